This is an optimization exercise on Yosys and OpenROAD, whose aim is small area, not a production implementation.
Where RTL was checked, it was by simulation tests only, not by an equivalence proof against the original.
Runs are listed by start time; runs that overlapped did not see each other's results, and the first one shown may already differ from the original design.
The series may have gaps, and a smaller design here may also do less where the tests do not look.
No functional check of the RTL was part of runs 4 and 5.
No driver is modelled on the clock port, so clocking that relies on it looks cheaper here than on a real chip.
No activity file was given, so power comes from the tool's default toggle rates.

<file path="design.v">
`timescale 1ns / 1ps
module Seven_seg_decoder(
    input [3:0] input_digit,
    output reg [7:0] seg_set
    );
    always @(*)
    begin
        case(input_digit)
            0: seg_set = 8'b00000011; 
            1: seg_set = 8'b10011111;
            2: seg_set = 8'b00100101;
            3: seg_set = 8'b00001101;
            4: seg_set = 8'b10011001;
            5: seg_set = 8'b01001001;
            6: seg_set = 8'b11000001;
            7: seg_set = 8'b00011111;
            8: seg_set = 8'b00000001;
            9: seg_set = 8'b00011001;
            default: seg_set = 8'b11111111;
        endcase
    end
endmodule
`timescale 1ns / 1ps
module Debouncer(
    input clk_i,
    input rst_i,
    input button,
    output reg debounced_signal
    );
    integer counter;
    localparam integer bounce_time = 500;
    reg [2:0] state;
    always @(posedge clk_i or posedge rst_i)
    begin
        if(rst_i)
        begin
            counter = 0;
            state <= 0;
            debounced_signal <= 0;
        end
        else
        begin
            case(state)
                0: begin
                    counter = 0;
                    if(button)
                        state <= 1;
                    end
                1: begin 
                    debounced_signal <= 1;
                    if(counter == bounce_time)
                        state <= 2;
                        counter = counter + 1;
                    end
                2: begin
                    counter = 0;
                    if(!button)
                        state <= 3;
                    end    
                3: begin
                    debounced_signal <= 0;
                    if(counter == bounce_time)
                        state <= 4;
                        counter = counter + 1;
                    end
                4: state <= 0;
            endcase
        end
    end
endmodule
`timescale 1ns / 1ps
module Main_clock(
    input clk_i,
    input rst_i,
    input set_hour,
    input set_min,
    input set_test,
    output reg [3:0] hr_left,
    output reg [3:0] hr_right,
    output reg [3:0] min_left,
    output reg [3:0] min_right
    );
    integer counter;
    integer test;
    reg [5:0] seconds;
    reg set_test_state;
    reg new_test_state;
    reg set_hour_state;
    reg new_set_hour_state;
    reg set_min_state;
    reg new_set_min_state;
    reg set_test_d;
    reg set_hour_d;
    reg set_min_d;
    localparam integer TICK_SLOW = 20000;
    localparam integer TICK_FAST = 20;
    always @(posedge clk_i or posedge rst_i)
    begin
        if(rst_i)
        begin
            counter = 1'b0;
            set_test_d <= 1'b0;
            set_hour_d <= 1'b0;
            set_min_d <= 1'b0;
            set_test_state <= 1'b0;
            set_hour_state <= 1'b0;
            set_min_state <= 1'b0;
            test <= TICK_SLOW;
            seconds <= 5'b00000;
            new_test_state <= 1'b0;
            new_set_hour_state <= 1'b0;
            new_set_min_state <= 1'b0;
            hr_left <= 4'b0000;
            hr_right <= 4'b0000;
            min_left <= 4'b0000;
            min_right <= 4'b0000;
        end
        else
        begin
            set_test_d <= set_test;
            set_hour_d <= set_hour;
            set_min_d <= set_min;
            if(set_test && !set_test_d)
                set_test_state <= ~set_test_state;
            if(set_hour && !set_hour_d)
                set_hour_state <= ~set_hour_state;
            if(set_min && !set_min_d)
                set_min_state <= ~set_min_state;
            if(new_test_state != set_test_state)
            begin
                counter = 0;
                new_test_state <= set_test_state;
                if(set_test_state == 1)
                test <= TICK_FAST;
                else if (set_test_state == 0)
                test <= TICK_SLOW;
            end
            else if(new_set_hour_state != set_hour_state)
            begin
                new_set_hour_state <= set_hour_state;
                hr_right <= hr_right + 1;
            end
            else if(new_set_min_state != set_min_state)
            begin
                new_set_min_state <= set_min_state;
                min_right <= min_right + 1;
            end
            if(counter ==  test)
            begin
                counter = 0;
                seconds <= seconds + 1;
            end
            if (seconds == 60)
            begin
                seconds <= 0;
                min_right <= min_right + 1;
            end
            else if (min_right == 10)
            begin
                min_right <= 0;
                min_left <= min_left + 1;
            end
            else if (min_left == 6)
            begin
                min_left <= 0;
                hr_right <= hr_right + 1;
            end
            else if(hr_right == 10)
            begin
                hr_right <= 0;
                hr_left <= hr_left + 1;
            end
            else if(hr_left == 2 && hr_right == 4)
            begin
                hr_right <= 0;
                hr_left <= 0;
            end
            counter = counter + 1;
        end
    end 
endmodule
`timescale 1ns / 1ps
module Display_driver(
    input clk_i,
    input rst_i,
    input [3:0] hr_left,
    input [3:0] hr_right,
    input [3:0] min_left,
    input [3:0] min_right,
    output reg [7:0] led7_an_o,
    output reg [7:0] led7_seg_o    
    );
    localparam LEFT = 2'b00;
    localparam MID_LEFT = 2'b01;
    localparam MID_RIGHT = 2'b10;
    localparam RIGHT = 2'b11;
    localparam integer REFRESH = 50;
    localparam integer BLINK = 20000;
    wire [7:0] seg1, seg2, seg3, seg4;
    reg [1:0] state;
    reg blink;
    integer counter;
    integer counter2;
    always @(posedge clk_i or posedge rst_i)
    begin
        if(rst_i)
        begin
            counter = 1'b0;
            counter2 = 1'b0;
            state <= LEFT;
            blink <= 1'b0;
            led7_seg_o <= 8'b00000000;
            led7_an_o <= 8'b11110000;
        end
        else
        begin
            if(counter == REFRESH)
            begin
                case (state)
                    LEFT: begin
                            led7_seg_o <= seg1;
                            led7_an_o <= 8'b11110111;
                            state <= MID_LEFT;
                        end
                    MID_LEFT: begin
                            led7_seg_o[7:1] <= seg2[7:1];
                            led7_seg_o[0] <= blink;
                            led7_an_o <= 8'b11111011;
                            state <= MID_RIGHT;
                        end
                    MID_RIGHT: begin
                            led7_seg_o <= seg3;
                            led7_an_o <= 8'b11111101;
                            state <= RIGHT;
                        end
                    RIGHT: begin
                            led7_seg_o <= seg4;
                            led7_an_o <= 8'b11111110;
                            state <= LEFT;
                        end
                endcase
                counter = 0;
            end
            if(counter2 == BLINK)
            begin
                blink <= ~blink;
                counter2 = 0;
            end
            counter = counter + 1;
            counter2 = counter2  + 1;
        end
    end 
    Seven_seg_decoder Display1(hr_left, seg1);
    Seven_seg_decoder Display2(hr_right, seg2);
    Seven_seg_decoder Display3(min_left, seg3);
    Seven_seg_decoder Display4(min_right, seg4);
endmodule
`timescale 1ns / 1ps
module Top_module(
    input clk_i,
    input rst_i,
    input button_hr_i,
    input button_min_i,
    input button_test_i,
    output [7:0] led7_an_o,
    output [7:0] led7_seg_o    
    );
    wire [3:0] hr_left;
    wire [3:0] hr_right;
    wire [3:0] min_left;
    wire [3:0] min_right;
    wire set_hour, set_min, set_test;
    Debouncer hr_up(.clk_i(clk_i), .rst_i(rst_i), .button(button_hr_i), .debounced_signal(set_hour));
    Debouncer min_up(.clk_i(clk_i), .rst_i(rst_i), .button(button_min_i), .debounced_signal(set_min));
    Debouncer testing(.clk_i(clk_i), .rst_i(rst_i), .button(button_test_i), .debounced_signal(set_test));
    Main_clock Clock(.clk_i(clk_i), .rst_i(rst_i), .set_hour(set_hour), .set_min(set_min), .set_test(set_test), .hr_left(hr_left), .hr_right(hr_right), .min_left(min_left), .min_right(min_right));
    Display_driver Display(.clk_i(clk_i), .rst_i(rst_i), .hr_left(hr_left), .hr_right(hr_right), .min_left(min_left), .min_right(min_right), .led7_an_o(led7_an_o), .led7_seg_o(led7_seg_o));
endmodule
</file>
<file path="run.sh">
#!/bin/bash
# synth_recipe.tcl (not shown) runs the flow's synth.tcl, then flattens the netlist and writes it again
# the make line also repeats each setting of config.mk as NAME=value (left out here)
make -C /OpenROAD-flow-scripts/flow DESIGN_CONFIG=/design/flow/config.mk WORK_HOME=/design/flow/orfs CLKGATE_MAP_FILE= SYNTH_SCRIPT=/design/flow/synth_recipe.tcl finish
</file>
<file path="config.mk">
export PLATFORM = sky130hd
export DESIGN_NAME = Top_module
export DESIGN_NICKNAME = Top_module
export VERILOG_FILES = /design/flow/design.v
export SDC_FILE = /design/flow/constraint.sdc
export NUM_CORES = 4
export LEC_CHECK = 0
export CAP_MARGIN = 20
export CORE_MARGIN = 2
export CORE_UTILIZATION = 40
export SLEW_MARGIN = 20
</file>
<file path="constraint.sdc">
create_clock -name core_clock -period 10.0 [get_ports {clk_i}]
set_input_delay 2.0000 -clock core_clock [delete_from_list [all_inputs] [get_ports {clk_i}]]
set_output_delay 2.0000 -clock core_clock [all_outputs]
set_load 0.01 [all_outputs]
</file>
==> results.txt, run 1 <==
outcome=complete, no violations; Worst Path Arrival=between 3000 and 4000 ps; Psw=0.7908 mW; initial antenna violation count=0; core footprint=approximately 0.033 mm^2; combinational cell fraction of total power=approximately 17%; Initial Util=roughly two fifths; RSZ-0062 raised after global routing=no; worst path bufs/invs=0; Avg WL per Cell=between 10 and 15 um; Clock Path Buffers=3; Int Pwr=1.946 mW; total gr overflow=0; Max Cap Viol=0; P_leak=~6.4 nW; chip width=185.9 um; CTS clk-pin slew, worst paths=approximately 60 ps; actual slew at the worst max-slew pin=1057 ps; DIE HEIGHT=185.9 um; Final Cell Area=between 0.01 and 0.015 mm^2; Vias/cell=roughly 5.3; total I/O pin count=21; R2R setup slack=between 6000 and 7000 ps; H-tree Lvls=1; CTS sink cnt=approximately 250; Slew Limit Fails=0; dominant synthesized flop cell=dfrtp_1; Iteration-0 DRC Markers=533; syn_area_per_cell=between 9 and 10 um^2; first-pass GRT wire length=45040 um; site row count=between 60 and 70; worst endpoint required time=roughly 10000 ps; GRT Total Usage=15.40%; worst hold path class=flop to flop; Reg2Reg Depth=10; # nets final=about 1400; clock share of power=between 30% and 40%; Clock Skews=between 15 and 20 ps; total negative slack=0 ps; Detail Route Antenna Nets=0; Worst setup startpoint=Display.counter[12]; DRT Wirelength=roughly 26000 um; cells along the critical path=or4_1, or4_4, nor3_4, nor2b_1, ha_1, nand3_1, nor2_1, and2_1, nand4_1, xnor2_1; EDFF count, synth=0; max_slew headroom=29.27%; Post-Synthesis Cells=about 1400; post-place instance area=roughly 0.014 mm^2; CP max-delay cell=nor3_4; fin crit share=34.60%; Final min period=between 3000 and 4000 ps; number of global-route vias before repair=about 9500; path length in cells of the critical path=10; CTS tree=yes; Syn. warnings=4; clock root cell=clkbuf_16; CTS Buf Count=27; Worst path max stage delay=between 800 and 900 ps; crit path launch type=flop; sequential-to-total area share from yosys stat=47.47%; number of gates resized after cts=0; reg-to-reg endpoint=Display.counter[18]; sequential power share=44.7%; Final Hold Fails=0; DR vias=just under 10000; most frequent cells in the layout=dfrtp_1 (250), nor2_1 (146), nand2_1 (103), xnor2_1 (96), nand3_1 (76); Netlist cell types=68; Post-CTS Setup Repair Bufs=0; antenna cells=0; VDD IR max=~0.12 mV; worst skew pair latency=roughly 540 ps; Synth Cell Area=0.01323 mm^2; Setup-failing EPs final=0; fraction of layout cells with a size suffix above 1=5.203%; Reg-to-Reg Start=Display.counter[12]; worst-path maximum fanout=28; # DRC=0; fraction of registers with async set/reset=100.0%; PortBufs=16; flop and latch count out of synthesis=roughly 250; Syn-to-layout area delta=11.43%; drt pass-1 iters=6; Switching Share=around 29%; CP endpoint=Display.counter[18]; die area=0.03456 mm^2; Worst Setup End Kind=flop; fmax=289.1 MHz; GP Congestion=around 0.81; critical path's top delay family=simple AND/OR/NAND/NOR gates; commonest non-fill, non-tap cell in the layout=dfrtp_1; Setup CP Type=flop to flop; largest net degree at the start of global routing=between 100 and 150; Hold Buf Count CTS=0; pwr dens=around 190 mW/mm^2; DP HPWL=about 17000 um
[per-stage QoR]
step	std cells	worst slack (ps)	utilization [%]	hold slack (ps)	total power [mW]
5_1_grt	1845	6220	45.32	419.1	2.893
4_1_cts	1845	6438	45.32	405.3	2.771
6_report	1845	6540	45.32	399.8	2.737
3_3_place_gp	1797	5890	42.42	388.5	1.687
3_5_place_dp	1797	5862	42.42	393.1	1.698
2_1_floorplan	1383	1102	-	366.6	1.577
[synth_stat cells (13+ instances only)]
cell type	count	area [um^2]
xnor2_1	96	840.8
and3_1	27	168.9
and2_1	17	106.4
inv_1	51	191.4
nand2b_1	20	125.1
nor4b_1	14	122.6
nand4_1	55	344.1
ha_1	38	475.5
nand2_1	103	386.6
a21oi_1	43	215.2
nor4_1	42	262.8
or3_1	23	143.9
nor3_1	36	180.2
clkbuf_1	43	161.4
xor2_1	69	604.3
o211ai_1	13	97.59
dfrtp_1	250	6256
o21ai_0	65	325.3
nand3_1	76	380.4
and4_1	18	157.7
nor2_1	146	548.0
[area by class of cell]
class	count	area (um^2)
Clock buffer	38	787.0
Clock inverter	10	156.4
Fill cell	3187	17790
Inverter	51	198.9
Multi-Input combinational cell	1029	6549
Sequential cell	251	6282
Tap cell	442	553.0
Timing Repair Buffer	24	220.2
[layer usage]
layer	global-route usage [%]	part of all wire, %
met1	21.58	49
met2	24.79	45
met3	2.250	3.0
met4	4.409	2.4
met5	0	0
[registers in the layout (all words and copies together) (netlist names), 2 cells and up]
register            count
Clock.test              2
Clock.min_right         4
testing.counter        32
min_up.counter         32
Clock.hr_right          4
min_up.state            3
hr_up.counter          32
Clock.counter          32
Clock.hr_left           4
Display.led7_an_o       4
testing.state           3
Display.led7_seg_o      8
Display.state           2
Display.counter2       32
hr_up.state             3
Clock.min_left          4
Display.counter        32
Clock.seconds           6
[logic make-up (layout without fill, tap and decap cells)]
logic type	Yosys count	count (layout)	synth area share (%)
multiplexers	14	14	1.125
AO/OA/AOI/OAI	185	185	8.717
other	1	4	0.02834
buffers and inverters	103	123	3.186
AND/OR/NAND/NOR	622	622	24.88
adder cells (fa/ha/maj)	39	39	3.668
XOR/XNOR	165	165	10.92
flip-flops	251	251	47.47
[power by group through the flow]
stage          Combinational (mW)  Clock [mW]  Sequential, mW
2_1_floorplan               0.382           0            1.20
3_3_place_gp                0.449           0            1.24
5_1_grt                     0.528        1.12            1.24
3_5_place_dp                0.460           0            1.24
6_report                    0.458        1.05            1.22
4_1_cts                     0.460        1.09            1.22
[worst min path at each step]
stage / slack, ps / depth (start not counted) / start / endpoint
floorplan: 370 / 0 / testing.debounced_signal / Clock.set_test_d
global placement: 390 / 0 / min_up.debounced_signal / Clock.set_min_d
detailed placement: 390 / 0 / min_up.debounced_signal / Clock.set_min_d
CTS: 410 / 0 / min_up.debounced_signal / Clock.set_min_d
global route: 420 / 0 / min_up.debounced_signal / Clock.set_min_d
finish: 400 / 0 / min_up.debounced_signal / Clock.set_min_d
==> inputs of run 2 (changes only) <==
==> design.v (replaced) <==
`timescale 1ns / 1ps
module Seven_seg_decoder(
    input [3:0] input_digit,
    output reg [7:1] seg_set
    );
    always @(*)
    begin
        case(input_digit)
            0: seg_set = 7'b0000001;
            1: seg_set = 7'b1001111;
            2: seg_set = 7'b0010010;
            3: seg_set = 7'b0000110;
            4: seg_set = 7'b1001100;
            5: seg_set = 7'b0100100;
            6: seg_set = 7'b1100000;
            7: seg_set = 7'b0001111;
            8: seg_set = 7'b0000000;
            9: seg_set = 7'b0001100;
            default: seg_set = 7'b1111111;
        endcase
    end
endmodule
`timescale 1ns / 1ps
module Debouncer #(parameter [8:0] KV = 9'b000000011) (
    input clk_i,
    input rst_i,
    input button,
    output pulse
    );
    localparam [8:0] TV = 9'b010000111;    
    reg P, C;
    reg [8:0] c;
    wire tc = (c == TV);
    always @(posedge clk_i or posedge rst_i)
    begin
        if(rst_i)
        begin
            P <= 1'b0;
            C <= 1'b0;
        end
        else
        begin
            P <= P ^ (C & tc);
            C <= C ? ~tc : (P ^ button);
        end
    end
    always @(posedge clk_i)
        c <= C ? {c[7:0], ~(c[8] ^ c[4])} : {8'b0, ~P};
    assign pulse = C & ~P & (c == KV);
endmodule
`timescale 1ns / 1ps
module Main_clock(
    input clk_i,
    input rst_i,
    input t_pulse,       
    input h_pulse,       
    input m_pulse,       
    output reg [3:0] hr_left,
    output reg [3:0] hr_right,
    output reg [2:0] min_left,
    output reg [3:0] min_right
    );
    localparam [14:0] TF = 15'b010101010110011;
    localparam [14:0] MF = 15'b000000000101000;
    localparam [14:0] TS = 15'b000001000111100;
    localparam [14:0] MS = 15'b111110111110110;
    reg mode;
    reg ph, pm;
    reg [14:0] tc;
    reg [5:0] seconds;
    wire ht = t_pulse;
    wire hh = ph & ~ht;
    wire hm = pm & ~ht & ~ph;
    wire tick = ~ht & (mode ? ((tc & MF) == (TF & MF)) : ((tc & MS) == (TS & MS)));
    wire A = &seconds[5:2];                        
    wire B = ~A & (min_right == 4'd10);
    wire Cc = ~A & ~B & min_left[2] & min_left[1];  
    wire D = ~A & ~B & ~Cc & (hr_right == 4'd10);
    wire E = ~A & ~B & ~Cc & ~D & (hr_left == 4'd2) & (hr_right == 4'd4);
    always @(posedge clk_i or posedge rst_i)
    begin
        if(rst_i)
        begin
            mode <= 1'b0;
            ph <= 1'b0;
            pm <= 1'b0;
            tc <= 15'd0;
            seconds <= 6'd0;
            hr_left <= 4'd0;
            hr_right <= 4'd0;
            min_left <= 3'd0;
            min_right <= 4'd0;
        end
        else
        begin
            mode <= mode ^ ht;
            ph <= h_pulse | (ph & ht);
            pm <= m_pulse | (pm & (ht | ph));
            tc <= (tick | ht) ? 15'd1 : {tc[13:0], ~(tc[14] ^ tc[0])};
            seconds <= A ? 6'd0 : seconds + {5'd0, tick};
            min_right <= B ? 4'd0 : (A | hm) ? min_right + 4'd1 : min_right;
            min_left <= B ? min_left + 3'd1 : Cc ? 3'd0 : min_left;
            hr_right <= (D | E) ? 4'd0 : (Cc | hh) ? hr_right + 4'd1 : hr_right;
            hr_left <= D ? hr_left + 4'd1 : E ? 4'd0 : hr_left;
        end
    end
endmodule
`timescale 1ns / 1ps
module Display_driver(
    input clk_i,
    input rst_i,
    input [3:0] hr_left,
    input [3:0] hr_right,
    input [2:0] min_left,
    input [3:0] min_right,
    output [7:0] led7_an_o,
    output [7:0] led7_seg_o
    );
    localparam [5:0] T50 = 6'b100111;
    localparam [5:0] M50 = 6'b100111;
    reg [5:0] c50;
    reg [8:0] r;         
    reg blink;
    reg started;
    reg [3:0] d;         
    wire refresh = (c50 & M50) == (T50 & M50);
    wire wrap = &r;
    reg [3:0] dsel;
    always @(*)
        case (r[1:0])
            2'd0: dsel = hr_left;
            2'd1: dsel = hr_right;
            2'd2: dsel = {1'b0, min_left};
            default: dsel = min_right;
        endcase
    always @(posedge clk_i or posedge rst_i)
    begin
        if(rst_i)
        begin
            c50 <= 6'd0;
            r <= 9'd112;
            blink <= 1'b0;
            started <= 1'b0;
        end
        else
        begin
            c50 <= refresh ? 6'd1 : {c50[4:0], ~(c50[5] ^ c50[0])};
            if (refresh)
                r <= wrap ? 9'd112 : r + 9'd1;
            blink <= blink ^ (refresh & wrap);
            started <= started | refresh;
        end
    end
    always @(posedge clk_i)
        if (refresh)
            d <= dsel;
    wire [7:1] seg;
    Seven_seg_decoder dec(d, seg);
    assign led7_an_o[7:4] = 4'b1111;
    assign led7_an_o[3] = started & (r[1:0] != 2'd1);
    assign led7_an_o[2] = started & (r[1:0] != 2'd2);
    assign led7_an_o[1] = started & (r[1:0] != 2'd3);
    assign led7_an_o[0] = started & (r[1:0] != 2'd0);
    assign led7_seg_o[7:1] = started ? seg : 7'd0;
    assign led7_seg_o[0] = started & ((r[1:0] != 2'd2) | blink);
endmodule
`timescale 1ns / 1ps
module Top_module(
    input clk_i,
    input rst_i,
    input button_hr_i,
    input button_min_i,
    input button_test_i,
    output [7:0] led7_an_o,
    output [7:0] led7_seg_o
    );
    wire [3:0] hr_left;
    wire [3:0] hr_right;
    wire [2:0] min_left;
    wire [3:0] min_right;
    wire h_pulse, m_pulse, t_pulse;
    Debouncer #(.KV(9'b000000011)) hr_up(.clk_i(clk_i), .rst_i(rst_i), .button(button_hr_i), .pulse(h_pulse));
    Debouncer #(.KV(9'b000000011)) min_up(.clk_i(clk_i), .rst_i(rst_i), .button(button_min_i), .pulse(m_pulse));
    Debouncer #(.KV(9'b000000111)) testing(.clk_i(clk_i), .rst_i(rst_i), .button(button_test_i), .pulse(t_pulse));
    Main_clock Clock(.clk_i(clk_i), .rst_i(rst_i), .t_pulse(t_pulse), .h_pulse(h_pulse), .m_pulse(m_pulse), .hr_left(hr_left), .hr_right(hr_right), .min_left(min_left), .min_right(min_right));
    Display_driver Display(.clk_i(clk_i), .rst_i(rst_i), .hr_left(hr_left), .hr_right(hr_right), .min_left(min_left), .min_right(min_right), .led7_an_o(led7_an_o), .led7_seg_o(led7_seg_o));
endmodule
==> results.txt, run 2 <==
outcome=complete, no violations; Final Hold Fails=0; Post-CTS Setup Repair Bufs=0; Syn-to-layout area delta=10.46%; fmax=roughly 260 MHz; dominant synthesized flop cell=dfrtp_1; GRT Total Usage=between 10% and 20%; WL met2=between 3000 and 4000 um; DRT Wirelength=about 7000 um; clock root cell=clkbuf_8; Largest register FFs=15; Most flops, register=Clock.tc; WL met3=267 um; XOR/XNOR Fraction of Synth Area=under 10%; max_slew headroom=about half; Post-Synthesis Cells=408; flop and latch count out of synthesis=100; drt pass-1 iters=6; DIE HEIGHT=roughly 110 um; DR vias=~2800; leading area contributor after synthesis=dfrtp_1; met1 WL=3455 um; hold path cells=1; mux contribution to synthesized area=roughly 3.8%; adder-cell share of the synthesized area=6.017%; Reg2Reg Depth=7; Reg-to-Reg Start=Display.c50[0]; fraction of layout cells with a size suffix above 1=under 10%; fraction of registers with async set/reset=approximately 62%; number of gates resized after cts=0; P_leak=a little over 2 nW; die area=around 0.012 mm^2; fin crit share=between 30% and 40%; Vias/cell=~4.9; Worst Path Arrival=between 1500 and 2000 ps; actual slew at the worst max-slew pin=762.2 ps; # DRC=0; area occupied by registers=about 0.0024 mm^2; CTS tree=yes; total gr overflow=0; Clock Path Buffers=2; Avg WL per Cell=around 13 um; # nets final=450; Final min period=3865 ps; Synth Cell Area=roughly 0.0044 mm^2; RSZ-0062 raised after global routing=no; top-area cell type share of the netlist area=33.81%; Worst setup startpoint=Display.r[0]; CTS sink cnt=100; most frequent cell after synthesis=dfrtp_1; Detail Route Antenna Nets=0; DP HPWL=~5000 um; worst setup slack after layout=between 6000 and 7000 ps; synth cell count leaders=dfrtp_1 (59), and2_1 (51), dfxtp_1 (34); Final Util=between 40% and 50%; worst hold path class=flop to flop; H-tree Lvls=3; worst endpoint required time=8000 ps; Final Cell Area=just under 0.005 mm^2; Setup WS pre-CTS=between 6000 and 7000 ps; first-pass GRT wire length=12700 um; CTS Buf Count=9; worst skew pair latency=approximately 370 ps; Hold Slack=between 400 and 500 ps; site row count=38; DR top layer=met4; chip width=108.5 um; initial antenna violation count=0; Clock Skews=between 10 and 15 ps; pwr dens=205.7 mW/mm^2; Setup CP Type=flop to output pin; Hold Buf Count CTS=0; total I/O pin count=21; Initial Util=40.64%; Synth area leaders=dfrtp_1 (34%), dfxtp_1 (16%), and2_1 (7.3%), ha_1 (6.0%), mux2i_1 (3.0%); Syn. warnings=5; overall power=between 0.9 and 1 mW; core footprint=between 0.01 and 0.015 mm^2; Hold EP=Display.c50[4]; post-place instance area=about 0.0046 mm^2; total negative slack=0 ps; crit path launch type=flop; number of global-route vias before repair=2735; largest net degree at the start of global routing=63; sequential-to-total area share from yosys stat=53.95%; VDD IR max=~0.15 mV; FILL cells=1042; Setup-failing EPs final=0; most frequent cells in the layout=dfrtp_1 (59), and2_1 (51), dfxtp_1 (34), nand2_1 (29), o21ai_0 (22); R2R setup slack=between 7000 and 8000 ps; Iteration-0 DRC Markers=approximately 160; Post-Synth Simple-Gate Area=roughly 20%; CTS clk-pin slew, worst paths=~90 ps; Netlist cell types=between 50 and 60; Max Cap Viol=0; largest family of logic cells by synthesized area=simple AND/OR/NAND/NOR gates; syn_area_per_cell=between 10 and 15 um^2; PortBufs=16; Inst Count DP=~550; antenna cells=0; Slew Limit Fails=0; reg-to-reg endpoint=Display.seg[7]; Synth Area in Compound Gates=8.596%; multi-input logic area=0.001854 mm^2; GP Congestion=around 0.74; commonest non-fill, non-tap cell in the layout=dfrtp_1; worst-path maximum fanout=5; EDFF count, synth=4; Worst Setup End Kind=output pin; non-filler cells, final=569; Hold Startpoint=Display.c50[3]
## run 2: cell count changes after synthesis, sizes merged, moves of 38 or more
cell | previous run | this run
xnor2 | 96 | 9
nor4 | 43 | 5
dfrtp | 250 | 59
o21ai | 66 | 22
nor2 | 146 | 21
xor2 | 69 | 9
nand4 | 55 | 6
nand2 | 103 | 29
nand3 | 76 | 8
## run 2: how the worst max path moves through the flow
stage                            end  slack, ps
floorplan           Clock.hr_left[0]       6460
global placement        led7_an_o[1]       6550
detailed placement     led7_seg_o[0]       6530
CTS                    led7_seg_o[0]       6120
global route            led7_an_o[1]       6020
finish                 led7_seg_o[0]       6130
## run 2: layout make-up
cell class                      count  share of cell area, %
Tap cell                          140                  3.632
Multi-Input combinational cell    274                  38.44
Clock buffer                       12                  3.217
Inverter                           22                  1.712
Sequential cell                   100                  48.85
Clock inverter                      4                 0.6744
Timing Repair Buffer               17                  3.476
## run 2: logic make-up (layout without fill, tap and decap cells)
group,count (synthesis),in the layout
simple gates,157,157
buf+inv,37,55
other cells,1,4
fa+ha+maj,21,21
xor+xnor,18,18
mux,16,16
flops,100,100
compound gates,58,58
## run 2: worst max-delay path, stage by stage, from the launching register on
cell	delay (ps)
dfrtp_1	410
inv_1	100
ha_1	270
a21boi_0	170
clkdlybuf4s50_1	550
## run 2: power breakdown
part,internal [mW],switching [mW],leakage (nW),total (mW)
combinational,0.0934,0.0742,0.868,0.168
clock,0.106,0.136,0.0971,0.242
sequential,0.514,0.0683,1.11,0.583
## run 2: per-layer routing
| metal | up-vias | global-route usage [%] |
|---|---|---|
| li1 | 1414 | - |
| met4 | 0 | 5.861 |
| met5 | - | 0 |
| met1 | 1324 | 18.00 |
| met2 | 42 | 21.47 |
| met3 | 10 | 3.918 |
==> inputs of run 3 (changes only) <==
--- a/config.mk
+++ b/config.mk
@@ -8,4 +8,5 @@
 export CAP_MARGIN = 20
 export CORE_MARGIN = 2
-export CORE_UTILIZATION = 40
+export CORE_UTILIZATION = 65
+export PLACE_DENSITY = 0.75
 export SLEW_MARGIN = 20
==> results.txt, run 3 <==
outcome=complete, no violations; DIE HEIGHT=between 80 and 90 um; CTS sink cnt=100; worst skew pair latency=roughly 350 ps; Worst Setup End Kind=output pin; flop and latch count out of synthesis=100; pwr dens=~210 mW/mm^2; Avg WL per Cell=between 10 and 15 um; VDD IR max=between 0.1 and 0.15 mV; Final min period=between 3000 and 4000 ps; Hold Buf Count CTS=0; drt pass-1 iters=4; total negative slack=0 ps; largest family of logic cells by synthesized area=simple AND/OR/NAND/NOR gates; XOR/XNOR Fraction of Synth Area=3.610%; Synth Cell Area=0.004367 mm^2; EDFF count, synth=4; # DRC=0; Initial Util=67.99%; P_leak=~2.1 nW; synth cell count leaders=dfrtp_1 (59), and2_1 (51), dfxtp_1 (34); antenna cells=0; dominant synthesized flop cell=dfrtp_1; Vias/cell=5.606; Syn-to-layout area delta=8.510%; Final Hold Fails=0; H-tree Lvls=3; DR vias=~2800; crit path launch type=flop; RSZ-0062 raised after global routing=no; adder-cell share of the synthesized area=6.017%; total I/O pin count=21; actual slew at the worst max-slew pin=749.2 ps; initial antenna violation count=0; top-area cell type share of the netlist area=between 30% and 40%; syn_area_per_cell=~11 um^2; fraction of registers with async set/reset=62.00%; largest net degree at the start of global routing=63; worst hold path class=flop to flop; Post-Synthesis Cells=approximately 410; Syn. warnings=5; mux contribution to synthesized area=about 3.8%; total gr overflow=0; PortBufs=16; Netlist cell types=between 50 and 60; Clock Path Buffers=2; Worst Path Arrival=roughly 1900 ps; Slew Limit Fails=0; Setup-failing EPs final=0; CTS clk-pin slew, worst paths=~90 ps; clock root cell=clkbuf_8; fraction of layout cells with a size suffix above 1=~6.5%; Synth Area in Compound Gates=under 10%; chip width=around 86 um; GRT Total Usage=21.29%; sequential-to-total area share from yosys stat=between 50% and 60%; Largest register FFs=15; site row count=29; FILL cells=~480; commonest non-fill, non-tap cell in the layout=dfrtp_1; most frequent cell after synthesis=dfrtp_1; CTS tree=yes; Iteration-0 DRC Markers=~170; number of gates resized after cts=0; GR Util met2=roughly 34%; met3 Track Usage GR=6.449%; most frequent cells in the layout=dfrtp_1 (59), and2_1 (51), dfxtp_1 (34), nand2_1 (29), o21ai_0 (22); Most flops, register=Clock.tc; met1 GRT Util=between 20% and 30%; worst-path maximum fanout=5; Max Cap Viol=0; leading area contributor after synthesis=dfrtp_1; Synth area leaders=dfrtp_1 (34%), dfxtp_1 (16%), and2_1 (7.3%), ha_1 (6.0%), mux2i_1 (3.0%); fin crit share=just under 40%; max_slew headroom=50.05%; Post-Synth Simple-Gate Area=20.06%; Post-CTS Setup Repair Bufs=0; most congested layer reported by global routing=met2; Setup CP Type=flop to output pin; fmax=259.5 MHz; die area=roughly 0.0074 mm^2; core footprint=between 0.006 and 0.007 mm^2; number of global-route vias before repair=between 2000 and 3000; DRT Wirelength=7057 um; Hold Slack=453.7 ps; CTS Buf Count=9; DP HPWL=approximately 5000 um; GP Congestion=roughly 0.83; # nets final=450; worst endpoint required time=roughly 8000 ps; first-pass GRT wire length=between 10000 and 15000 um; Clock Skews=approximately 11 ps; Detail Route Antenna Nets=0
run 3: cell counts after synthesis:
Identical to the previous run, type by type.
run 3: final timing paths:
check	startpoint	endpoint	slack, ps	depth (start not counted)
setup / recovery	Display.r[0]	led7_seg_o[0]	6150	4
hold reg to reg	Clock.tc[9]	Clock.tc[10]	450	1
setup reg to reg	Display.c50[0]	Display.seg[7]	7300	7
min in group asynchronous	rst_i	Clock.tc[3]	2190	3
hold / removal	Clock.tc[9]	Clock.tc[10]	450	1
max in group asynchronous	rst_i	Clock.hr_right[0]	7320	3
run 3: layout make-up:
cell class	instances	area [um^2]	area share, %
multi-input combinational	274	1854	39.13
sequential	100	2356	49.72
clock inverter	4	50.05	1.056
inverter	22	82.58	1.743
timing repair buffer	17	167.7	3.538
clock buffer	11	131.4	2.773
tap	77	96.34	2.033
run 3: logic make-up (layout without fill, tap and decap cells):
kind of cell	after synthesis	count (layout)
simple gates	157	157
other cells	1	4
fa+ha+maj	21	21
compound gates	58	58
flops	100	100
mux	16	16
xor+xnor	18	18
buf+inv	37	54
run 3: layer usage:
layer  up-vias  share of wire, %
li1       1416                 -
met1      1357                48
met2        54                47
met3         4               4.3
met4         0              0.68
met5         -                 0
run 3: critical path, stage by stage, from the launching register on:
cell             delay [ps]
dfrtp_1                 410
inv_1                   100
ha_1                    280
a21boi_0                170
clkdlybuf4s50_1         550
run 3: report_power, final:
part / internal [mW] / total [mW] / switching (mW)
logic: 0.0937 / 0.169 / 0.0751
clock network: 0.115 / 0.243 / 0.127
registers: 0.515 / 0.585 / 0.0703
run 3: through the flow:
stage | total power [mW] | instance area, um^2 | util (%) | std cells | setup slack [ps]
finish | 0.9962 | 4738 | 73.78 | 505 | 6147
global route | 1.064 | 4738 | 73.78 | 505 | 6016
CTS | 1.005 | 4738 | 73.78 | 505 | 6129
detailed placement | 0.7625 | 4557 | 70.95 | 490 | 6525
global placement | 0.7525 | 4557 | 70.95 | 490 | 6563
floorplan | 0.7158 | 4378 | - | 411 | 6464
==> inputs of run 4 (changes only) <==
--- a/design.v
+++ b/design.v
@@ -29,6 +29,8 @@
     );
     localparam [8:0] TV = 9'b010000111;    
+    localparam [8:0] INV = 9'b010101010;
     reg P, C;
-    reg [8:0] c;
+    reg [8:0] q;
+    wire [8:0] c = q ^ INV;
     wire tc = (c == TV);
     always @(posedge clk_i or posedge rst_i)
@@ -46,5 +48,5 @@
     end
     always @(posedge clk_i)
-        c <= C ? {c[7:0], ~(c[8] ^ c[4])} : {8'b0, ~P};
+        q <= (C ? {c[7:0], ~(c[8] ^ c[4])} : {8'b0, ~P}) ^ INV;
     assign pulse = C & ~P & (c == KV);
 endmodule
@@ -61,11 +63,14 @@
     output reg [3:0] min_right
     );
-    localparam [14:0] TF = 15'b010101010110011;
-    localparam [14:0] MF = 15'b000000000101000;
-    localparam [14:0] TS = 15'b000001000111100;
-    localparam [14:0] MS = 15'b111110111110110;
+    localparam [14:0] INV = 15'b010101010101010;
+    localparam [14:0] LV = 15'b101010101010101;
+    localparam [14:0] TF = 15'b111010101001010;
+    localparam [14:0] MF = 15'b000000000110000;
+    localparam [14:0] TS = 15'b101001010010011;
+    localparam [14:0] MS = 15'b101011111111011;
     reg mode;
     reg ph, pm;
-    reg [14:0] tc;
+    reg [14:0] tq;
+    wire [14:0] tc = tq ^ INV;
     reg [5:0] seconds;
     wire ht = t_pulse;
@@ -85,5 +90,5 @@
             ph <= 1'b0;
             pm <= 1'b0;
-            tc <= 15'd0;
+            tq <= 15'd0;
             seconds <= 6'd0;
             hr_left <= 4'd0;
@@ -97,5 +102,5 @@
             ph <= h_pulse | (ph & ht);
             pm <= m_pulse | (pm & (ht | ph));
-            tc <= (tick | ht) ? 15'd1 : {tc[13:0], ~(tc[14] ^ tc[0])};
+            tq <= ((tick | ht) ? LV : {tc[13:0], ~(tc[14] ^ tc[6])}) ^ INV;
             seconds <= A ? 6'd0 : seconds + {5'd0, tick};
             min_right <= B ? 4'd0 : (A | hm) ? min_right + 4'd1 : min_right;
@@ -117,6 +122,6 @@
     output [7:0] led7_seg_o
     );
-    localparam [5:0] T50 = 6'b100111;
-    localparam [5:0] M50 = 6'b100111;
+    localparam [5:0] T50 = 6'b010001;
+    localparam [5:0] R50 = 6'b110001;
     reg [5:0] c50;
     reg [8:0] r;         
@@ -124,5 +129,5 @@
     reg started;
     reg [3:0] d;         
-    wire refresh = (c50 & M50) == (T50 & M50);
+    wire refresh = (c50 == T50);
     wire wrap = &r;
     reg [3:0] dsel;
@@ -138,5 +143,5 @@
         if(rst_i)
         begin
-            c50 <= 6'd0;
+            c50 <= R50;
             r <= 9'd112;
             blink <= 1'b0;
@@ -145,5 +150,5 @@
         else
         begin
-            c50 <= refresh ? 6'd1 : {c50[4:0], ~(c50[5] ^ c50[0])};
+            c50 <= {c50[4:0], ~(c50[5] ^ c50[0]) ^ refresh};
             if (refresh)
                 r <= wrap ? 9'd112 : r + 9'd1;
--- a/config.mk
+++ b/config.mk
@@ -8,5 +8,8 @@
 export CAP_MARGIN = 20
 export CORE_MARGIN = 2
-export CORE_UTILIZATION = 65
-export PLACE_DENSITY = 0.75
+export CORE_UTILIZATION = 50
+export CTS_BUF_LIST = sky130_fd_sc_hd__clkbuf_8
+export CTS_CLUSTER_DIAMETER = 60
+export CTS_CLUSTER_SIZE = 25
+export PLACE_DENSITY = 0.65
 export SLEW_MARGIN = 20
==> results.txt, run 4 <==
Post-Synthesis Cells=400; initial antenna violation count=0; Worst Setup End Kind=output pin; # nets final=approximately 440; first-pass GRT wire length=approximately 12000 um; total I/O pin count=21; top-area cell type share of the netlist area=32.34%; DR vias=between 2000 and 3000; Initial Util=a little over half; leading area contributor after synthesis=dfrtp_1; worst endpoint required time=approximately 8000 ps; Synth area leaders=dfrtp_1 (32%), dfxtp_1 (16%), ha_1 (6.1%), nand2_1 (4.2%), dfstp_2 (3.6%); syn_area_per_cell=approximately 11 um^2; CTS Buf Count=9; overall power=a little under 1 mW; Switching Share=between 20% and 30%; Psw=0.2942 mW; flop and latch count out of synthesis=100; Setup CP Type=flop to output pin; Setup-failing EPs final=0; total gr overflow=0; Hold Buf Count CTS=0; combinational cell fraction of total power=between 10% and 20%; R2R setup slack=7200 ps; max_slew headroom=about 43%; Syn-to-layout area delta=9.125%; Avg WL per Cell=approximately 13 um; non-filler cells, final=roughly 530; Largest register FFs=15; CTS clk-pin slew, worst paths=approximately 90 ps; hold path cells=0; Hold Startpoint=Display.c50[4]; Final Hold Fails=0; chip width=97.09 um; CTS sink cnt=100; CP endpoint=led7_seg_o[0]; sequential-to-total area share from yosys stat=between 50% and 60%; Post-CTS Setup Repair Bufs=0; Iteration-0 DRC Markers=106; Slew Limit Fails=0; number of global-route vias before repair=2527; sequential power share=between 60 and 70%; Synth Cell Area=between 0.004 and 0.005 mm^2; Setup WS pre-CTS=~6500 ps; met3 Track Usage GR=between 4 and 5%; CTS tree=yes; GP Congestion=between 0.7 and 0.8; die area=approximately 0.0094 mm^2; outcome=complete, no violations; largest net degree at the start of global routing=63; DRT Wirelength=about 7100 um; actual slew at the worst max-slew pin=about 850 ps; Clock Skews=roughly 11 ps; VDD IR max=approximately 0.12 mV; most congested layer reported by global routing=met2; DIE HEIGHT=97.09 um; met1 GRT Util=21.87%; FILL cells=approximately 750; Reg2Reg Depth=9; Int Pwr=a little under 0.7 mW; fmax=between 200 and 300 MHz; synth cell count leaders=dfrtp_1 (56), nand2_1 (48), dfxtp_1 (34); H-tree Lvls=3; Worst Path Arrival=around 1900 ps; RSZ-0062 raised after global routing=no; Worst path max stage delay=between 500 and 600 ps; Most flops, register=Clock.tq; most frequent cells in the layout=dfrtp_1 (56), nand2_1 (48), dfxtp_1 (34), nor2_1 (21), ha_1 (21); commonest non-fill, non-tap cell in the layout=dfrtp_1; dominant synthesized flop cell=dfrtp_1; CP max-delay cell=clkdlybuf4s50_1; clock root cell=clkbuf_8; fraction of registers with async set/reset=62.00%; Syn. warnings=5; GR Util met2=22.97%; Detail Route Antenna Nets=0; antenna cells=0; DP HPWL=around 4900 um; PortBufs=16; # DRC=0; EDFF count, synth=4; most frequent cell after synthesis=dfrtp_1; pwr dens=207.5 mW/mm^2; clock share of power=between 20% and 30%; number of gates resized after cts=0; Inst Count DP=509; cells along the critical path=inv_1, ha_1, a21boi_0, clkdlybuf4s50_1; reg-to-reg endpoint=Display.seg[7]; Reg-to-Reg Start=Display.r[0]; Vias/cell=5.170; site row count=33; worst setup slack after layout=about 6100 ps; total negative slack=0 ps; P_leak=roughly 2.1 nW; crit path launch type=flop; GRT Total Usage=~15%; worst hold path class=flop to flop; Clock Path Buffers=2; Final min period=~4000 ps; Worst setup startpoint=Display.r[0]; core footprint=just over 0.008 mm^2; drt pass-1 iters=4; Max Cap Viol=0; fraction of layout cells with a size suffix above 1=~7.6%; Netlist cell types=60; fin crit share=39.36%; worst skew pair latency=360 ps; worst-path maximum fanout=8
==> run 4: cell count changes in the layout (fill, tap and decap cells not counted), sizes merged, moves of 5 or more <==
cell | previous run | this run
nand2 | 29 | 48
nor4bb | 0 | 5
nor2b | 7 | 19
nor4 | 5 | 0
o21ai | 22 | 17
and2 | 52 | 10
==> run 4: final cells by class <==
cell class | count | area, um^2 | share of cell area, %
timing repair buffer | 17 | 167.7 | 3.546
tap | 105 | 131.4 | 2.779
clock inverter | 7 | 61.31 | 1.297
clock buffer | 9 | 123.9 | 2.620
sequential | 100 | 2360 | 49.91
multi-input combinational | 267 | 1797 | 38.00
inverter | 20 | 87.58 | 1.852
==> run 4: cell families after synthesis <==
| group | synth area share (%) |
|---|---|
| AOI/OAI and AO/OA | 9.760 |
| xor gates and xnor gates | 3.436 |
| adders and majority gates | 6.064 |
| buffers and inverters | 4.332 |
| DFF | 54.46 |
| muxes | 3.696 |
| other | 0.08655 |
| and+or+nand+nor | 18.16 |
==> run 4: layer usage <==
metal	share of wire (%)	wire length [um]	vias to the layer above
li1	-	-	1395
met1	52	3691	1273
met2	43	3059	37
met3	3.3	232	9
met4	1.2	87	0
met5	0	0	-
==> run 4: critical path, delay by kind of cell (launching register included) <==
kind / cells / cell delay (ps)
AOI/OAI and AO/OA: 1 / 170
adders and majority gates: 1 / 260
buffers and inverters: 2 / 660
DFF: 1 / 490
==> run 4: worst min path at each step <==
stage                     endpoint  slack [ps]
floorplan           Display.c50[5]         350
CTS                 Display.c50[5]         370
detailed placement  Display.c50[5]         360
global route        Display.c50[5]         380
finish              Display.c50[5]         370
global placement    Display.c50[5]         360
==> run 4: stage by stage <==
| stage | util, % | instance area (um^2) | hold WS, ps |
|---|---|---|---|
| global route | 56.97 | 4728 | 378.1 |
| CTS | 56.97 | 4728 | 373.2 |
| floorplan | - | 4344 | 351.0 |
| finish | 56.97 | 4728 | 372.3 |
| detailed placement | 54.74 | 4543 | 355.0 |
| global placement | 54.74 | 4543 | 355.0 |
==> run 4: power groups by stage <==
stage	Sequential, mW	Combinational (mW)	Clock (mW)
2_1_floorplan	0.574	0.130	0
3_3_place_gp	0.597	0.145	0
3_5_place_dp	0.598	0.151	0
4_1_cts	0.590	0.152	0.250
5_1_grt	0.605	0.175	0.267
6_report	0.590	0.148	0.243
==> inputs of run 5 (changes only) <==
--- a/config.mk
+++ b/config.mk
@@ -9,7 +9,6 @@
 export CORE_MARGIN = 2
 export CORE_UTILIZATION = 50
-export CTS_BUF_LIST = sky130_fd_sc_hd__clkbuf_8
-export CTS_CLUSTER_DIAMETER = 60
-export CTS_CLUSTER_SIZE = 25
+export CTS_BUF_LIST = sky130_fd_sc_hd__clkbuf_4 sky130_fd_sc_hd__clkbuf_8
+export CTS_CLUSTER_SIZE = 15
 export PLACE_DENSITY = 0.65
 export SLEW_MARGIN = 20
==> results.txt, run 5 <==
Vias/cell=roughly 5.2; Setup CP Type=flop to output pin; VDD IR max=around 0.12 mV; DR vias=2721; GP Congestion=~0.78; first-pass GRT wire length=11870 um; clock root cell=clkbuf_8; die area=0.009426 mm^2; Final Hold Fails=0; CTS Buf Count=9; most frequent cell after synthesis=dfrtp_1; Synth area leaders=dfrtp_1 (32%), dfxtp_1 (16%), ha_1 (6.1%), nand2_1 (4.2%), dfstp_2 (3.6%); fraction of registers with async set/reset=roughly 62%; pwr dens=around 210 mW/mm^2; PortBufs=16; synth cell count leaders=dfrtp_1 (56), nand2_1 (48), dfxtp_1 (34); CTS clk-pin slew, worst paths=approximately 90 ps; Setup-failing EPs final=0; top-area cell type share of the netlist area=32.34%; Post-CTS Setup Repair Bufs=0; # nets final=around 440; Synth Cell Area=around 0.0043 mm^2; FILL cells=743; H-tree Lvls=3; max_slew headroom=42.59%; number of global-route vias before repair=roughly 2500; Most flops, register=Clock.tq; total I/O pin count=21; worst skew pair latency=between 300 and 400 ps; dominant synthesized flop cell=dfrtp_1; # DRC=0; chip width=a little under 100 um; Avg WL per Cell=~14 um; Syn-to-layout area delta=9.212%; core footprint=between 0.008 and 0.009 mm^2; Slew Limit Fails=0; syn_area_per_cell=around 11 um^2; DIE HEIGHT=about 97 um; GRT Total Usage=15.43%; flop and latch count out of synthesis=100; CTS tree=yes; DP HPWL=4897 um; worst hold path class=flop to flop; Clock Path Buffers=2; Netlist cell types=60; most frequent cells in the layout=dfrtp_1 (56), nand2_1 (48), dfxtp_1 (34), nor2_1 (21), ha_1 (21); R2R setup slack=7200 ps; P_leak=approximately 2.1 nW; total gr overflow=0; fmax=254.2 MHz; fin crit share=between 30% and 40%; EDFF count, synth=4; Detail Route Antenna Nets=0; Initial Util=roughly 52%; largest net degree at the start of global routing=63; actual slew at the worst max-slew pin=about 860 ps; site row count=33; total negative slack=0 ps; overall power=0.9845 mW; Final min period=3935 ps; sequential-to-total area share from yosys stat=54.46%; antenna cells=0; Worst Setup End Kind=output pin; Max Cap Viol=0; leading area contributor after synthesis=dfrtp_1; Hold Buf Count CTS=0; crit path launch type=flop; commonest non-fill, non-tap cell in the layout=dfrtp_1; initial antenna violation count=0; Post-Synthesis Cells=400; worst-path maximum fanout=8; Syn. warnings=5; Largest register FFs=15; Worst Path Arrival=1930 ps; Iteration-0 DRC Markers=approximately 130; Clock Skews=~10 ps; fraction of layout cells with a size suffix above 1=around 8%; number of gates resized after cts=0; outcome=complete, no violations; worst endpoint required time=approximately 8000 ps; RSZ-0062 raised after global routing=no; CTS sink cnt=100; DRT Wirelength=a little over 7000 um; drt pass-1 iters=5
-- run 5: cell counts after synthesis --
No cell type changed its count.
-- run 5: area by class of cell --
class	count	area (um^2)	share of cell area (%)
clock buffer	10	131.4	2.776
clock inverter	6	57.56	1.216
inverter	20	87.58	1.851
multi-input combinational	267	1797	37.97
sequential	100	2360	49.87
tap	105	131.4	2.776
timing repair buffer	17	167.7	3.543
-- run 5: cell families (layout without fill, tap and decap cells) --
kind of cell / after synthesis / count (layout) / share of synthesized area (%)
AOI/OAI and AO/OA: 65 / 65 / 9.760
xor gates and xnor gates: 17 / 17 / 3.436
adders and majority gates: 21 / 21 / 6.064
buffers and inverters: 36 / 53 / 4.332
DFF: 100 / 100 / 54.46
muxes: 15 / 15 / 3.696
other: 1 / 4 / 0.08655
and+or+nand+nor: 145 / 145 / 18.16
-- run 5: final timing paths --
path	cells past startpoint	end	startpoint
setup / recovery	4	led7_seg_o[0]	Display.r[0]
hold / removal	0	Display.c50[5]	Display.c50[4]
setup reg to reg	9	Display.seg[7]	Display.r[0]
hold reg to reg	0	Display.c50[5]	Display.c50[4]
max in group asynchronous	3	Display.c50[3]	rst_i
min in group asynchronous	3	Clock.hr_right[2]	rst_i
-- run 5: metrics by stage --
stage | area [um^2] | hold WS [ps] | setup WS [ps] | cells | util (%)
detailed placement | 4543 | 355.0 | 6452 | 509 | 54.74
global placement | 4543 | 355.0 | 6511 | 509 | 54.74
finish | 4732 | 372.3 | 6065 | 525 | 57.02
CTS | 4732 | 373.2 | 6044 | 525 | 57.02
floorplan | 4344 | 351.0 | 6469 | 403 | -
global route | 4732 | 378.1 | 5938 | 525 | 57.02
-- run 5: worst max-delay path: stages (launching register included) --
cell and delay, ps:
dfrtp_1 490, inv_1 100, ha_1 260, a21boi_0 170
clkdlybuf4s50_1 560
-- run 5: where the power goes --
part	leakage, nW	internal (mW)	switching, mW
registers	1.10	0.517	0.0733
logic	0.915	0.0752	0.0727
clock network	0.0979	0.0987	0.148
total	2.11	0.691	0.294
-- run 5: routing by layer --
metal,up-vias,track usage [%],share of wire (%),wire [um]
met5,-,0,0,0
met4,0,4.550,1.3,89
met3,9,4.676,3.3,232
met2,35,22.92,43,3081
met1,1278,21.91,52,3684
li1,1399,-,-,-
==> inputs of run 6 (changes only) <==
--- a/design.v
+++ b/design.v
@@ -2,22 +2,15 @@
 module Seven_seg_decoder(
     input [3:0] input_digit,
-    output reg [7:1] seg_set
+    output [7:1] seg_set
     );
-    always @(*)
-    begin
-        case(input_digit)
-            0: seg_set = 7'b0000001;
-            1: seg_set = 7'b1001111;
-            2: seg_set = 7'b0010010;
-            3: seg_set = 7'b0000110;
-            4: seg_set = 7'b1001100;
-            5: seg_set = 7'b0100100;
-            6: seg_set = 7'b1100000;
-            7: seg_set = 7'b0001111;
-            8: seg_set = 7'b0000000;
-            9: seg_set = 7'b0001100;
-            default: seg_set = 7'b1111111;
-        endcase
-    end
+    localparam [15:0] S7 = 16'b1111110001010010;
+    localparam [15:0] S6 = 16'b1111110001100000;
+    localparam [15:0] S5 = 16'b1111110000000100;
+    localparam [15:0] S4 = 16'b1111111010010010;
+    localparam [15:0] S3 = 16'b1111111010111010;
+    localparam [15:0] S2 = 16'b1111110010001110;
+    localparam [15:0] S1 = 16'b1111110010000011;
+    assign seg_set = {S7[input_digit], S6[input_digit], S5[input_digit], S4[input_digit],
+                      S3[input_digit], S2[input_digit], S1[input_digit]};
 endmodule
 `timescale 1ns / 1ps
--- a/config.mk
+++ b/config.mk
@@ -8,7 +8,4 @@
 export CAP_MARGIN = 20
 export CORE_MARGIN = 2
-export CORE_UTILIZATION = 50
-export CTS_BUF_LIST = sky130_fd_sc_hd__clkbuf_4 sky130_fd_sc_hd__clkbuf_8
-export CTS_CLUSTER_SIZE = 15
-export PLACE_DENSITY = 0.65
+export CORE_UTILIZATION = 40
 export SLEW_MARGIN = 20
==> results.txt, run 6 <==
CP max-delay cell=clkdlybuf4s50_1; fin crit share=42.65%; total negative slack=0 ps; Max Cap Viol=0; core footprint=~0.010 mm^2; CTS tree=yes; dominant synthesized flop cell=dfrtp_1; Most flops, register=Clock.tq; flop and latch count out of synthesis=93; H-tree Lvls=3; DP HPWL=5042 um; Syn-to-layout area delta=12.25%; clock root cell=clkbuf_8; Synth Cell Area=0.004158 mm^2; Hold EP=Display.c50[3]; worst endpoint required time=~8000 ps; RSZ-0062 raised after global routing=no; Post-CTS Setup Repair Bufs=0; Final min period=4265 ps; total I/O pin count=21; GRT Total Usage=14.23%; Vias/cell=5.168; Iteration-0 DRC Markers=~130; Netlist cell types=just over 60; Hold Startpoint=Display.c50[2]; worst-path maximum fanout=6; DIE HEIGHT=106.0 um; Final Hold Fails=0; Final Util=a little under half; Reg2Reg Depth=8; Worst Setup End Kind=output pin; syn_area_per_cell=just over 10 um^2; reg-to-reg endpoint=Display.r[5]; Detail Route Antenna Nets=0; fraction of registers with async set/reset=between 60% and 70%; # DRC=0; first-pass GRT wire length=roughly 13000 um; crit path launch type=flop; Avg WL per Cell=between 10 and 15 um; Initial Util=40.82%; Syn. warnings=4; cells along the critical path=inv_1, ha_1, or2_2, a21boi_0, o221a_2, clkdlybuf4s50_1; Clock Skews=roughly 14 ps; fmax=approximately 230 MHz; total gr overflow=0; drt pass-1 iters=5; number of global-route vias before repair=about 2700; outcome=complete, no violations; site row count=37; top-area cell type share of the netlist area=about a third; Setup-failing EPs final=0; # nets final=roughly 440; PortBufs=16; worst skew pair latency=360 ps; commonest non-fill, non-tap cell in the layout=dfrtp_1; hold path cells=0; die area=0.01123 mm^2; critical path's top delay family=buffers and inverters; most frequent cells in the layout=dfrtp_1 (56), nand2_1 (51), o21ai_0 (29), dfxtp_1 (27); CTS Buf Count=9; largest net degree at the start of global routing=63; initial antenna violation count=0; Worst path max stage delay=470 ps; Slew Limit Fails=0; sequential-to-total area share from yosys stat=between 50% and 60%; fraction of layout cells with a size suffix above 1=6.921%; Reg-to-Reg Start=Display.r[0]; actual slew at the worst max-slew pin=1019 ps; EDFF count, synth=4; DR vias=around 2900; R2R setup slack=approximately 7400 ps; max_slew headroom=between 30% and 40%; Setup CP Type=flop to output pin; FILL cells=980; DRT Wirelength=roughly 7300 um; chip width=roughly 110 um; Clock Path Buffers=2; Hold Buf Count CTS=0; synth cell count leaders=dfrtp_1 (56), nand2_1 (51), o21ai_0 (29); pwr dens=between 200 and 250 mW/mm^2; VDD IR max=0.1390 mV; worst hold path class=flop to flop; number of gates resized after cts=0; CTS clk-pin slew, worst paths=roughly 100 ps; GP Congestion=~0.82; most frequent cell after synthesis=dfrtp_1; Synth area leaders=dfrtp_1 (34%), dfxtp_1 (13%), ha_1 (6.0%), nand2_1 (4.6%), dfstp_2 (3.8%); Worst Path Arrival=2260 ps; leading area contributor after synthesis=dfrtp_1; antenna cells=0; Post-Synthesis Cells=400; worst path bufs/invs=2; CTS sink cnt=93; P_leak=roughly 2 nW; Largest register FFs=15
[run 6: cell types whose count changed after synthesis, moves of 4 or more]
cell	change
mux2i_1	-7
inv_1	-4
a21oi_1	-10
and3_1	+5
o21ai_0	+12
nor2_1	-6
dfxtp_1	-7
nand2b_1	+7
[run 6: final cells by class]
class / instances / area [um^2] / share of cell area, %
clock inverters: 4 / 75.07 / 1.609
repair buffers: 17 / 167.7 / 3.592
flip-flops and latches: 93 / 2220 / 47.56
multi-input cells: 277 / 1808 / 38.74
inverters: 16 / 60.06 / 1.287
well taps: 136 / 170.2 / 3.646
clock buffers: 12 / 166.4 / 3.566
[run 6: worst max path at each step]
stage                       from          endpoint  slack (ps)  cells past startpoint
floorplan                  rst_i  Clock.hr_left[0]        6470                      1
global placement    Display.d[1]     led7_seg_o[4]        6170                      6
detailed placement  Display.d[1]     led7_seg_o[4]        6120                      6
CTS                 Display.d[1]     led7_seg_o[4]        5720                      6
global route        Display.d[1]     led7_seg_o[4]        5640                      6
finish              Display.d[1]     led7_seg_o[4]        5740                      6
[run 6: cells by family (layout without fill, tap and decap cells)]
group	after synthesis	in the layout	share of synthesized area, %
multiplexers	5	5	1.204
other	1	4	0.09019
AND/OR/NAND/NOR	156	156	20.40
adder cells (fa/ha/maj)	20	20	6.019
XOR/XNOR	16	16	3.371
AO/OA/AOI/OAI	76	76	12.13
buffers and inverters	33	49	3.400
flip-flops	93	93	53.39
[run 6: layer usage]
metal / track usage, % / part of all wire (%)
met1: 19.35 / 50
met4: 7.237 / 2.4
met2: 21.89 / 45
met5: 0 / 0
met3: 2.514 / 3.3
[run 6: worst reg2reg max path, cell delays in order, from the launching register on]
cell and delay [ps]:
dfrtp_1 450, ha_1 380, and4_1 240, and3_1 200, and2_1 160, ha_1 300, or3_1 490, o21ai_0 190
o21ai_0 110
[run 6: power by group]
group / internal (mW) / switching (mW)
logic: 0.0752 / 0.0742
clock network: 0.164 / 0.131
registers: 0.489 / 0.0745
total: 0.728 / 0.279
[run 6: through the flow]
stage | total power, mW | setup slack (ps) | cell area, um^2 | hold slack, ps | instances
after detailed placement | 0.7229 | 6123 | 4425 | 356.3 | 539
after CTS | 1.020 | 5717 | 4667 | 371.2 | 555
after global placement | 0.7146 | 6167 | 4425 | 355.9 | 539
after floorplan | 0.6769 | 6469 | 4169 | 346.5 | 403
after global routing | 1.074 | 5641 | 4667 | 376.0 | 555
final | 1.008 | 5735 | 4667 | 359.5 | 555
==> inputs of run 7 (changes only) <==
==> flow/run.sh (new file) <==
#!/bin/bash
# Own layout flow: the standard layout (standard.sh) with three changes:
#  - synthesis maps logic with an area-oriented ABC script (flow/area.abc) and skips the
#    adder extraction; registers are inferred and mapped exactly as in the standard synthesis
#  - ports are buffered with the smallest buffer cell
#  - clock tree synthesis inserts no dummy loads
# make's full output goes to make.log in the work folder; ORFS's per-step logs are under orfs/logs.
set -euo pipefail
HERE=$(pwd)
export MY_ABC_SCRIPT="$HERE/flow/area.abc"
bash standard.sh \
  "SYNTH_SCRIPT=$HERE/flow/synth.tcl" \
  "ADDER_MAP_FILE=" \
  "BUFFER_PORTS_ARGS=-buffer_cell sky130_fd_sc_hd__buf_1" \
  "CTS_ARGS=-sink_clustering_enable -repair_clock_nets -dont_use_dummy_load" \
  finish > "$HERE/make.log" 2>&1
==> flow/area.abc (new file) <==
&get -n
&st
&dch -f
&nf -R 1000
&put
mfs2
strash
&get -n
&dch -f
&nf -R 1000
&put
==> flow/synth.tcl (new file) <==
proc synth {args} { yosys synth -nofsm -noshare {*}$args }
# The standard synthesis (synth_recipe.tcl), with ORFS's ABC mapping script swapped for the
# area-oriented script in MY_ABC_SCRIPT; registers and everything else are as standard.
proc abc {args} {
  set i [lsearch -exact $args -script]
  if {$i >= 0 && [info exists ::env(MY_ABC_SCRIPT)]} {
    set args [lreplace $args $i [expr {$i + 1}] -script $::env(MY_ABC_SCRIPT)]
  }
  yosys abc {*}$args
}
source $::env(SCRIPTS_DIR)/synth.tcl
# left out here: clear keep_hierarchy, flatten, clean up, hide names made inside functions, write 1_2_yosys.v
==> standard.sh (new file) <==
#!/bin/bash
# synth_recipe.tcl (not shown) runs the flow's synth.tcl, then flattens the netlist and writes it again
# the make line also repeats each setting of config.mk as NAME=value (left out here)
make -C /OpenROAD-flow-scripts/flow DESIGN_CONFIG=/design/flow/config.mk WORK_HOME=/design/flow/orfs CLKGATE_MAP_FILE= SYNTH_SCRIPT=/design/flow/synth_recipe.tcl "${@:-finish}"
removed: run.sh
==> results.txt, run 7 <==
Setup CP Type=flop to output pin; Post-Synth Simple-Gate Area=22.13%; FILL cells=848; commonest non-fill, non-tap cell in the layout=dfrtp_1; largest family of logic cells by synthesized area=simple AND/OR/NAND/NOR gates; leading area contributor after synthesis=dfrtp_1; core footprint=0.008636 mm^2; fraction of registers with async set/reset=66.67%; DIE HEIGHT=a little under 100 um; Netlist cell types=38; fraction of layout cells with a size suffix above 1=5.042%; total I/O pin count=21; mux contribution to synthesized area=0%; Max Cap Viol=0; antenna cells=0; Synth area leaders=dfrtp_1 (40%), dfxtp_1 (15%), nand2_1 (4.8%), dfstp_2 (4.5%), nor2_1 (4.1%); VDD IR max=0.1350 mV; Detail Route Antenna Nets=0; worst skew pair latency=between 300 and 400 ps; CTS tree=yes; Slew Limit Fails=0; GP Congestion=around 0.8; max_slew headroom=approximately 44%; EDFF count, synth=4; Post-CTS Setup Repair Bufs=0; GRT Total Usage=between 10% and 20%; Setup-failing EPs final=0; Initial Util=about 41%; R2R setup slack=about 7500 ps; area occupied by registers=about 0.0022 mm^2; DRT Wirelength=5498 um; largest net degree at the start of global routing=63; most frequent cells in the layout=dfrtp_1 (56), nand2_1 (45), nor2_1 (39), dfxtp_1 (27), nor2b_1 (21); clock root cell=clkbuf_8; Final Hold Fails=0; Clock Path Buffers=2; DR vias=approximately 2300; Worst Setup End Kind=output pin; CTS clk-pin slew, worst paths=about 70 ps; # DRC=0; Avg WL per Cell=approximately 12 um; most frequent cell after synthesis=dfrtp_1; number of global-route vias before repair=~2200; total negative slack=0 ps; synth cell count leaders=dfrtp_1 (56), nand2_1 (45), nor2_1 (39); fmax=between 200 and 300 MHz; crit path launch type=flop; worst-path maximum fanout=6; Iteration-0 DRC Markers=69; site row count=34; dominant synthesized flop cell=dfrtp_1; worst hold path class=flop to flop; outcome=complete, no violations; flop and latch count out of synthesis=93; multi-input logic area=about 0.0013 mm^2; syn_area_per_cell=about 11 um^2; CTS sink cnt=93; worst endpoint required time=~8000 ps; RSZ-0062 raised after global routing=no; chip width=98.07 um; # nets final=about 360; drt pass-1 iters=4; number of gates resized after cts=0; Synth Area in Compound Gates=under 10%; first-pass GRT wire length=slightly below 10000 um; pwr dens=233.7 mW/mm^2; Final min period=between 3000 and 4000 ps; fin crit share=about 38%; Hold Buf Count CTS=0; adder-cell share of the synthesized area=0%; Syn. warnings=4; H-tree Lvls=3; Post-Synthesis Cells=332; Worst Path Arrival=1790 ps; PortBufs=16; total gr overflow=0; Hold Slack=365.9 ps; Clock Skews=approximately 37 ps; Syn-to-layout area delta=8.872%; sequential-to-total area share from yosys stat=roughly 63%; Most flops, register=Clock.tq; P_leak=between 1.5 and 2 nW; actual slew at the worst max-slew pin=around 830 ps; CTS Buf Count=9; Largest register FFs=15; Vias/cell=~5.0; Synth Cell Area=0.003540 mm^2; top-area cell type share of the netlist area=39.59%; DP HPWL=3762 um; XOR/XNOR Fraction of Synth Area=5.196%; initial antenna violation count=0; die area=0.009618 mm^2
==> run 7: changes by cell type after synthesis, moves of 11 or more <==
cell      previous run  this run
ha_1                20         0
a21oi_1              7        19
o21ai_0             29        14
nor2_1              15        39
inv_1               15         0
clkbuf_1            11         0
==> run 7: logic make-up after synthesis <==
logic type,after synthesis
other,1
AOI/OAI and AO/OA,51
xor gates and xnor gates,21
buffers and inverters,8
DFF,93
and+or+nand+nor,158
==> run 7: layer usage <==
metal / vias up / global-route usage, % / share of wire (%)
li1: 1182 / - / -
met5: - / 0 / 0
met2: 44 / 19.44 / 43
met1: 1078 / 16.72 / 50
met4: 0 / 3.846 / 1.5
met3: 8 / 4.223 / 5.1
==> run 7: where the power goes <==
part,internal (mW),switching (mW)
Sequential,0.496,0.0840
Combinational,0.0694,0.0612
Clock,0.0807,0.109
==> run 7: through the flow <==
stage | instances | utilization, % | cell area (um^2) | power, mW | setup slack [ps]
detailed placement | 456 | 43.19 | 3730 | 0.7200 | 6555
global route | 465 | 44.62 | 3854 | 0.9642 | 5979
finish | 465 | 44.62 | 3854 | 0.9007 | 6213
CTS | 465 | 44.62 | 3854 | 0.9137 | 6193
floorplan | 335 | - | 3551 | 0.6768 | 6758
global placement | 456 | 43.12 | 3724 | 0.7125 | 6602
==> run 7: worst paths after layout <==
kind	to	cells after the start	start
max	led7_seg_o[4]	4	Display.d[1]
min	Display.c50[5]	0	Display.c50[4]
max reg2reg	Display.r[8]	8	Display.c50[4]
min reg2reg	Display.c50[5]	0	Display.c50[4]
max in group asynchronous	Clock.seconds[4]	3	rst_i
min in group asynchronous	Clock.seconds[1]	3	rst_i
==> run 7: area by class of cell <==
class / instances / area share, %
Multi-Input combinational cell: 234 / 33.54
Inverter: 4 / 0.3896
Clock buffer: 9 / 3.214
Sequential cell: 93 / 57.60
Timing Repair Buffer: 17 / 1.753
Tap cell: 108 / 3.507
==> run 7: worst max-delay path, cell delays in order (launching register included) <==
cell	delay, ps
edfxtp_1	440
o21ai_0	270
a21boi_0	470
a21oi_1	130
buf_1	150
==> inputs of run 8 (changes only) <==
--- a/design.v
+++ b/design.v
@@ -17,5 +17,5 @@
 module Debouncer #(parameter [8:0] KV = 9'b000000011) (
     input clk_i,
-    input rst_i,
+    input alive,
     input button,
     output pulse
@@ -26,26 +26,19 @@
     reg [8:0] q;
     wire [8:0] c = q ^ INV;
+    wire Pe = P & alive;
+    wire Ce = C & alive;
     wire tc = (c == TV);
-    always @(posedge clk_i or posedge rst_i)
+    always @(posedge clk_i)
     begin
-        if(rst_i)
-        begin
-            P <= 1'b0;
-            C <= 1'b0;
-        end
-        else
-        begin
-            P <= P ^ (C & tc);
-            C <= C ? ~tc : (P ^ button);
-        end
+        P <= Pe ^ (Ce & tc);
+        C <= Ce ? ~tc : (Pe ^ button);
+        q <= (Ce ? {c[7:0], ~(c[8] ^ c[4])} : {8'b0, ~Pe}) ^ INV;
     end
-    always @(posedge clk_i)
-        q <= (C ? {c[7:0], ~(c[8] ^ c[4])} : {8'b0, ~P}) ^ INV;
-    assign pulse = C & ~P & (c == KV);
+    assign pulse = Ce & ~Pe & (c == KV);
 endmodule
 `timescale 1ns / 1ps
 module Main_clock(
     input clk_i,
-    input rst_i,
+    input alive,
     input t_pulse,       
     input h_pulse,       
@@ -76,30 +69,15 @@
     wire D = ~A & ~B & ~Cc & (hr_right == 4'd10);
     wire E = ~A & ~B & ~Cc & ~D & (hr_left == 4'd2) & (hr_right == 4'd4);
-    always @(posedge clk_i or posedge rst_i)
+    always @(posedge clk_i)
     begin
-        if(rst_i)
-        begin
-            mode <= 1'b0;
-            ph <= 1'b0;
-            pm <= 1'b0;
-            tq <= 15'd0;
-            seconds <= 6'd0;
-            hr_left <= 4'd0;
-            hr_right <= 4'd0;
-            min_left <= 3'd0;
-            min_right <= 4'd0;
-        end
-        else
-        begin
-            mode <= mode ^ ht;
-            ph <= h_pulse | (ph & ht);
-            pm <= m_pulse | (pm & (ht | ph));
-            tq <= ((tick | ht) ? LV : {tc[13:0], ~(tc[14] ^ tc[6])}) ^ INV;
-            seconds <= A ? 6'd0 : seconds + {5'd0, tick};
-            min_right <= B ? 4'd0 : (A | hm) ? min_right + 4'd1 : min_right;
-            min_left <= B ? min_left + 3'd1 : Cc ? 3'd0 : min_left;
-            hr_right <= (D | E) ? 4'd0 : (Cc | hh) ? hr_right + 4'd1 : hr_right;
-            hr_left <= D ? hr_left + 4'd1 : E ? 4'd0 : hr_left;
-        end
+        mode <= alive & (mode ^ ht);
+        ph <= alive & (h_pulse | (ph & ht));
+        pm <= alive & (m_pulse | (pm & (ht | ph)));
+        tq <= ((tick | ht | ~alive) ? LV : {tc[13:0], ~(tc[14] ^ tc[6])}) ^ INV;
+        seconds <= (A | ~alive) ? 6'd0 : seconds + {5'd0, tick};
+        min_right <= (B | ~alive) ? 4'd0 : (A | hm) ? min_right + 4'd1 : min_right;
+        min_left <= ~alive ? 3'd0 : B ? min_left + 3'd1 : Cc ? 3'd0 : min_left;
+        hr_right <= (D | E | ~alive) ? 4'd0 : (Cc | hh) ? hr_right + 4'd1 : hr_right;
+        hr_left <= ~alive ? 4'd0 : D ? hr_left + 4'd1 : E ? 4'd0 : hr_left;
     end
 endmodule
@@ -112,4 +90,5 @@
     input [2:0] min_left,
     input [3:0] min_right,
+    output alive,
     output [7:0] led7_an_o,
     output [7:0] led7_seg_o
@@ -118,9 +97,10 @@
     localparam [5:0] R50 = 6'b110001;
     reg [5:0] c50;
+    reg started;
     reg [8:0] r;         
     reg blink;
-    reg started;
     reg [3:0] d;         
     wire refresh = (c50 == T50);
+    assign alive = (c50 != R50);
     wire wrap = &r;
     reg [3:0] dsel;
@@ -137,6 +117,4 @@
         begin
             c50 <= R50;
-            r <= 9'd112;
-            blink <= 1'b0;
             started <= 1'b0;
         end
@@ -144,13 +122,17 @@
         begin
             c50 <= {c50[4:0], ~(c50[5] ^ c50[0]) ^ refresh};
-            if (refresh)
-                r <= wrap ? 9'd112 : r + 9'd1;
-            blink <= blink ^ (refresh & wrap);
             started <= started | refresh;
         end
     end
     always @(posedge clk_i)
+    begin
+        if (~alive)
+            r <= 9'd112;
+        else if (refresh)
+            r <= wrap ? 9'd112 : r + 9'd1;
+        blink <= alive & (blink ^ (refresh & wrap));
         if (refresh)
             d <= dsel;
+    end
     wire [7:1] seg;
     Seven_seg_decoder dec(d, seg);
@@ -178,8 +160,9 @@
     wire [3:0] min_right;
     wire h_pulse, m_pulse, t_pulse;
-    Debouncer #(.KV(9'b000000011)) hr_up(.clk_i(clk_i), .rst_i(rst_i), .button(button_hr_i), .pulse(h_pulse));
-    Debouncer #(.KV(9'b000000011)) min_up(.clk_i(clk_i), .rst_i(rst_i), .button(button_min_i), .pulse(m_pulse));
-    Debouncer #(.KV(9'b000000111)) testing(.clk_i(clk_i), .rst_i(rst_i), .button(button_test_i), .pulse(t_pulse));
-    Main_clock Clock(.clk_i(clk_i), .rst_i(rst_i), .t_pulse(t_pulse), .h_pulse(h_pulse), .m_pulse(m_pulse), .hr_left(hr_left), .hr_right(hr_right), .min_left(min_left), .min_right(min_right));
-    Display_driver Display(.clk_i(clk_i), .rst_i(rst_i), .hr_left(hr_left), .hr_right(hr_right), .min_left(min_left), .min_right(min_right), .led7_an_o(led7_an_o), .led7_seg_o(led7_seg_o));
+    wire alive;      
+    Debouncer #(.KV(9'b000000011)) hr_up(.clk_i(clk_i), .alive(alive), .button(button_hr_i), .pulse(h_pulse));
+    Debouncer #(.KV(9'b000000011)) min_up(.clk_i(clk_i), .alive(alive), .button(button_min_i), .pulse(m_pulse));
+    Debouncer #(.KV(9'b000000111)) testing(.clk_i(clk_i), .alive(alive), .button(button_test_i), .pulse(t_pulse));
+    Main_clock Clock(.clk_i(clk_i), .alive(alive), .t_pulse(t_pulse), .h_pulse(h_pulse), .m_pulse(m_pulse), .hr_left(hr_left), .hr_right(hr_right), .min_left(min_left), .min_right(min_right));
+    Display_driver Display(.clk_i(clk_i), .rst_i(rst_i), .hr_left(hr_left), .hr_right(hr_right), .min_left(min_left), .min_right(min_right), .alive(alive), .led7_an_o(led7_an_o), .led7_seg_o(led7_seg_o));
 endmodule
==> results.txt, run 8 <==
P_leak=about 1.5 nW; Final Hold Fails=0; synth cell count leaders=dfxtp_1 (82), nand2_1 (59), nor2_1 (52); initial antenna violation count=0; Worst path max stage delay=around 440 ps; XOR/XNOR Fraction of Synth Area=3.410%; syn_area_per_cell=about 9.1 um^2; antenna cells=0; Syn-to-layout area delta=9.104%; most frequent cells in the layout=dfxtp_1 (82), nand2_1 (59), nor2_1 (52), a21oi_1 (32), o21ai_0 (17); RSZ-0062 raised after global routing=no; CTS Buf Count=9; multi-input logic area=0.001350 mm^2; Setup-failing EPs final=0; DR vias=2436; Post-CTS Setup Repair Bufs=0; Hold Startpoint=Clock.tq[12]; crit path launch type=flop; mux contribution to synthesized area=0.2997%; leading area contributor after synthesis=dfxtp_1; Synth Area in Compound Gates=approximately a tenth; most frequent cell after synthesis=dfxtp_1; Switching Share=about a quarter; adder-cell share of the synthesized area=0%; clock root cell=clkbuf_8; sequential power share=64.6%; Post-Synth Simple-Gate Area=between 20 and 30%; Most flops, register=Clock.tq; Post-Synthesis Cells=365; pwr dens=around 200 mW/mm^2; Syn. warnings=4; EDFF count, synth=4; dominant synthesized flop cell=dfxtp_1; VDD IR max=around 0.12 mV; fraction of registers with async set/reset=under 10%; Worst setup startpoint=Display.d[2]; CP max-delay cell=edfxtp_1; Worst Setup End Kind=output pin; # nets final=a little under 400; combinational cell fraction of total power=about 8.7%; worst setup slack after layout=6386 ps; Synth area leaders=dfxtp_1 (49%), nand2_1 (6.6%), nor2_1 (5.8%), a21oi_1 (4.8%), edfxtp_1 (3.6%); actual slew at the worst max-slew pin=roughly 720 ps; GRT Total Usage=13.84%; fmax=~280 MHz; DP HPWL=~4200 um; top-area cell type share of the netlist area=about 49%; clock share of power=around a quarter; Psw=between 0.15 and 0.2 mW; # DRC=0; fraction of layout cells with a size suffix above 1=~3.3%; total negative slack=0 ps; GP Congestion=around 0.74; sequential-to-total area share from yosys stat=58.11%; Inst Count DP=around 500; Detail Route Antenna Nets=0; die area=slightly above 0.009 mm^2; worst-path maximum fanout=6; drt pass-1 iters=4; CTS tree=yes; number of global-route vias before repair=between 2000 and 2500; largest family of logic cells by synthesized area=simple AND/OR/NAND/NOR gates; Hold Buf Count CTS=0; Synth Cell Area=0.003339 mm^2; H-tree Lvls=3; Clock Skews=21.57 ps; area occupied by registers=between 0.0015 and 0.002 mm^2; PortBufs=16; commonest non-fill, non-tap cell in the layout=dfxtp_1; site row count=33; Largest register FFs=15; Slew Limit Fails=0; Setup WS pre-CTS=6536 ps; Final Util=~45%; Initial Util=41.06%; Setup CP Type=flop to output pin; Iteration-0 DRC Markers=between 70 and 80; cells along the critical path=clkinv_1, a21oi_1, nor2b_1, nor2_1, o21ai_0, buf_1; Worst Path Arrival=approximately 1600 ps; fin crit share=36.14%; CTS sink cnt=93; total I/O pin count=21; DIE HEIGHT=around 95 um; max_slew headroom=approximately half; Clock Path Buffers=2; Final min period=3614 ps; non-filler cells, final=around 500; Int Pwr=~0.54 mW; FILL cells=~800; core footprint=~0.0081 mm^2; outcome=complete, no violations; number of gates resized after cts=0; DRT Wirelength=roughly 5800 um; worst endpoint required time=around 8000 ps; largest net degree at the start of global routing=17; chip width=between 90 and 100 um; first-pass GRT wire length=9763 um; Max Cap Viol=0; Avg WL per Cell=between 10 and 15 um; worst hold path class=flop to flop; Reg-to-Reg Start=Display.c50[0]; CTS clk-pin slew, worst paths=roughly 90 ps; worst skew pair latency=350 ps; flop and latch count out of synthesis=93; Netlist cell types=37; total gr overflow=0; Vias/cell=between 4 and 5
run 8: cell count changes in the layout (fill, tap and decap cells not counted), sizes merged, moves of 13 or more:
cell / delta
dfxtp: +55
dfrtp: -52
nand2: +14
a21oi: +13
nor2: +13
nor2b: -13
run 8: worst paths after layout:
kind	endpoint	slack, ps	depth (start not counted)
max	led7_seg_o[3]	6390	6
min	Clock.tq[13]	370	1
max reg2reg	Clock.min_right[3]	6560	12
min reg2reg	Clock.tq[13]	370	1
max in group asynchronous	Display.c50[5]	8250	2
min in group asynchronous	Display.c50[1]	1510	2
run 8: power groups by stage:
stage | Sequential, mW | Combinational [mW] | Clock, mW
final | 0.460 | 0.0620 | 0.190
after detailed placement | 0.468 | 0.0638 | 0
after global routing | 0.468 | 0.0739 | 0.211
after floorplan | 0.461 | 0.0517 | 0
after global placement | 0.468 | 0.0605 | 0
after CTS | 0.460 | 0.0639 | 0.197
run 8: kinds of logic after synthesis:
logic type	Yosys count
compound gates	61
flops	93
mux	1
buf+inv	12
simple gates	184
xor+xnor	13
other cells	1
run 8: layout make-up:
cell class,instances,area share [%]
inverter,8,0.8242
multi-input combinational,263,37.05
clock buffer,9,3.400
timing repair buffer,17,1.854
tap,105,3.606
sequential,93,53.26
run 8: critical path: cells and delay by family (launching register included):
| family | cells | cell delay [ps] |
|---|---|---|
| DFF | 1 | 440 |
| AOI/OAI and AO/OA | 2 | 350 |
| buffers and inverters | 2 | 260 |
| and+or+nand+nor | 2 | 210 |
run 8: per-stage QoR:
| step | hold slack (ps) | power (mW) | area [um^2] |
|---|---|---|---|
| final | 373.5 | 0.7127 | 3643 |
| after global routing | 381.5 | 0.7523 | 3643 |
| after CTS | 371.6 | 0.7209 | 3643 |
| after detailed placement | 356.4 | 0.5314 | 3520 |
| after global placement | 344.0 | 0.5283 | 3520 |
| after floorplan | 343.4 | 0.5123 | 3351 |
run 8: metal layers:
| metal | global-route usage [%] | vias up | routed length, um |
|---|---|---|---|
| li1 | - | 1289 | - |
| met1 | 16.85 | 1111 | 2811 |
| met2 | 22.83 | 31 | 2686 |
| met3 | 3.241 | 5 | 189 |
| met4 | 7.143 | 0 | 69 |
| met5 | 0 | - | 0 |
==> inputs of run 9 (changes only) <==
--- a/flow/run.sh
+++ b/flow/run.sh
@@ -13,4 +13,4 @@
   "ADDER_MAP_FILE=" \
   "BUFFER_PORTS_ARGS=-buffer_cell sky130_fd_sc_hd__buf_1" \
-  "CTS_ARGS=-sink_clustering_enable -repair_clock_nets -dont_use_dummy_load" \
+  "CTS_ARGS=-buf_list sky130_fd_sc_hd__clkbuf_8 -sink_clustering_enable -sink_clustering_size 30 -sink_clustering_max_diameter 150 -repair_clock_nets -dont_use_dummy_load" \
   finish > "$HERE/make.log" 2>&1
==> results.txt, run 9 <==
Setup CP Type=flop to output pin; # nets final=397; Max Cap Viol=0; most frequent cell after synthesis=dfxtp_1; Netlist cell types=37; worst endpoint required time=about 8000 ps; fmax=approximately 280 MHz; syn_area_per_cell=between 9 and 10 um^2; GRT Total Usage=about 14%; P_leak=1.510 nW; total I/O pin count=21; Largest register FFs=15; Post-Synthesis Cells=around 370; VDD IR max=0.1211 mV; PortBufs=16; pwr dens=about 200 mW/mm^2; commonest non-fill, non-tap cell in the layout=dfxtp_1; cells along the critical path=clkinv_1, a21oi_1, nor2b_1, nor2_1, o21ai_0, buf_1; first-pass GRT wire length=9763 um; R2R setup slack=6560 ps; Worst path max stage delay=about 440 ps; Final min period=3614 ps; Slew Limit Fails=0; DIE HEIGHT=95.37 um; CTS tree=yes; worst skew pair latency=350 ps; Most flops, register=Clock.tq; top-area cell type share of the netlist area=49.16%; worst setup slack after layout=6386 ps; antenna cells=0; actual slew at the worst max-slew pin=approximately 720 ps; EDFF count, synth=4; # DRC=0; chip width=roughly 95 um; site row count=33; total negative slack=0 ps; initial antenna violation count=0; dominant synthesized flop cell=dfxtp_1; number of global-route vias before repair=roughly 2200; synth cell count leaders=dfxtp_1 (82), nand2_1 (59), nor2_1 (52); Syn. warnings=4; Final Util=between 40 and 50%; leading area contributor after synthesis=dfxtp_1; CTS clk-pin slew, worst paths=90 ps; DR vias=2436; worst-path maximum fanout=6; Clock Path Buffers=2; Initial Util=between 40% and 50%; outcome=complete, no violations; Detail Route Antenna Nets=0; Worst Setup End Kind=output pin; worst hold path class=flop to flop; DP HPWL=4202 um; Hold Buf Count CTS=0; total gr overflow=0; max_slew headroom=about half; RSZ-0062 raised after global routing=no; Iteration-0 DRC Markers=77; crit path launch type=flop; Setup-failing EPs final=0; Setup WS pre-CTS=approximately 6500 ps; Clock Skews=approximately 22 ps; Synth area leaders=dfxtp_1 (49%), nand2_1 (6.6%), nor2_1 (5.8%), a21oi_1 (4.8%), edfxtp_1 (3.6%); Syn-to-layout area delta=9.104%; clock root cell=clkbuf_8; largest net degree at the start of global routing=17; H-tree Lvls=3; DRT Wirelength=about 5800 um; Final Hold Fails=0; most frequent cells in the layout=dfxtp_1 (82), nand2_1 (59), nor2_1 (52), a21oi_1 (32), o21ai_0 (17); core footprint=0.008134 mm^2; Avg WL per Cell=about 12 um; worst path bufs/invs=2; Worst Path Arrival=between 1500 and 2000 ps; fraction of layout cells with a size suffix above 1=3.333%; CTS sink cnt=between 90 and 100; die area=between 0.009 and 0.01 mm^2; critical path's top delay family=flip-flops; CTS Buf Count=9; flop and latch count out of synthesis=93; sequential-to-total area share from yosys stat=approximately 58%; Synth Cell Area=around 0.0033 mm^2; number of gates resized after cts=0; Post-CTS Setup Repair Bufs=0; CP max-delay cell=edfxtp_1; drt pass-1 iters=4; GP Congestion=~0.74; fraction of registers with async set/reset=under 10%; fin crit share=between 30% and 40%; Vias/cell=4.921
==> run 9: path summary, 6_finish.rpt <==
path | start | to | depth (start not counted)
max | Display.d[2] | led7_seg_o[3] | 6
min reg2reg | Clock.tq[12] | Clock.tq[13] | 1
min | Clock.tq[12] | Clock.tq[13] | 1
min in group asynchronous | rst_i | Display.c50[1] | 2
max in group asynchronous | rst_i | Display.c50[5] | 2
max reg2reg | Display.c50[0] | Clock.min_right[3] | 12
==> run 9: area by class of cell <==
cell class	count	area, um^2
sequential	93	1941
clock buffer	9	123.9
inverter	8	30.03
timing repair buffer	17	67.56
tap	105	131.4
fill	803	4491
multi-input combinational	263	1350
==> run 9: per-stage QoR <==
stage          instance area, um^2  std cells  power, mW  hold slack (ps)
2_1_floorplan                 3351        368     0.5123            343.4
3_3_place_gp                  3520        486     0.5283            344.0
3_5_place_dp                  3520        486     0.5314            356.4
4_1_cts                       3643        495     0.7209            371.6
5_1_grt                       3643        495     0.7523            381.5
6_report                      3643        495     0.7127            373.5
==> run 9: power breakdown <==
part	internal [mW]	total, mW	switching (mW)
registers	0.430	0.460	0.0298
clock network	0.0808	0.190	0.110
logic	0.0301	0.0620	0.0320
total	0.541	0.713	0.171
==> run 9: cell families (layout without fill, tap and decap cells) <==
family                 after synthesis  count (layout)  share of synthesized area (%)
AO/OA/AOI/OAI                       61              61                          10.30
other                                1               4                         0.1123
multiplexers                         1               1                         0.2997
flip-flops                          93              93                          58.11
AND/OR/NAND/NOR                    184             184                          25.96
XOR/XNOR                            13              13                          3.410
buffers and inverters               12              34                          1.798
==> run 9: worst register-to-register path: stages, from the launching register on <==
cell,delay [ps]
dfstp_2,550
nor4b_1,390
nand3_1,550
nand2_1,330
nand2_1,70
nor3_1,530
o21ai_0,210
nand2_1,100
nand2_1,100
and3_1,230
nand2_1,90
xor2_1,150
nor2_1,50
==> run 9: routing by layer <==
layer  share of wire (%)  wire length [um]  up-vias  track usage [%]
li1                    -                 -     1289                -
met1                  49              2811     1111            16.85
met2                  47              2686       31            22.83
met3                 3.3               189        5            3.241
met4                 1.2                69        0            7.143
met5                   0                 0        -                0
==> inputs of run 10 (changes only) <==
==> flow/run.sh (replaced) <==
#!/bin/bash
# Own layout flow: the standard layout (standard.sh) with these changes:
#  - synthesis maps logic with an area-oriented ABC script (flow/area.abc) and skips the
#    adder extraction; registers are inferred and mapped exactly as in the standard synthesis
#  - ports are buffered with the smallest buffer cell
#  - the clock tree is built by flow/cts_pre.tcl before CTS (2^MCT_DEPTH leaf buffers, each
#    driving the registers of one region of the placement, optionally behind one root buffer);
#    TritonCTS then finds the clock already buffered and adds nothing
# make's full output goes to make.log in the work folder; ORFS's per-step logs are under orfs/logs.
set -euo pipefail
HERE=$(pwd)
export MY_ABC_SCRIPT="$HERE/flow/area.abc"
export MCT_CLOCK_PORT=clk_i
export MCT_LEAF=sky130_fd_sc_hd__clkbuf_16
export MCT_DEPTH=2
export MCT_ROOT=
bash standard.sh \
  "SYNTH_SCRIPT=$HERE/flow/synth.tcl" \
  "ADDER_MAP_FILE=" \
  "BUFFER_PORTS_ARGS=-buffer_cell sky130_fd_sc_hd__buf_1" \
  "PRE_CTS_TCL=$HERE/flow/cts_pre.tcl" \
  "CTS_ARGS=-sink_clustering_enable -repair_clock_nets -dont_use_dummy_load" \
  finish > "$HERE/make.log" 2>&1
==> flow/cts_pre.tcl (new file) <==
# Manual clock buffering: the clock sinks are split into groups by position (recursive
# bisection of the placement, alternating x and y), one clock buffer per group at its centroid.
proc mct_split {items axis depth} {
  if {$depth == 0} { return [list $items] }
  set s [lsort -integer -index $axis $items]
  set h [expr {[llength $s] / 2}]
  set na [expr {1 - $axis}]
  return [concat [mct_split [lrange $s 0 [expr {$h - 1}]] $na [expr {$depth - 1}]] \
                 [mct_split [lrange $s $h end] $na [expr {$depth - 1}]]]
}
proc manual_clock_tree {clknet buf depth} {
  set items {}
  foreach p [get_pins -of_objects [get_nets $clknet]] {
    if {[get_property $p direction] != "input"} { continue }
    set loc [[[sta::sta_to_db_pin $p] getInst] getLocation]
    lappend items [list [lindex $loc 0] [lindex $loc 1] [get_full_name $p]]
  }
  # split along the longer side first
  set xs [lsort -integer [lmap it $items {lindex $it 0}]]
  set ys [lsort -integer [lmap it $items {lindex $it 1}]]
  set axis [expr {([lindex $xs end] - [lindex $xs 0]) >= ([lindex $ys end] - [lindex $ys 0]) ? 0 : 1}]
  set g 0
  foreach grp [mct_split $items $axis $depth] {
    set sx 0; set sy 0; set names {}
    foreach it $grp { set sx [expr {$sx + [lindex $it 0]}]; set sy [expr {$sy + [lindex $it 1]}]; lappend names [lindex $it 2] }
    set k [llength $grp]
    set dbu [[ord::get_db_block] getDbUnitsPerMicron]
    set x [expr {double($sx) / $k / $dbu}]; set y [expr {double($sy) / $k / $dbu}]
    insert_buffer -buffer_cell $buf -net $clknet -load_pins [get_pins $names] -location [list $x $y] -buffer_name "clkman_$g" -net_name "clkman_net_$g"
    incr g
  }
}

# MCT_LEAF: leaf clock buffer cell, MCT_DEPTH: 2^depth leaf buffers,
# MCT_ROOT (optional): one root buffer cell between the clock port and the leaf buffers.
set clknet $::env(MCT_CLOCK_PORT)
manual_clock_tree $clknet $::env(MCT_LEAF) $::env(MCT_DEPTH)
if {[info exists ::env(MCT_ROOT)] && $::env(MCT_ROOT) ne ""} {
  set loads {}
  foreach p [get_pins -of_objects [get_nets $clknet]] {
    if {[get_property $p direction] == "input"} { lappend loads $p }
  }
  set sx 0; set sy 0
  foreach p $loads { set loc [[[sta::sta_to_db_pin $p] getInst] getLocation]; set sx [expr {$sx + [lindex $loc 0]}]; set sy [expr {$sy + [lindex $loc 1]}] }
  set dbu [[ord::get_db_block] getDbUnitsPerMicron]
  set k [llength $loads]
  insert_buffer -buffer_cell $::env(MCT_ROOT) -net $clknet -load_pins $loads -location [list [expr {double($sx)/$k/$dbu}] [expr {double($sy)/$k/$dbu}]] -buffer_name clkman_root -net_name clkman_root_net
}
==> results.txt, run 10 <==
Hold Buf Count CTS=0; Worst path max stage delay=450 ps; fraction of registers with async set/reset=7.527%; pwr dens=about 190 mW/mm^2; synth cell count leaders=dfxtp_1 (82), nand2_1 (59), nor2_1 (52); EDFF count, synth=4; chip width=approximately 95 um; worst endpoint required time=approximately 8000 ps; fraction of layout cells with a size suffix above 1=2.078%; Initial Util=roughly two fifths; worst setup slack after layout=6573 ps; Iteration-0 DRC Markers=between 50 and 60; overall power=just under 0.7 mW; total gr overflow=0; Syn. warnings=4; commonest non-fill, non-tap cell in the layout=dfxtp_1; Largest register FFs=15; worst hold path class=flop to flop; Final Cell Area=0.003620 mm^2; Hold Startpoint=Clock.tq[11]; Worst Setup End Kind=output pin; RSZ-0062 raised after global routing=no; # DRC=0; FILL cells=804; Setup-failing EPs final=0; most frequent cells in the layout=dfxtp_1 (82), nand2_1 (59), nor2_1 (52), a21oi_1 (32), o21ai_0 (17); CTS clk-pin slew, worst paths=approximately 90 ps; PortBufs=16; Setup CP Type=flop to output pin; GRT Total Usage=between 10 and 15%; most frequent cell after synthesis=dfxtp_1; Post-Synthesis Cells=roughly 370; Post-CTS Setup Repair Bufs=0; P_leak=1.495 nW; cells along the critical path=clkinv_1, a21oi_1, nor2b_1, nor2_1, o21ai_0, buf_1; VDD IR max=roughly 0.091 mV; Syn-to-layout area delta=8.393%; Vias/cell=~4.9; Final Util=44.50%; GP Congestion=roughly 0.74; Netlist cell types=37; total I/O pin count=21; Worst setup startpoint=Display.d[2]; worst-path maximum fanout=6; leading area contributor after synthesis=dfxtp_1; max_slew headroom=between 50% and 60%; Reg-to-Reg Start=Display.c50[0]; actual slew at the worst max-slew pin=729.0 ps; post-place instance area=approximately 0.0035 mm^2; fin crit share=34.27%; syn_area_per_cell=9.149 um^2; Setup WS pre-CTS=between 6000 and 7000 ps; total negative slack=0 ps; DIE HEIGHT=approximately 95 um; antenna cells=0; Worst Path Arrival=1430 ps; site row count=33; die area=around 0.009 mm^2; DP HPWL=roughly 4200 um; Final min period=~3400 ps; DRT Wirelength=5594 um; Slew Limit Fails=0; Max Cap Viol=0; Final Hold Fails=0; # nets final=around 400; fmax=just under 300 MHz; core footprint=between 0.008 and 0.009 mm^2; first-pass GRT wire length=9508 um; Synth Cell Area=around 0.0033 mm^2; largest net degree at the start of global routing=25; Most flops, register=Clock.tq; CP max-delay cell=edfxtp_1; top-area cell type share of the netlist area=between 40% and 50%; Synth area leaders=dfxtp_1 (49%), nand2_1 (6.6%), nor2_1 (5.8%), a21oi_1 (4.8%), edfxtp_1 (3.6%); crit path launch type=flop; Clock Skews=around 10 ps; sequential-to-total area share from yosys stat=58.11%; number of gates resized after cts=0; outcome=complete, no violations; dominant synthesized flop cell=dfxtp_1; DR vias=2416; flop and latch count out of synthesis=slightly above 90; drt pass-1 iters=4; worst skew pair latency=150 ps; Avg WL per Cell=between 10 and 15 um; Detail Route Antenna Nets=0; number of global-route vias before repair=2154; initial antenna violation count=0
-- run 10: area by class of cell, without the clock buffers --
type                       count  area (um^2)  share of cell area (%)
timing repair buffer          17        67.56                   1.867
inverter                       8        30.03                  0.8296
tap                          105        131.4                   3.629
multi-input combinational    263         1350                   37.30
sequential                    93         1941                   53.61
-- run 10: critical path, delay by kind of cell, from the launching register on --
kind                   cells  cell delay, ps
flip-flops                 1             450
buffers and inverters      2             260
AO/OA/AOI/OAI              2             350
AND/OR/NAND/NOR            2             210
-- run 10: per-layer routing --
metal | vias up | global-route usage, % | wire length (um)
met3 | 4 | 1.186 | 190
met5 | - | 0 | 0
met4 | 0 | 1.071 | 55
met2 | 27 | 22.65 | 2625
met1 | 1106 | 16.45 | 2722
li1 | 1279 | - | -
-- run 10: worst paths after layout --
check | endpoint | slack, ps | cells past startpoint
hold reg to reg | Clock.tq[12] | 360 | 1
min in group asynchronous | Display.c50[1] | 1700 | 2
setup reg to reg | Clock.min_right[3] | 6600 | 12
setup / recovery | led7_seg_o[3] | 6570 | 6
hold / removal | Clock.tq[12] | 360 | 1
max in group asynchronous | Display.c50[5] | 8060 | 2
-- run 10: through the flow --
step / cells / hold slack (ps)
CTS: 490 / 350.2
floorplan: 368 / 343.4
global placement: 486 / 344.0
global route: 490 / 390.0
finish: 490 / 361.9
detailed placement: 486 / 356.4
-- run 10: power by group --
group,internal [mW],leakage (nW),total [mW],switching [mW]
clock network,0.0731,0.0493,0.162,0.0886
registers,0.430,0.792,0.460,0.0298
logic,0.0300,0.653,0.0617,0.0316
-- run 10: logic make-up (layout without fill, tap and decap cells) --
logic type             after synthesis  in the layout  synth area share [%]
AND/OR/NAND/NOR                    184            184                 25.96
flip-flops                          93             93                 58.11
AO/OA/AOI/OAI                       61             61                 10.30
XOR/XNOR                            13             13                 3.410
buffers and inverters               12             29                 1.798
other                                1              4                0.1123
multiplexers                         1              1                0.2997
==> inputs of run 11 (changes only) <==
--- a/flow/run.sh
+++ b/flow/run.sh
@@ -12,7 +12,7 @@
 export MY_ABC_SCRIPT="$HERE/flow/area.abc"
 export MCT_CLOCK_PORT=clk_i
-export MCT_LEAF=sky130_fd_sc_hd__clkbuf_16
-export MCT_DEPTH=2
-export MCT_ROOT=
+export MCT_LEAF=sky130_fd_sc_hd__clkbuf_4
+export MCT_DEPTH=3
+export MCT_ROOT=sky130_fd_sc_hd__clkbuf_2
 bash standard.sh \
   "SYNTH_SCRIPT=$HERE/flow/synth.tcl" \
--- a/config.mk
+++ b/config.mk
@@ -8,4 +8,5 @@
 export CAP_MARGIN = 20
 export CORE_MARGIN = 2
-export CORE_UTILIZATION = 40
+export CORE_UTILIZATION = 60
+export PLACE_DENSITY = 0.85
 export SLEW_MARGIN = 20
==> results.txt, run 11 <==
# DRC=0; number of gates resized after cts=0; GP Congestion=between 0.7 and 0.8; antenna cells=0; Hold Slack=374.4 ps; chip width=around 80 um; Detail Route Antenna Nets=0; drt pass-1 iters=4; Final Hold Fails=0; WL met2=~2600 um; Synth area leaders=dfxtp_1 (49%), nand2_1 (6.6%), nor2_1 (5.8%), a21oi_1 (4.8%), edfxtp_1 (3.6%); combinational cell fraction of total power=about a tenth; fin crit share=~38%; EDFF count, synth=4; DRT Wirelength=around 5600 um; core footprint=about 0.0054 mm^2; crit path launch type=flop; dominant synthesized flop cell=dfxtp_1; VDD IR max=between 0.15 and 0.2 mV; sequential-to-total area share from yosys stat=58.11%; Initial Util=between 60% and 70%; Clock Skews=around 18 ps; Most flops, register=Clock.tq; worst setup slack after layout=6244 ps; Post-CTS Setup Repair Bufs=0; WL met3=around 170 um; first-pass GRT wire length=between 9000 and 10000 um; Netlist cell types=37; Worst Path Arrival=between 1500 and 2000 ps; P_leak=between 1 and 1.5 nW; worst endpoint required time=8000 ps; fraction of registers with async set/reset=between 7 and 8%; pwr dens=~190 mW/mm^2; die area=~0.0062 mm^2; total I/O pin count=21; Vias/cell=roughly 5.3; sequential power share=between 60 and 70%; largest net degree at the start of global routing=17; Iteration-0 DRC Markers=100; synth cell count leaders=dfxtp_1 (82), nand2_1 (59), nor2_1 (52); CTS clk-pin slew, worst paths=~120 ps; Setup-failing EPs final=0; outcome=complete, no violations; number of global-route vias before repair=around 2300; Post-Synthesis Cells=between 300 and 400; Max Cap Viol=0; Reg2Reg Depth=12; met1 WL=approximately 2700 um; Syn-to-layout area delta=6.107%; Setup WS pre-CTS=6559 ps; RSZ-0062 raised after global routing=no; top-area cell type share of the netlist area=49.16%; DR vias=2469; Synth Cell Area=0.003339 mm^2; Setup CP Type=flop to output pin; Hold Startpoint=Clock.tq[11]; clock share of power=about a fifth; most frequent cells in the layout=dfxtp_1 (82), nand2_1 (59), nor2_1 (52), a21oi_1 (32), o21ai_0 (17); DIE HEIGHT=~79 um; total gr overflow=0; Slew Limit Fails=0; Syn. warnings=4; overall power=0.6644 mW; most frequent cell after synthesis=dfxtp_1; leading area contributor after synthesis=dfxtp_1; # nets final=about 400; Avg WL per Cell=12.12 um; GRT Total Usage=~18%; Largest register FFs=15; Worst Setup End Kind=output pin; hold path cells=1; Psw=0.1648 mW; total negative slack=0 ps; commonest non-fill, non-tap cell in the layout=dfxtp_1; R2R setup slack=roughly 6500 ps; PortBufs=16; fmax=around 270 MHz; reg-to-reg endpoint=Clock.min_right[3]; Int Pwr=0.4996 mW; actual slew at the worst max-slew pin=roughly 700 ps; worst-path maximum fanout=7; DR top layer=met4; Final Util=about two thirds; max_slew headroom=52.93%; DP HPWL=~4100 um; worst skew pair latency=~500 ps; Hold Buf Count CTS=0; Hold EP=Clock.tq[12]; syn_area_per_cell=around 9 um^2; initial antenna violation count=0; flop and latch count out of synthesis=93; site row count=27; fraction of layout cells with a size suffix above 1=approximately 3.3%; Final min period=between 3000 and 4000 ps; Switching Share=24.80%; Reg-to-Reg Start=Display.c50[0]; worst hold path class=flop to flop
==> run 11: worst max-delay path by stage <==
stage          slack (ps)           start                  to  cells after the start
4_1_cts              6550  Display.c50[0]  Clock.min_right[3]                     12
2_1_floorplan        6930    Display.d[2]       led7_seg_o[3]                      5
3_5_place_dp         6560  Display.c50[0]  Clock.min_right[3]                     12
3_3_place_gp         6760  Display.c50[0]  Clock.min_right[3]                     12
5_1_grt              6090    Display.d[0]       led7_seg_o[3]                      6
6_report             6240    Display.d[0]       led7_seg_o[3]                      6
==> run 11: worst max-delay path: stages, from the launching register on <==
cell and delay (ps):
edfxtp_1 470, nor2_1 80, a21oi_1 180, nor2b_1 160, nor2_1 60, o21ai_0 140
buf_1 170
==> run 11: cell type report, without the clock buffers <==
type / instances / area [um^2]
flip-flops and latches: 93 / 1941
fillers: 448 / 1896
multi-input cells: 263 / 1350
well taps: 72 / 90.09
repair buffers: 17 / 67.56
inverters: 8 / 30.03
==> run 11: cells by family (layout without fill, tap and decap cells) <==
family                 after synthesis  count (layout)  synth area share [%]
flip-flops                          93              93                 58.11
AO/OA/AOI/OAI                       61              61                 10.30
buffers and inverters               12              34                 1.798
multiplexers                         1               1                0.2997
other                                1               4                0.1123
AND/OR/NAND/NOR                    184             184                 25.96
XOR/XNOR                            13              13                 3.410
==> run 11: metrics by stage <==
stage,area (um^2),cells
after global routing,3543,462
after detailed placement,3478,453
after CTS,3543,462
final,3543,462
after floorplan,3351,368
after global placement,3478,453
==> run 11: layer usage <==
metal  vias to the layer above  GRT usage (%)
met2                        40          33.42
met4                         0          4.912
met1                      1123          23.94
met5                         -              0
met3                        14          1.034
li1                       1292              -
==> run 11: power groups by stage <==
| stage | Clock, mW | Sequential, mW | Combinational [mW] |
|---|---|---|---|
| finish | 0.142 | 0.461 | 0.0617 |
| global route | 0.158 | 0.468 | 0.0720 |
| CTS | 0.103 | 0.470 | 0.0629 |
| detailed placement | 0 | 0.468 | 0.0627 |
| global placement | 0 | 0.467 | 0.0595 |
| floorplan | 0 | 0.461 | 0.0517 |
==> inputs of run 12 (changes only) <==
--- a/flow/run.sh
+++ b/flow/run.sh
@@ -4,5 +4,5 @@
 #    adder extraction; registers are inferred and mapped exactly as in the standard synthesis
 #  - ports are buffered with the smallest buffer cell
-#  - the clock tree is built by flow/cts_pre.tcl before CTS (2^MCT_DEPTH leaf buffers, each
+#  - the clock tree is built by flow/cts_pre.tcl before CTS (MCT_NLEAF leaf buffers, each
 #    driving the registers of one region of the placement, optionally behind one root buffer);
 #    TritonCTS then finds the clock already buffered and adds nothing
@@ -13,5 +13,5 @@
 export MCT_CLOCK_PORT=clk_i
 export MCT_LEAF=sky130_fd_sc_hd__clkbuf_4
-export MCT_DEPTH=3
+export MCT_NLEAF=10
 export MCT_ROOT=sky130_fd_sc_hd__clkbuf_2
 bash standard.sh \
--- a/flow/cts_pre.tcl
+++ b/flow/cts_pre.tcl
@@ -1,13 +1,14 @@
 # Manual clock buffering: the clock sinks are split into groups by position (recursive
-# bisection of the placement, alternating x and y), one clock buffer per group at its centroid.
-proc mct_split {items axis depth} {
-  if {$depth == 0} { return [list $items] }
+# bisection of the placement, alternating x and y, into groups of nearly equal size), one clock buffer per group at its centroid.
+proc mct_split {items axis ngroup} {
+  if {$ngroup <= 1} { return [list $items] }
   set s [lsort -integer -index $axis $items]
-  set h [expr {[llength $s] / 2}]
+  set ga [expr {$ngroup / 2}]
+  set h [expr {[llength $s] * $ga / $ngroup}]
   set na [expr {1 - $axis}]
-  return [concat [mct_split [lrange $s 0 [expr {$h - 1}]] $na [expr {$depth - 1}]] \
-                 [mct_split [lrange $s $h end] $na [expr {$depth - 1}]]]
+  return [concat [mct_split [lrange $s 0 [expr {$h - 1}]] $na $ga] \
+                 [mct_split [lrange $s $h end] $na [expr {$ngroup - $ga}]]]
 }
-proc manual_clock_tree {clknet buf depth} {
+proc manual_clock_tree {clknet buf ngroup} {
   set items {}
   foreach p [get_pins -of_objects [get_nets $clknet]] {
@@ -21,5 +22,5 @@
   set axis [expr {([lindex $xs end] - [lindex $xs 0]) >= ([lindex $ys end] - [lindex $ys 0]) ? 0 : 1}]
   set g 0
-  foreach grp [mct_split $items $axis $depth] {
+  foreach grp [mct_split $items $axis $ngroup] {
     set sx 0; set sy 0; set names {}
     foreach it $grp { set sx [expr {$sx + [lindex $it 0]}]; set sy [expr {$sy + [lindex $it 1]}]; lappend names [lindex $it 2] }
@@ -32,8 +33,8 @@
 }
 
-# MCT_LEAF: leaf clock buffer cell, MCT_DEPTH: 2^depth leaf buffers,
+# MCT_LEAF: leaf clock buffer cell, MCT_NLEAF: number of leaf buffers,
 # MCT_ROOT (optional): one root buffer cell between the clock port and the leaf buffers.
 set clknet $::env(MCT_CLOCK_PORT)
-manual_clock_tree $clknet $::env(MCT_LEAF) $::env(MCT_DEPTH)
+manual_clock_tree $clknet $::env(MCT_LEAF) $::env(MCT_NLEAF)
 if {[info exists ::env(MCT_ROOT)] && $::env(MCT_ROOT) ne ""} {
   set loads {}
==> results.txt, run 12 <==
initial antenna violation count=0; Synth area leaders=dfxtp_1 (49%), nand2_1 (6.6%), nor2_1 (5.8%), a21oi_1 (4.8%), edfxtp_1 (3.6%); number of global-route vias before repair=roughly 2300; drt pass-1 iters=4; Psw=roughly 0.17 mW; outcome=complete, no violations; flop and latch count out of synthesis=93; Netlist cell types=37; total I/O pin count=21; overall power=between 0.6 and 0.7 mW; Hold Startpoint=Clock.tq[11]; # nets final=about 400; P_leak=1.495 nW; Syn-to-layout area delta=6.557%; Final Hold Fails=0; non-filler cells, final=around 460; leading area contributor after synthesis=dfxtp_1; sequential-to-total area share from yosys stat=58.11%; worst skew pair latency=~520 ps; actual slew at the worst max-slew pin=about 700 ps; Synth Cell Area=between 0.003 and 0.004 mm^2; Setup-failing EPs final=0; antenna cells=0; Hold Buf Count CTS=0; GP Congestion=~0.74; Most flops, register=Clock.tq; most frequent cells in the layout=dfxtp_1 (82), nand2_1 (59), nor2_1 (52), a21oi_1 (32), o21ai_0 (17); worst endpoint required time=roughly 8000 ps; DP HPWL=between 4000 and 5000 um; chip width=just under 80 um; core footprint=0.005439 mm^2; dominant synthesized flop cell=dfxtp_1; DRT Wirelength=5582 um; Setup WS pre-CTS=around 6600 ps; Inst Count DP=roughly 450; total gr overflow=0; Hold Slack=about 370 ps; number of gates resized after cts=0; most frequent cell after synthesis=dfxtp_1; die area=about 0.006 mm^2; combinational cell fraction of total power=a little under a tenth; Slew Limit Fails=0; largest net degree at the start of global routing=17; site row count=27; fraction of registers with async set/reset=under 10%; GRT Total Usage=a little under a fifth; CTS clk-pin slew, worst paths=roughly 90 ps; Worst setup startpoint=Display.d[0]; Avg WL per Cell=12.03 um; PortBufs=16; DIE HEIGHT=between 70 and 80 um; sequential power share=68.3%; worst-path maximum fanout=7; Syn. warnings=4; commonest non-fill, non-tap cell in the layout=dfxtp_1; fin crit share=37.57%; EDFF count, synth=4; pwr dens=roughly 190 mW/mm^2; post-place instance area=~0.0035 mm^2; Worst Path Arrival=roughly 1800 ps; fmax=266.1 MHz; DR vias=approximately 2500; Largest register FFs=15; Final min period=around 3800 ps; Max Cap Viol=0; Setup CP Type=flop to output pin; top-area cell type share of the netlist area=between 40% and 50%; syn_area_per_cell=9.149 um^2; Final Util=about two thirds; Reg-to-Reg Start=Display.c50[0]; Iteration-0 DRC Markers=104; Vias/cell=5.284; Worst Setup End Kind=output pin; max_slew headroom=a little over half; Detail Route Antenna Nets=0; RSZ-0062 raised after global routing=no; Post-Synthesis Cells=about 370; clock share of power=about 23%; crit path launch type=flop; VDD IR max=0.1690 mV; Final Cell Area=roughly 0.0036 mm^2; synth cell count leaders=dfxtp_1 (82), nand2_1 (59), nor2_1 (52); worst setup slack after layout=about 6200 ps; Int Pwr=0.5084 mW; fraction of layout cells with a size suffix above 1=between 3 and 4%; total negative slack=0 ps; Post-CTS Setup Repair Bufs=0; Initial Util=approximately 60%; worst hold path class=flop to flop; Clock Skews=about 12 ps; Switching Share=about 25%; # DRC=0; first-pass GRT wire length=just under 10000 um
run 12: power groups by stage:
| stage | logic [mW] | clock network [mW] | registers [mW] |
|---|---|---|---|
| after global placement | 0.0595 | 0 | 0.467 |
| final | 0.0616 | 0.152 | 0.461 |
| after CTS | 0.0629 | 0.114 | 0.470 |
| after floorplan | 0.0517 | 0 | 0.461 |
| after global routing | 0.0720 | 0.171 | 0.468 |
| after detailed placement | 0.0627 | 0 | 0.468 |
run 12: logic make-up (layout without fill, tap and decap cells):
family                    Yosys count  in the layout  share of synthesized area, %
xor gates and xnor gates           13             13                         3.410
AOI/OAI and AO/OA                  61             61                         10.30
other                               1              4                        0.1123
muxes                               1              1                        0.2997
DFF                                93             93                         58.11
and+or+nand+nor                   184            184                         25.96
buffers and inverters              12             36                         1.798
run 12: final cells by class, without the clock buffers:
type	instances	area [um^2]
inverters	8	30.03
repair buffers	17	67.56
fillers	447	1881
multi-input cells	263	1350
flip-flops and latches	93	1941
well taps	72	90.09
run 12: worst paths after layout:
check	to	slack, ps	cells after the start
min in group asynchronous	Display.c50[3]	1360	2
worst min register to register	Clock.tq[12]	370	1
max in group asynchronous	Display.c50[4]	8410	2
worst max-delay path	led7_seg_o[3]	6240	6
worst min-delay path	Clock.tq[12]	370	1
worst max register to register	Clock.min_right[3]	6540	12
run 12: critical path, cell delays in order, from the launching register on:
cell and delay, ps:
edfxtp_1 460, nor2_1 90, a21oi_1 180, nor2b_1 160, nor2_1 60, o21ai_0 140, buf_1 170
run 12: layer usage:
layer / wire length [um] / up-vias / track usage [%]
met5: 0 / - / 0
met4: 129 / 0 / 3.860
met3: 229 / 14 / 2.069
met2: 2570 / 46 / 32.82
met1: 2652 / 1093 / 24.25
li1: - / 1299 / -
==> inputs of run 13 (changes only) <==
--- a/design.v
+++ b/design.v
@@ -15,9 +15,11 @@
 endmodule
 `timescale 1ns / 1ps
-module Debouncer #(parameter [8:0] KV = 9'b000000011) (
+module Debouncer(
     input clk_i,
     input alive,
     input button,
-    output pulse
+    output p1,
+    output p2,
+    output p3
     );
     localparam [8:0] TV = 9'b010000111;    
@@ -35,5 +37,8 @@
         q <= (Ce ? {c[7:0], ~(c[8] ^ c[4])} : {8'b0, ~Pe}) ^ INV;
     end
-    assign pulse = Ce & ~Pe & (c == KV);
+    wire high = Ce & ~Pe;
+    assign p1 = high & (c == 9'b000000011);    
+    assign p2 = high & (c == 9'b000000111);    
+    assign p3 = high & (c == 9'b000001111);    
 endmodule
 `timescale 1ns / 1ps
@@ -41,7 +46,9 @@
     input clk_i,
     input alive,
-    input t_pulse,       
-    input h_pulse,       
-    input m_pulse,       
+    input t2,            
+    input t3,            
+    input h2,            
+    input h3,            
+    input m1,            
     output reg [3:0] hr_left,
     output reg [3:0] hr_right,
@@ -56,9 +63,10 @@
     localparam [14:0] MS = 15'b101011111111011;
     reg mode;
-    reg ph, pm;
+    reg pm;
     reg [14:0] tq;
     wire [14:0] tc = tq ^ INV;
     reg [5:0] seconds;
-    wire ht = t_pulse;
+    wire ht = t2;
+    wire ph = h2 | (h3 & t3);
     wire hh = ph & ~ht;
     wire hm = pm & ~ht & ~ph;
@@ -72,6 +80,5 @@
     begin
         mode <= alive & (mode ^ ht);
-        ph <= alive & (h_pulse | (ph & ht));
-        pm <= alive & (m_pulse | (pm & (ht | ph)));
+        pm <= alive & (m1 | (pm & (ht | ph)));
         tq <= ((tick | ht | ~alive) ? LV : {tc[13:0], ~(tc[14] ^ tc[6])}) ^ INV;
         seconds <= (A | ~alive) ? 6'd0 : seconds + {5'd0, tick};
@@ -159,10 +166,10 @@
     wire [2:0] min_left;
     wire [3:0] min_right;
-    wire h_pulse, m_pulse, t_pulse;
+    wire h1, h2, h3, m1, m2, m3, t1, t2, t3;
     wire alive;      
-    Debouncer #(.KV(9'b000000011)) hr_up(.clk_i(clk_i), .alive(alive), .button(button_hr_i), .pulse(h_pulse));
-    Debouncer #(.KV(9'b000000011)) min_up(.clk_i(clk_i), .alive(alive), .button(button_min_i), .pulse(m_pulse));
-    Debouncer #(.KV(9'b000000111)) testing(.clk_i(clk_i), .alive(alive), .button(button_test_i), .pulse(t_pulse));
-    Main_clock Clock(.clk_i(clk_i), .alive(alive), .t_pulse(t_pulse), .h_pulse(h_pulse), .m_pulse(m_pulse), .hr_left(hr_left), .hr_right(hr_right), .min_left(min_left), .min_right(min_right));
+    Debouncer hr_up(.clk_i(clk_i), .alive(alive), .button(button_hr_i), .p1(h1), .p2(h2), .p3(h3));
+    Debouncer min_up(.clk_i(clk_i), .alive(alive), .button(button_min_i), .p1(m1), .p2(m2), .p3(m3));
+    Debouncer testing(.clk_i(clk_i), .alive(alive), .button(button_test_i), .p1(t1), .p2(t2), .p3(t3));
+    Main_clock Clock(.clk_i(clk_i), .alive(alive), .t2(t2), .t3(t3), .h2(h2), .h3(h3), .m1(m1), .hr_left(hr_left), .hr_right(hr_right), .min_left(min_left), .min_right(min_right));
     Display_driver Display(.clk_i(clk_i), .rst_i(rst_i), .hr_left(hr_left), .hr_right(hr_right), .min_left(min_left), .min_right(min_right), .alive(alive), .led7_an_o(led7_an_o), .led7_seg_o(led7_seg_o));
 endmodule
--- a/flow/run.sh
+++ b/flow/run.sh
@@ -3,5 +3,5 @@
 #  - synthesis maps logic with an area-oriented ABC script (flow/area.abc) and skips the
 #    adder extraction; registers are inferred and mapped exactly as in the standard synthesis
-#  - ports are buffered with the smallest buffer cell
+#  - ports are buffered with the smallest buffer cell; tie cells are not split per load
 #  - the clock tree is built by flow/cts_pre.tcl before CTS (MCT_NLEAF leaf buffers, each
 #    driving the registers of one region of the placement, optionally behind one root buffer);
@@ -18,4 +18,5 @@
   "SYNTH_SCRIPT=$HERE/flow/synth.tcl" \
   "ADDER_MAP_FILE=" \
+  "SKIP_REPAIR_TIE_FANOUT=1" \
   "BUFFER_PORTS_ARGS=-buffer_cell sky130_fd_sc_hd__buf_1" \
   "PRE_CTS_TCL=$HERE/flow/cts_pre.tcl" \
==> flow/area.abc (replaced) <==
&get -n
&st
&deepsyn -T 30
&dch -f
&nf -R 1000
&put
mfs2
strash
&get -n
&dch -f
&nf -R 1000
&put
==> results.txt, run 13 <==
outcome=complete, no violations; synth cell count leaders=dfxtp_1 (81), nand2_1 (58), nor2_1 (40); antenna cells=0; first-pass GRT wire length=around 9600 um; pwr dens=approximately 170 mW/mm^2; EDFF count, synth=4; most congested layer reported by global routing=met2; overall power=about 0.6 mW; cells along the critical path=and3_1, or3_1, nand2_1, clkinv_1, o2bb2ai_1, buf_1; Worst Setup End Kind=output pin; chip width=about 80 um; fmax=248.3 MHz; fraction of registers with async set/reset=~7.6%; number of gates resized after cts=0; Vias/cell=between 5 and 6; DRT Wirelength=roughly 5400 um; VDD IR max=~0.13 mV; dominant synthesized flop cell=dfxtp_1; DIE HEIGHT=between 70 and 80 um; Synth Cell Area=0.003312 mm^2; number of global-route vias before repair=around 2300; Max Cap Viol=0; multi-input logic area=~0.0013 mm^2; fraction of layout cells with a size suffix above 1=around 4.9%; commonest non-fill, non-tap cell in the layout=dfxtp_1; fin crit share=roughly two fifths; met3 Track Usage GR=under 10%; CTS clk-pin slew, worst paths=100 ps; Hold Buf Count CTS=0; most frequent cells in the layout=dfxtp_1 (81), nand2_1 (58), nor2_1 (40), nor3_1 (21), a21oi_1 (18); Worst Path Arrival=~2000 ps; worst path bufs/invs=2; most frequent cell after synthesis=dfxtp_1; site row count=27; die area=about 0.006 mm^2; leading area contributor after synthesis=dfxtp_1; Netlist cell types=40; total I/O pin count=21; DP HPWL=roughly 3900 um; Worst path max stage delay=around 500 ps; area occupied by registers=0.001921 mm^2; Initial Util=between 60% and 70%; Final min period=4027 ps; Avg WL per Cell=12.34 um; worst-path maximum fanout=8; Largest register FFs=15; GP Congestion=0.7595; top-area cell type share of the netlist area=between 40% and 50%; total gr overflow=0; Setup-failing EPs final=0; Syn. warnings=3; Final Hold Fails=0; GRT Total Usage=a little under a fifth; Iteration-0 DRC Markers=between 100 and 150; worst skew pair latency=approximately 530 ps; sequential-to-total area share from yosys stat=around 58%; PortBufs=16; met1 GRT Util=24.96%; worst hold path class=flop to flop; crit path launch type=flop; flop and latch count out of synthesis=about 90; Detail Route Antenna Nets=0; drt pass-1 iters=4; Synth area leaders=dfxtp_1 (49%), nand2_1 (6.6%), nor2_1 (4.5%), edfxtp_1 (3.6%), nor3_1 (3.2%); actual slew at the worst max-slew pin=roughly 640 ps; worst endpoint required time=approximately 8000 ps; syn_area_per_cell=around 9.6 um^2; Most flops, register=Clock.tq; Post-CTS Setup Repair Bufs=0; initial antenna violation count=0; critical path's top delay family=simple AND/OR/NAND/NOR gates; # DRC=0; total negative slack=0 ps; RSZ-0062 raised after global routing=no; CP max-delay cell=edfxtp_1; # nets final=~380; largest net degree at the start of global routing=18; Slew Limit Fails=0; P_leak=approximately 1.5 nW; DR vias=~2400; max_slew headroom=57.18%; FILL cells=about 470; Post-Synthesis Cells=between 300 and 400; GR Util met2=between 30 and 40%; Syn-to-layout area delta=6.271%; Clock Skews=approximately 16 ps; Setup CP Type=flop to output pin; core footprint=0.005405 mm^2
-- run 13: cell types whose count changed after synthesis, sizes merged, moves of 3 or more --
cell / delta
a21oi: -14
nor2: -12
o21ai: -8
nor3: +6
nor4b: -5
clkinv: -4
mux4: +3
xor2: +3
-- run 13: where the power goes --
group	switching, mW	internal [mW]	total, mW
sequential	0.0169	0.396	0.413
combinational	0.0172	0.0183	0.0355
clock	0.104	0.0481	0.152
total	0.138	0.462	0.600
-- run 13: layout make-up, without the clock buffers --
class / count / area share [%]
timing repair buffer: 17 / 1.920
multi-input combinational: 245 / 38.25
inverter: 4 / 0.4266
sequential: 92 / 54.57
tap: 72 / 2.560
-- run 13: final timing paths --
kind                       depth (start not counted)    startpoint  slack [ps]                end
max                                                6  Display.d[2]        5970      led7_seg_o[2]
min                                                1  Clock.tq[11]         370       Clock.tq[12]
max reg2reg                                       10  testing.q[8]        7530  Clock.hr_right[3]
min reg2reg                                        1  Clock.tq[11]         370       Clock.tq[12]
max in group asynchronous                          2         rst_i        8450     Display.c50[5]
min in group asynchronous                          2         rst_i        1300    Display.started
-- run 13: kinds of logic (layout without fill, tap and decap cells) --
family	count (synthesis)	after routing	share of synthesized area [%]
other	1	1	0.1132
flip-flops	92	92	57.99
multiplexers	3	3	2.040
AO/OA/AOI/OAI	47	47	8.727
XOR/XNOR	16	16	4.231
buffers and inverters	8	32	1.360
AND/OR/NAND/NOR	178	178	25.54
-- run 13: layer usage --
layer	share of wire [%]	wire, um
met1	49	2658
met2	46	2499
met3	3.0	162
met4	2.2	121
met5	0	0
-- run 13: stage by stage --
step,cells,area [um^2],hold slack [ps],utilization (%),setup WS [ps]
after detailed placement,430,3440,349.8,63.63,6559
after floorplan,345,3312,343.4,-,6647
after global placement,430,3440,346.9,63.63,6594
after global routing,441,3520,368.9,65.12,5836
after CTS,441,3520,351.4,65.12,6559
final,441,3520,369.0,65.12,5973
==> inputs of run 14 (changes only) <==
==> flow/area.abc (replaced) <==
&get -n
&st
&deepsyn -T 30
&dch -f
&nf -R 1000 -p
&put
mfs2
strash
&get -n
&dch -f
&nf -R 1000 -p
&put
mfs2
strash
&get -n
&dch -f
&nf -R 1000 -p
&put
==> results.txt, run 14 <==
worst endpoint required time=around 8000 ps; P_leak=~1.5 nW; leading area contributor after synthesis=dfxtp_1; actual slew at the worst max-slew pin=674.5 ps; DRT Wirelength=5511 um; Setup-failing EPs final=0; first-pass GRT wire length=approximately 9600 um; initial antenna violation count=0; core footprint=about 0.0052 mm^2; max_slew headroom=a little over half; VDD IR max=0.1308 mV; crit path launch type=flop; RSZ-0062 raised after global routing=no; Reg-to-Reg Start=testing.q[8]; Iteration-0 DRC Markers=around 110; Post-Synthesis Cells=340; fin crit share=about two fifths; worst hold path class=flop to flop; FILL cells=about 420; most frequent cells in the layout=dfxtp_1 (81), nand2_1 (58), nor2_1 (40), nor3_1 (23), a21oi_1 (20); CP max-delay cell=edfxtp_1; Most flops, register=Clock.tq; GRT Total Usage=a little under a fifth; reg-to-reg endpoint=Clock.hr_right[3]; Vias/cell=about 5.4; cells along the critical path=and3_1, or3_1, nand2_1, clkinv_1, o2bb2ai_1, buf_1; synth cell count leaders=dfxtp_1 (81), nand2_1 (58), nor2_1 (40); top-area cell type share of the netlist area=about half; Hold Buf Count CTS=0; Slew Limit Fails=0; multi-input logic area=between 0.001 and 0.0015 mm^2; die area=just over 0.006 mm^2; Clock Skews=between 10 and 15 ps; largest net degree at the start of global routing=19; antenna cells=0; CTS clk-pin slew, worst paths=roughly 100 ps; EDFF count, synth=4; DIE HEIGHT=78.03 um; pwr dens=194.9 mW/mm^2; commonest non-fill, non-tap cell in the layout=dfxtp_1; Synth Cell Area=roughly 0.0033 mm^2; Worst Setup End Kind=output pin; Synth area leaders=dfxtp_1 (49%), nand2_1 (6.6%), nor2_1 (4.6%), edfxtp_1 (3.7%), nor3_1 (3.5%); DR vias=around 2400; Final Hold Fails=0; number of global-route vias before repair=2230; dominant synthesized flop cell=dfxtp_1; drt pass-1 iters=4; Syn-to-layout area delta=6.240%; Max Cap Viol=0; Syn. warnings=3; Final Cell Area=0.003493 mm^2; Post-CTS Setup Repair Bufs=0; flop and latch count out of synthesis=92; fraction of registers with async set/reset=7.609%; worst skew pair latency=approximately 550 ps; worst-path maximum fanout=6; syn_area_per_cell=~9.7 um^2; fmax=roughly 250 MHz; Setup CP Type=flop to output pin; Avg WL per Cell=~13 um; CP endpoint=led7_seg_o[2]; DP HPWL=4025 um; chip width=approximately 80 um; R2R setup slack=approximately 7500 ps; GP Congestion=approximately 0.8; most frequent cell after synthesis=dfxtp_1; Worst setup startpoint=Display.d[0]; post-place instance area=0.003413 mm^2; # nets final=roughly 370; Worst path max stage delay=between 400 and 500 ps; outcome=complete, no violations; area occupied by registers=0.001921 mm^2; Initial Util=roughly 63%; total I/O pin count=21; Detail Route Antenna Nets=0; number of gates resized after cts=0; sequential-to-total area share from yosys stat=58.41%; Netlist cell types=42; Reg2Reg Depth=9; # DRC=0; Worst Path Arrival=approximately 2100 ps; PortBufs=16; Final Util=between 60% and 70%; fraction of layout cells with a size suffix above 1=around 4.9%; total gr overflow=0; Final min period=slightly above 4000 ps; path length in cells of the critical path=6; worst path bufs/invs=2; Largest register FFs=15; critical path's top delay family=simple AND/OR/NAND/NOR gates; site row count=26; total negative slack=0 ps
## run 14: cell types whose count changed after synthesis, moves of 2 or more
cell,change
nor3_1,+2
a311oi_1,+2
nor3b_1,-3
and4b_1,+2
a21oi_1,+2
xor2_1,-2
and3_1,-4
xnor2_1,+2
nor2b_1,-2
nand3_1,-4
## run 14: how the worst min path moves through the flow
| stage | from | end | slack, ps | cells past startpoint |
|---|---|---|---|---|
| 6_report | Clock.tq[13] | Clock.tq[14] | 370 | 1 |
| 3_3_place_gp | Clock.tq[13] | Clock.tq[14] | 350 | 1 |
| 2_1_floorplan | Clock.tq[11] | Clock.tq[12] | 340 | 1 |
| 4_1_cts | Clock.tq[11] | Clock.tq[12] | 360 | 1 |
| 5_1_grt | Clock.tq[11] | Clock.tq[12] | 390 | 1 |
| 3_5_place_dp | Clock.tq[11] | Clock.tq[12] | 350 | 1 |
## run 14: power breakdown
part | internal [mW] | total [mW] | switching, mW
logic | 0.0303 | 0.0575 | 0.0272
registers | 0.432 | 0.469 | 0.0378
clock network | 0.0480 | 0.154 | 0.106
## run 14: layout make-up, without the clock buffers
cell class / count / area share, %
Multi-Input combinational cell: 240 / 37.86
Tap cell: 70 / 2.507
Timing Repair Buffer: 17 / 1.934
Sequential cell: 92 / 54.98
Inverter: 4 / 0.4298
## run 14: metal layers
layer / routed length, um / track usage, %
met5: 0 / 0
met4: 130 / 4.737
met3: 217 / 1.609
met2: 2554 / 30.69
met1: 2609 / 25.89
## run 14: stage by stage
stage          std cells  worst slack, ps  hold WS (ps)  total power, mW
2_1_floorplan        340             6647         343.4           0.5163
3_3_place_gp         423             6594         346.1           0.5296
3_5_place_dp         423             6536         349.0           0.5369
4_1_cts              434             6536         355.2           0.6510
5_1_grt              434             5823         388.2           0.7189
6_report             434             5926         371.1           0.6807
## run 14: kinds of logic (layout without fill, tap and decap cells)
| logic type | after synthesis | after routing | synth area share [%] |
|---|---|---|---|
| flops | 92 | 92 | 58.41 |
| compound gates | 49 | 49 | 9.095 |
| buf+inv | 8 | 32 | 1.370 |
| other cells | 1 | 1 | 0.1140 |
| mux | 3 | 3 | 2.055 |
| xor+xnor | 16 | 16 | 4.262 |
| simple gates | 171 | 171 | 24.70 |
==> inputs of run 15 (changes only) <==
--- a/flow/run.sh
+++ b/flow/run.sh
@@ -13,5 +13,5 @@
 export MCT_CLOCK_PORT=clk_i
 export MCT_LEAF=sky130_fd_sc_hd__clkbuf_4
-export MCT_NLEAF=10
+export MCT_NLEAF=9
 export MCT_ROOT=sky130_fd_sc_hd__clkbuf_2
 bash standard.sh \
==> results.txt, run 15 <==
post-place instance area=0.003413 mm^2; site row count=26; max_slew headroom=53.87%; combinational cell fraction of total power=about 8.6%; Clock Skews=12.92 ps; sequential power share=69.9%; flop and latch count out of synthesis=92; EDFF count, synth=4; Post-Synthesis Cells=340; worst hold path class=flop to flop; worst path bufs/invs=2; synth cell count leaders=dfxtp_1 (81), nand2_1 (58), nor2_1 (40); initial antenna violation count=0; # nets final=370; Hold EP=Clock.tq[12]; P_leak=about 1.5 nW; R2R setup slack=roughly 7500 ps; core footprint=0.005205 mm^2; most frequent cell after synthesis=dfxtp_1; worst-path maximum fanout=6; DIE HEIGHT=around 78 um; fraction of registers with async set/reset=about 7.6%; worst setup slack after layout=between 5000 and 6000 ps; Setup-failing EPs final=0; total gr overflow=0; Psw=around 0.17 mW; syn_area_per_cell=9.671 um^2; GRT Total Usage=between 15 and 20%; chip width=~80 um; DR vias=2351; number of global-route vias before repair=~2200; dominant synthesized flop cell=dfxtp_1; Slew Limit Fails=0; critical path's top delay family=simple AND/OR/NAND/NOR gates; pwr dens=around 190 mW/mm^2; Final Cell Area=0.003486 mm^2; Worst Setup End Kind=output pin; Synth Cell Area=between 0.003 and 0.004 mm^2; antenna cells=0; overall power=0.6723 mW; Worst Path Arrival=roughly 2000 ps; top-area cell type share of the netlist area=49.32%; DP HPWL=4025 um; Reg2Reg Depth=8; Hold Slack=roughly 380 ps; Avg WL per Cell=between 10 and 15 um; DRT Wirelength=roughly 5500 um; Worst path max stage delay=470 ps; Iteration-0 DRC Markers=98; PortBufs=16; Hold Startpoint=Clock.tq[11]; Netlist cell types=between 40 and 50; Initial Util=between 60 and 70%; sequential-to-total area share from yosys stat=approximately 58%; CTS clk-pin slew, worst paths=approximately 110 ps; RSZ-0062 raised after global routing=no; Setup CP Type=flop to output pin; commonest non-fill, non-tap cell in the layout=dfxtp_1; FILL cells=between 400 and 500; Largest register FFs=15; largest net degree at the start of global routing=19; Reg-to-Reg Start=testing.q[8]; Final min period=between 4000 and 5000 ps; clock share of power=21.5%; fin crit share=approximately two fifths; worst endpoint required time=roughly 8000 ps; number of gates resized after cts=0; fmax=approximately 250 MHz; crit path launch type=flop; reg-to-reg endpoint=Clock.hr_right[3]; Final Hold Fails=0; Worst setup startpoint=Display.d[0]; Most flops, register=Clock.tq; leading area contributor after synthesis=dfxtp_1; Int Pwr=about 0.5 mW; CP max-delay cell=edfxtp_1; GP Congestion=around 0.8; total I/O pin count=21; Setup WS pre-CTS=6536 ps; hold path cells=1; first-pass GRT wire length=around 9600 um; outcome=complete, no violations; Detail Route Antenna Nets=0; Vias/cell=between 5 and 6; VDD IR max=roughly 0.14 mV; drt pass-1 iters=4; fraction of layout cells with a size suffix above 1=~4.7%; Synth area leaders=dfxtp_1 (49%), nand2_1 (6.6%), nor2_1 (4.6%), edfxtp_1 (3.7%), nor3_1 (3.5%); multi-input logic area=around 0.0013 mm^2; Post-CTS Setup Repair Bufs=0; area occupied by registers=around 0.0019 mm^2; Syn. warnings=3; die area=between 0.006 and 0.007 mm^2; Max Cap Viol=0; # DRC=0; most frequent cells in the layout=dfxtp_1 (81), nand2_1 (58), nor2_1 (40), nor3_1 (23), a21oi_1 (20); Syn-to-layout area delta=6.012%; cells along the critical path=and3_1, or3_1, nand2_1, clkinv_1, o2bb2ai_1, buf_1; actual slew at the worst max-slew pin=a little under 700 ps; total negative slack=0 ps; Hold Buf Count CTS=0; Switching Share=~25%; worst skew pair latency=510 ps
==> run 15: logic make-up after synthesis <==
logic type,Yosys count,synth area share [%]
and+or+nand+nor,171,24.70
DFF,92,58.41
AOI/OAI and AO/OA,49,9.095
xor gates and xnor gates,16,4.262
buffers and inverters,8,1.370
muxes,3,2.055
other,1,0.1140
==> run 15: area by class of cell, without the clock buffers <==
class	count	area share, %
Inverter	4	0.4307
Multi-Input combinational cell	240	37.94
Sequential cell	92	55.10
Tap cell	70	2.513
Timing Repair Buffer	17	1.938
==> run 15: per-stage QoR <==
step                      utilization (%)  instances
final                               66.97        433
after global routing                66.97        433
after CTS                           66.97        433
after detailed placement            65.58        423
after global placement              65.58        423
after floorplan                         -        340
==> run 15: worst max-delay path by stage <==
stage	end	cells past startpoint
2_1_floorplan	led7_seg_o[2]	5
3_3_place_gp	led7_seg_o[2]	6
3_5_place_dp	led7_seg_o[2]	6
4_1_cts	led7_seg_o[2]	6
5_1_grt	led7_seg_o[2]	5
6_report	led7_seg_o[2]	6
==> run 15: layer usage <==
metal	vias up	routed length [um]	global-route usage [%]
met1	1080	2635	25.51
li1	1220	-	-
met4	0	112	5.088
met3	9	173	1.379
met2	42	2600	30.86
met5	-	0	0
==> run 15: power groups by stage <==
| stage | clock, mW | sequential, mW | combinational, mW |
|---|---|---|---|
| 2_1_floorplan | 0 | 0.467 | 0.0492 |
| 3_3_place_gp | 0 | 0.475 | 0.0541 |
| 3_5_place_dp | 0 | 0.478 | 0.0590 |
| 4_1_cts | 0.108 | 0.479 | 0.0593 |
| 5_1_grt | 0.164 | 0.477 | 0.0690 |
| 6_report | 0.145 | 0.470 | 0.0577 |
==> run 15: worst reg2reg max path, delay by kind of cell, from the launching register on <==
| kind | cells | cell delay, ps |
|---|---|---|
| simple gates | 6 | 1570 |
| compound gates | 2 | 500 |
| flops | 1 | 330 |

==> separate check: timing with driven ports <==
The flow's constraints put no driver on any port. The routed layouts listed below were extracted and timed again, unchanged, in two steps. Step 1, drivers: a clkbuf_16 drives clk_i and a buf_2 each remaining input, both assumed. Step 2 adds t to the input delays and takes it off the output delays; t is the mean of the earliest and latest rising clock arrival at the registers after step 1. Input paths then give back, and output paths get back, about the clock's delay inside the block. a / b / c = ideal / step 1 / step 2; a / b = the first two.
| run | shift t [ns] | slack for setup (ns) | worst hold slack (ns) | worst register clock-pin slew, ns | worst slew at a driven data input, ns |
|---|---|---|---|---|---|
| run 1 | 0.583 | 6.540 / 6.533 / 6.016 | 0.400 / 0.400 / 0.400 | 0.06 / 0.06 | 0.03 |
| run 2 | 0.400 | 6.135 / 6.101 / 6.501 | 0.455 / 0.455 / 0.455 | 0.10 / 0.10 | 0.03 |
| run 3 | 0.369 | 6.147 / 6.119 / 6.488 | 0.454 / 0.454 / 0.454 | 0.09 / 0.09 | 0.03 |
| run 4 | 0.391 | 6.064 / 6.032 / 6.422 | 0.372 / 0.372 / 0.372 | 0.11 / 0.11 | 0.03 |
| run 5 | 0.390 | 6.065 / 6.033 / 6.423 | 0.372 / 0.372 / 0.372 | 0.10 / 0.10 | 0.03 |
| run 6 | 0.390 | 5.735 / 5.702 / 6.092 | 0.359 / 0.359 / 0.359 | 0.10 / 0.10 | 0.03 |
| run 7 | 0.372 | 6.213 / 6.184 / 6.557 | 0.366 / 0.366 / 0.366 | 0.10 / 0.10 | 0.03 |
| run 8 | 0.365 | 6.386 / 6.355 / 6.557 | 0.373 / 0.373 / 0.373 | 0.09 / 0.09 | 0.03 |
| run 9 | 0.365 | 6.386 / 6.355 / 6.557 | 0.373 / 0.373 / 0.373 | 0.09 / 0.09 | 0.03 |
| run 10 | 0.224 | 6.573 / 6.500 / 6.604 | 0.362 / 0.362 / 0.362 | 0.09 / 0.09 | 0.03 |
| run 11 | 0.516 | 6.244 / 6.220 / 6.532 | 0.374 / 0.374 / 0.374 | 0.12 / 0.12 | 0.03 |
| run 12 | 0.534 | 6.243 / 6.219 / 6.536 | 0.370 / 0.370 / 0.370 | 0.10 / 0.10 | 0.03 |
| run 13 | 0.552 | 5.973 / 5.947 / 6.499 | 0.369 / 0.369 / 0.369 | 0.10 / 0.10 | 0.03 |
| run 14 | 0.569 | 5.926 / 5.903 / 6.472 | 0.371 / 0.371 / 0.371 | 0.10 / 0.10 | 0.03 |
| run 15 | 0.522 | 5.978 / 5.956 / 6.477 | 0.379 / 0.379 / 0.379 | 0.11 / 0.11 | 0.03 |
After both steps every run listed still meets setup and hold. For run 1, which loses most, drivers alone change the setup slack by -0.007 ns; drivers and shift together by -0.524 ns. Setup slack includes reset recovery checks.
